Source: an optimization exercise on an open RTL-to-GDS flow (aim: small area). Production flows keep margins and buffers that such runs may drop.
Where RTL was checked, it was by simulation tests only, not by an equivalence proof against the original.
The runs stand in the order in which they began. Some may have run side by side, so a run need not build on the results above it, and the first need not be the original design.
Some runs may be left out. An edit can pass the tests and still lose a function that they never use.
For run 4, only the layout was checked, not whether the RTL still works.
Power and IR drop assume default switching activity.

[design/flow/config.mk]
export PLATFORM = sky130hd
export DESIGN_NAME = calculator
export DESIGN_NICKNAME = calculator
export VERILOG_FILES = /design/flow/design.v
export SDC_FILE = /design/flow/constraint.sdc
export NUM_CORES = 4
export LEC_CHECK = 0
export ABC_AREA = 1
export CAP_MARGIN = 20
export CORE_MARGIN = 2
export CORE_UTILIZATION = 40
export SLEW_MARGIN = 20
[design/flow/constraint.sdc]
create_clock -name core_clock -period 50.0 [get_ports {CLOCK_50}]
set_input_delay 10.0000 -clock core_clock [delete_from_list [all_inputs] [get_ports {CLOCK_50}]]
set_output_delay 10.0000 -clock core_clock [all_outputs]
set_load 0.01 [all_outputs]
[design/flow/design.v]
module alu (input signed [10:0] regA, regB,  
				input [1:0] opcode,
				input clock, computestrobe,
				output reg signed[20:0] result,  
				output reg remain,  
				output reg [20:0] remainder  
				);
	reg [10:0] N, D;
	reg signed [20:0] res_t;
	reg [20:0] rem_t;
	reg signed [22:0] P;
	integer i;
	always @(posedge clock) begin
		if (computestrobe) begin
			res_t = result;
			rem_t = remainder; 
			remain <= 1'b0;
			case(opcode)
			2'b00 : begin 
				res_t = regA + regB;
			end
			2'b01 : begin
				res_t = regA - regB;
			end
			2'b10 : begin
				P = {{11{1'b0}}, regB, 1'b0};
				for (i = 11; i > 0; i = i-1) begin
					case (P [1:0]) 
						2'b01 : P[22:12] = P[22:12] + regA;
						2'b10 : P[22:12] = P[22:12] - regA;
						default: begin end
					endcase
					P = {P[22], P[22:1]};
				end
				res_t = P [21:1];
			end
			2'b11 : begin
				res_t = 21'd0;
				rem_t = 21'd0;
				N = (regA[10] == 1)? -regA: regA;
				D = (regB[10] == 1)? -regB: regB;
				if(D != 11'd0) begin  
					for (i = 10; i >= 0; i = i-1) begin
						rem_t = rem_t << 1;
						rem_t[0] = N[i];
						if (rem_t >= D) begin
							rem_t = rem_t - D;
							res_t[i] = 1'b1;
						end
					end
					if(regA[10] == 1'b1 && rem_t != 21'd0) begin  
						rem_t = D - rem_t;
						res_t = res_t + 1'b1;
					end
					res_t = ((regA[10] == 1)^(regB[10] == 1))? -res_t:res_t;
					remain <= 1'b1;
				end
			end
			default : begin	end
			endcase
			result <= res_t;
			remainder <= rem_t;
		end
	end
endmodule 
module bcdtobin (
	input [31:0] BCD,
	output reg signed [10:0] binout);
	reg signed [10:0] temp;
	always @ (*) begin
		temp = 11'd0;  
		if(BCD[3:0] < 4'b1010) begin  
			temp = temp + BCD[3:0];		
		end else if (BCD[3:0] == 4'b1110) begin  
			temp = -temp;  
		end
		if(BCD[7:4] < 4'b1010) begin  
			temp = temp + (11'd10*BCD[7:4]);		
		end else if (BCD[7:4] == 4'b1110) begin  
			temp = -temp;
		end
		if(BCD[11:8] < 4'b1010) begin  
			temp = temp + (11'd100 * BCD[11:8]);
		end else if (BCD[11:8] == 4'b1110) begin  
			temp = -temp;
		end
		if(BCD[15:12] == 4'b1110) begin  
			temp = -temp;
		end
		binout = temp;
	end
endmodule 
module bintobcd(input signed [20:0] bin,
						output reg [31:0] bcdnum);
		reg [51:0] masterreg;
		reg negative;
		integer i;
		always @(bin) begin
			masterreg = {52{1'b0}};
			negative = (bin[20] == 1)? 1'b1: 1'b0;
			masterreg[19:0] = (negative)? -bin[19:0]: bin[19:0];
			for (i = 0; i < 20; i = i + 1) begin
				if(masterreg[23:20] >= 4'd5 ) begin
				  masterreg[23:20] = masterreg[23:20] + 4'd3;
				end
				if(masterreg[27:24] >= 4'd5 ) begin
				  masterreg[27:24] = masterreg[27:24] + 4'd3;
				end
				if(masterreg[31:28] >= 4'd5 ) begin
				  masterreg[31:28] = masterreg[31:28] + 4'd3;
				end
				if(masterreg[35:32] >= 4'd5 ) begin
				  masterreg[35:32] = masterreg[35:32] + 4'd3;
				end
				if(masterreg[39:36] >= 4'd5 ) begin
				  masterreg[39:36] = masterreg[39:36] + 4'd3;
				end
				if(masterreg[43:40] >= 4'd5 ) begin
				  masterreg[43:40] = masterreg[43:40] + 4'd3;
				end
				if(masterreg[47:44] >= 4'd5 ) begin
				  masterreg[47:44] = masterreg[47:44] + 4'd3;
				end
				masterreg = masterreg << 1;
			end
			masterreg[51:48] = (negative)? 4'b1110 : 4'b1111;
			bcdnum = masterreg[51:20];
		end
	endmodule 
module numlength (input signed [20:0] binary_num,
	output reg [3:0]length);
reg signed [20:0] abs_num;
always @ (*) begin
	abs_num = (binary_num[20] == 1)? -binary_num: binary_num;
	length <= 3'd1;
	if (abs_num > 22'd9) length <= 3'd2;
	if (abs_num > 22'd99) length <= 3'd3;
	if (abs_num > 22'd999) length <= 3'd4;
	if (abs_num > 22'd9999) length <= 3'd5;
	if (abs_num > 22'd99999) length <= 3'd6;
end
endmodule
module resultformatter (input clock, remain,
					input [20:0] ALUresult, ALUremainder,
					output reg [31:0] formattedresult, 
					output reg [31:0] result_formem);
	wire [3:0] length_result, length_remainder;
	reg [31:0] temp_result, temp_result_1, temp_remainder;
	reg [3:0] result_used, result_used_1, remainder_used;
	wire [31:0] result_bcd, remainder_bcd;
	wire result_neg;
	numlength resultlength (.binary_num(ALUresult),
									.length(length_result));
	numlength remainderlength (.binary_num(ALUremainder),
										.length(length_remainder));
	bintobcd result_to_bcd(.bin(ALUresult),
									.bcdnum(result_bcd));
	bintobcd remainder_to_bcd(.bin(ALUremainder),
									.bcdnum(remainder_bcd));
	assign result_neg = ALUresult[20];
	integer i;
	reg [31:0] fr_t, fm_t;
	always @ (posedge clock) begin
		fr_t = formattedresult;
		result_used = 4'd0;
		remainder_used = 4'd0;
		temp_remainder = remainder_bcd;
		temp_result = result_bcd;
		for (i = 0; i < 8; i = i + 1) begin
			fr_t = fr_t >> 4;  
			if (remainder_used < length_remainder && remain) begin  
				fr_t[31:28] = temp_remainder[3:0];  
				temp_remainder = temp_remainder >> 4;  
				remainder_used = remainder_used + 1'd1;  
			end else if (remainder_used == length_remainder && remain) begin
				fr_t[31:28] = 4'b1010;  
				remainder_used = remainder_used + 1'd1;
			end else if (result_used < length_result) begin  
				fr_t[31:28] = temp_result[3:0];  
				temp_result = temp_result >> 4;  
				result_used = result_used + 1'd1;  
			end else if (result_used == length_result && result_neg == 1) begin  
				fr_t[31:28] = 4'b1110;  
				result_used = result_used + 1'd1;
			end else begin
				fr_t[31:28] = 4'b1111;  
			end
		end
		formattedresult <= fr_t;
	end
	always @ (posedge clock) begin
		fm_t = result_formem;
		result_used_1 = 3'd0;
		temp_result_1 = result_bcd;
		for (i = 0; i < 8; i = i + 1) begin
			fm_t = fm_t >> 4;
			if (result_used_1 < length_result && result_used_1 < 3'd3) begin  
				fm_t[31:28] = temp_result_1[3:0];
				temp_result_1 = temp_result_1 >> 4;
				result_used_1 = result_used_1 + 1'd1;
			end else begin
				fm_t[31:28] = 4'b1111;  
			end
		end
		result_formem <= fm_t;
	end
endmodule 
module control (input dig_in,
				input reset_in,
				input ex_in,
				input op_in,
				input bksp_in,
				input MS_in,
				input MR_in,
				input MC_in,
				input sub_in,
				input clock,
				input rst,
				output reg bksp_A,
				output reg bksp_B,
				output reg load_A,
				output reg load_B,
				output reg load_mem,
				output reg clear_mem,
				output reg load_A_mem,
				output reg load_B_mem,
				output reg load_op,
				output reg execute,
				output reg reset_out,
				output reg [1:0] display_select);
	parameter start = 0, op_A = 1, op_A_neg = 2, oprnd = 3, op_B = 4, op_B_neg = 5, result = 6;
	reg[2:0]state;
	always @(posedge clock) begin
		if (rst) state <= start;
		else case(state)
			start: begin
				if (sub_in) state <= op_A_neg;
				if (dig_in || MR_in) state <= op_A;
			end
			op_A: begin
				if(op_in) state <= oprnd;
				if(reset_in) state <= start;
			end
			op_A_neg: begin
				if (sub_in || bksp_in) state <= start;
				if (dig_in || MR_in) state <= op_A;
				if(reset_in) state <= start;
			end
			oprnd: begin
				if (sub_in) state <= op_B_neg;
				if(dig_in) state <= op_B;
				if(reset_in) state <= start;
			end
			op_B: begin
				if(ex_in) state <= result;
				if(reset_in) state <= start;
			end
			op_B_neg: begin
				if (sub_in || bksp_in) state <= oprnd;
				if (dig_in || MR_in) state <= op_B;
				if(reset_in) state <= start;
			end
			result: begin
				if (reset_in) state <= start;
			end
		endcase
	end
	always @(*) begin
		bksp_A <= 0;
		bksp_B <= 0;
		load_A <= 0;
		load_B <= 0;
		load_mem <= (MS_in)? 1'b1:1'b0;
		clear_mem <= (MC_in)? 1'b1:1'b0;
		load_A_mem <= 0;
		load_B_mem <= 0;
		load_op <= 0;
		execute <= 0;
		reset_out <= 0;
		case(state)
			start: begin
				if (MR_in) load_A_mem <=1;
				else if (sub_in || dig_in) load_A <= 1;
				else 	reset_out <= 1;
				display_select <= 2'b00;
			end
			op_A: begin
				if(dig_in) load_A <= 1;
				if(MR_in) load_A_mem <=1;
				if(bksp_in) bksp_A <= 1;
				if (op_in) load_op <= 1;
				display_select = 2'b00;
			end
			op_B: begin
				if(dig_in) load_B <= 1;
				if(MR_in) load_B_mem <=1;
				if(bksp_in) bksp_B <= 1;
				if(ex_in) execute <= 1;
				display_select = 2'b01;
			end
			op_A_neg: begin
				if(dig_in) load_A <= 1;
				if (sub_in || bksp_in) bksp_A <= 1'b1;
				if(MR_in) load_A_mem <=1;
				display_select = 2'b00;
			end
			op_B_neg: begin
				if(dig_in) load_B <= 1;
				if(MR_in) load_B_mem <=1;
				if (sub_in || bksp_in) bksp_B <= 1'b1;
				display_select = 2'b01;
			end
			oprnd: begin
				if (sub_in || dig_in) load_B <= 1'b1;
				display_select = 2'b01;
			end
			result: begin
				display_select = 2'b10;
			end
			default : begin
				display_select <= 2'b00;
			end
		endcase
	end
endmodule
module bcdreg (input clock,
			input rst,
			input [3:0] digit,
			input [31:0] mem,
			input load,
			input bksp,
			input clear,
			input load_mem,
			output reg [31:0] bcdreg
);
	reg [31:0] nxt;
	always @ (posedge clock) begin
			nxt = bcdreg;
			if (rst || clear) begin  
				nxt = {8{4'b1111}};
			end else if (load_mem) begin
				nxt = mem;
			end else if (bksp) begin
				nxt = nxt >> 4;
				nxt[31:28] = 4'b1111;
			end else if (load) begin
				if(nxt[11:8] == 4'b1110) begin 
					nxt[15:0] = nxt[15:0] << 4;
				end else begin
					nxt[11:0] = nxt[11:0] << 4;
				end
				nxt[3:0] = digit;
			end
		bcdreg <= nxt;
	end
endmodule 
module memreg (input clock,
			input rst,
			input [31:0] mem_input,
			input load,
			input clear,
			output reg [31:0] memreg
);
	always @ (posedge clock) begin
			if (rst || clear) begin
				memreg <= {{7{4'b1111}},4'b0000};
			end else if (load) begin
				memreg <= mem_input;
			end 
	end
endmodule 
module memmux (input [1:0] display_select,
					input [31:0] A, B, result,
					output reg [31:0] mem_input);
	always @(*) begin
		case (display_select)
			2'b00 : mem_input = A;
			2'b01 : mem_input = B;
			2'b10 : mem_input = result;
			default : mem_input = A;
		endcase
	end
endmodule 
module displaymux (input [1:0] display_select,
					input [31:0] reg_A, reg_B, reg_result,
					output reg [3:0] hex0_out, hex1_out, hex2_out, hex3_out, hex4_out, hex5_out, hex6_out, hex7_out);
	reg [31:0] selected_reg;
	always @(*) begin
		case (display_select)
			2'b00 : selected_reg = reg_A;
			2'b01 : selected_reg = reg_B;
			2'b10 : selected_reg = reg_result;
			default : selected_reg = reg_A;
		endcase
	 hex0_out = selected_reg[3:0];
	 hex1_out = selected_reg[7:4];
	 hex2_out = selected_reg[11:8];
	 hex3_out = selected_reg[15:12];
	 hex4_out = selected_reg[19:16];
	 hex5_out = selected_reg[23:20];
	 hex6_out = selected_reg[27:24];
	 hex7_out = selected_reg[31:28];
	end
endmodule 
module char_7seg( input [3:0] S,
						output reg [0:6] Display);
	always @(S)
	begin
		case (S)
		4'b0000  : Display <= 7'b0000001;  
		4'b0001  : Display <= 7'b1001111;  
		4'b0010  : Display <= 7'b0010010;  
		4'b0011  : Display <= 7'b0000110;  
		4'b0100  : Display <= 7'b1001100;  
		4'b0101  : Display <= 7'b0100100;  
		4'b0110  : Display <= 7'b0100000;  
		4'b0111  : Display <= 7'b0001111;  
		4'b1000  : Display <= 7'b0000000;  
		4'b1001  : Display <= 7'b0001100;  
		4'b1010  : Display <= 7'b1111010;  
		4'b1110  : Display <= 7'b1111110;  
		default  : Display <= 7'b1111111;  
		endcase
	end
endmodule
module inputhandler (
	input keystrobe,
	input [3:0] keycode,
	output dig_strobe,
	output reset_strobe,
	output ex_strobe,
	output op_strobe,
	output sub_strobe,
	output [3:0] dig_code,
	output [1:0] op_code);
assign dig_strobe = ((keycode < 4'b1010) && keystrobe)? 1'b1:1'b0;
assign reset_strobe = ((keycode == 4'b1010) && keystrobe)? 1'b1:1'b0;
assign ex_strobe = ((keycode == 4'b1011) && keystrobe)? 1'b1:1'b0;
assign op_strobe = ((keycode > 4'b1011) && keystrobe)? 1'b1:1'b0;
assign sub_strobe = ((keycode == 4'b1110) && keystrobe)? 1'b1:1'b0;
assign dig_code = keycode;
assign op_code = ~keycode[1:0];  
endmodule
module opreg (input load,
			input [1:0] op_code,
			input clock,
			output reg [1:0] operator);
	always @ (posedge clock) begin
		if(load)	operator <= op_code;
	end
endmodule 
module posedgetrigger (
		input clock,
		input rst,
		input signal,
		output strobe);
	reg signal_last;
	always @(posedge clock) begin
			if (rst) signal_last <= 1'b0;
			else signal_last <= signal;
	end
	assign strobe = (signal && ~signal_last)? 1'b1:1'b0;
endmodule 
module negedgetrigger (
		input clock,
		input rst,
		input signal,
		output strobe);
	reg signal_last;
	always @(posedge clock) begin
			if (rst) signal_last <= 1'b1;
			else signal_last <= signal;
	end
	assign strobe = (~signal && signal_last)? 1'b1:1'b0;
endmodule 
module PBhandler (
	input [3:0] KEY,
	input clock,
	input rst,
	output bksp_strobe,
	output MS_strobe,
	output MR_strobe,
	output MC_strobe);
negedgetrigger bksp (.clock(clock), .rst(rst), .signal(KEY[0]), .strobe(bksp_strobe));
negedgetrigger MS (.clock(clock), .rst(rst), .signal(KEY[1]), .strobe(MS_strobe));
negedgetrigger MR (.clock(clock), .rst(rst), .signal(KEY[2]), .strobe(MR_strobe));
negedgetrigger MC (.clock(clock), .rst(rst), .signal(KEY[3]), .strobe(MC_strobe));
endmodule
`default_nettype none
module calculator (input CLOCK_50,
							input RESET,
							input KEYPRESSED,
							input [3:0] KEYCODE,
							input [3:0] KEY,
							output [0:6] HEX0, HEX1, HEX2, HEX3, HEX4, HEX5, HEX6, HEX7
							);
		wire clockmain = CLOCK_50;
		wire rst = RESET;
		wire [3:0] keycode = KEYCODE;
		wire keystrobe;
		wire load_A, load_B;
		wire bksp_A, bksp_B;
		posedgetrigger keypressedge (.clock(clockmain), .rst(rst), .signal(KEYPRESSED), .strobe(keystrobe));
		wire dig_strobe, reset_strobe, ex_strobe, op_strobe, sub_strobe;
		wire [3:0] dig_code;
		wire [1:0] op_code;
		inputhandler keypad (
			.keystrobe(keystrobe),
			.keycode(keycode),
			.dig_strobe(dig_strobe),
			.reset_strobe(reset_strobe),
			.ex_strobe(ex_strobe),
			.op_strobe(op_strobe),
			.sub_strobe(sub_strobe),
			.dig_code(dig_code),
			.op_code(op_code)
		);
		wire bksp_strobe, MS_strobe, MR_strobe, MC_strobe;
		PBhandler PB (
			.KEY(KEY),
			.clock(clockmain),
			.rst(rst),
			.bksp_strobe(bksp_strobe),
			.MS_strobe(MS_strobe),
			.MR_strobe(MR_strobe),
			.MC_strobe(MC_strobe)
		);
		wire [1:0] display_select;
		wire load_op, reset_state, execute, load_A_mem, load_B_mem, load_mem, clear_mem;
		control FSM (
			.dig_in(dig_strobe),
			.reset_in(reset_strobe),
			.ex_in(ex_strobe),
			.op_in(op_strobe),
			.bksp_in(bksp_strobe),
			.MS_in(MS_strobe),
			.MR_in(MR_strobe),
			.MC_in(MC_strobe),
			.sub_in(sub_strobe),
			.clock(clockmain),
			.rst(rst),
			.bksp_A(bksp_A),
			.bksp_B(bksp_B),
			.load_A(load_A),
			.load_B(load_B),
			.load_mem(load_mem),
			.clear_mem(clear_mem),
			.load_A_mem(load_A_mem),
			.load_B_mem(load_B_mem),
			.load_op(load_op),
			.reset_out(reset_state),
			.execute(execute),  
			.display_select(display_select)
		);
		wire[31:0] reg_A, reg_B;
		wire [31:0] memory_selected, memory_stored;
		bcdreg operand_A (.clock(clockmain), .rst(rst),
							.digit(dig_code),
							.load(load_A),
							.bksp(bksp_A),
							.clear(reset_state),
							.bcdreg(reg_A),
							.mem(memory_stored),
							.load_mem(load_A_mem)
							);
		bcdreg operand_B (.clock(clockmain), .rst(rst),
							.digit(dig_code),
							.load(load_B),
							.bksp(bksp_B),
							.clear(reset_state),
							.bcdreg(reg_B),
							.mem(memory_stored),
							.load_mem(load_B_mem)
							);
		wire [1:0] operator;
		opreg op (.clock(clockmain),
			.load(load_op),
			.op_code(op_code),
			.operator(operator)
		);
		wire [10:0] reg_A_binary, reg_B_binary;
		wire [31:0] reg_result, reg_memresult;
		wire [20:0] result_bin, remainder_bin; 
		wire remain;
		bcdtobin reg_A_tobinary (.BCD(reg_A), .binout(reg_A_binary));
		bcdtobin reg_B_tobinary (.BCD(reg_B), .binout(reg_B_binary));
		alu alu_1 (.regA(reg_A_binary), 
					.regB(reg_B_binary),
					.opcode(operator),
					.clock(clockmain),
					.computestrobe(execute),
					.result(result_bin),
					.remain(remain),
					.remainder(remainder_bin));
		resultformatter resultformatter_1 (.clock(clockmain),
														.remain(remain),
														.ALUresult(result_bin),
														.ALUremainder(remainder_bin),
														.formattedresult(reg_result),
														.result_formem(reg_memresult));
		memmux memory_select (.display_select(display_select),
									.A(reg_A),
									.B(reg_B),
									.result(reg_memresult),
									.mem_input(memory_selected));
		memreg memory_register (.clock(clockmain), .rst(rst),
										.mem_input(memory_selected),
										.load(load_mem),
										.clear(clear_mem),
										.memreg(memory_stored));
		wire [3:0] hex0char_A, hex1char_A, hex2char_A, bcdneg_A;
		wire [3:0] hex0char_B, hex1char_B, hex2char_B, bcdneg_B;
		wire [3:0] hex0_out, hex1_out, hex2_out, hex3_out, hex4_out, hex5_out, hex6_out, hex7_out;
		displaymux displayMUX (.display_select(display_select),
								.reg_A(reg_A),
								.reg_B(reg_B),
								.reg_result(reg_result),
								.hex0_out(hex0_out), 
								.hex1_out(hex1_out), 
								.hex2_out(hex2_out), 
								.hex3_out(hex3_out), 
								.hex4_out(hex4_out), 
								.hex5_out(hex5_out), 
								.hex6_out(hex6_out), 
								.hex7_out(hex7_out)
								);
		char_7seg H0 (.S(hex0_out), .Display(HEX0));
		char_7seg H1 (.S(hex1_out), .Display(HEX1));
		char_7seg H2 (.S(hex2_out), .Display(HEX2));
		char_7seg H3 (.S(hex3_out), .Display(HEX3));
		char_7seg H4 (.S(hex4_out), .Display(HEX4));
		char_7seg H5 (.S(hex5_out), .Display(HEX5));
		char_7seg H6 (.S(hex6_out), .Display(HEX6));
		char_7seg H7 (.S(hex7_out), .Display(HEX7));
endmodule 
[design/flow/run.sh]
#!/bin/bash
# synth_recipe.tcl (not shown) runs the flow's synth.tcl, then flattens the netlist and writes it again
# the make line also repeats each setting of config.mk as NAME=value (left out here)
make -C /OpenROAD-flow-scripts/flow DESIGN_CONFIG=/design/flow/config.mk WORK_HOME=/design/flow/orfs CLKGATE_MAP_FILE= SYNTH_SCRIPT=/design/flow/synth_recipe.tcl finish
==> results of run 1 <==
## how the worst min path moves through the flow
stage                               start                         end  slack (ns)  cells after the start
2_1_floorplan        operand_B.bcdreg[15]        operand_B.bcdreg[15]        0.45                      2
3_3_place_gp   memory_register.memreg[14]  memory_register.memreg[14]        0.47                      2
3_5_place_dp   memory_register.memreg[12]  memory_register.memreg[12]        0.47                      2
4_1_cts        memory_register.memreg[12]  memory_register.memreg[12]        0.49                      2
5_1_grt        memory_register.memreg[12]  memory_register.memreg[12]        0.51                      2
6_report       memory_register.memreg[16]  memory_register.memreg[16]        0.49                      2
## layout by cell type, fill, tap and decap left out, types with 15 or more instances in the layout
cell	count
a211oi_1	26
a21oi_1	384
a31oi_1	27
buf_4	47
clkbuf_16	30
clkdlybuf4s50_1	66
clkinv_1	17
conb_1	20
dfxtp_1	168
edfxtp_1	45
fa_1	31
ha_1	670
inv_1	1511
inv_2	38
mux2i_1	15
nand2_1	2040
nand2_2	63
nand2_4	24
nand3_1	756
nand3_2	31
nand3b_1	35
nand4_1	109
nor2_1	888
nor2_2	21
nor2_4	20
nor3_1	88
nor4_1	15
o211ai_1	58
o21ai_0	812
o21ai_1	86
o21bai_1	42
o221ai_1	24
o22ai_1	28
o31ai_1	59
or2_2	53
xnor2_1	73
xor2_1	247
## metrics by stage
stage,hold WS [ns],utilization [%],worst slack (ns),area (sq um),instances
finish,0.487,42.7,14.31,54300,10500
global route,0.513,42.7,9.87,54300,10500
CTS,0.487,42.7,14.35,54300,10500
detailed placement,0.473,42.0,14.52,53400,10400
global placement,0.466,42.0,15.51,53400,10400
floorplan,0.451,-,19.05,51200,8875
## metal layers
metal | global-route usage (%) | vias to the layer above | share of wire [%]
met1 | 30.4 | 24800 | 45
met3 | 1.30 | 249 | 4.6
met5 | 0 | - | 0.0082
met4 | 6.23 | 2 | 2.7
met2 | 42.0 | 1361 | 47
li1 | - | 28600 | -
## final cells by class
cell class                 count  share of cell area, %
inverter                    1572                   10.9
sequential                   213                   8.68
tap                         1662                   3.83
clock buffer                  36                   1.52
timing repair buffer         114                   1.92
clock inverter                16                  0.216
multi-input combinational   6884                   72.9
## state kept, by name (all words and copies together), names as in the netlist, 2 cells and up
| register | cells |
|---|---|
| FSM.state | 3 |
| alu_1.remainder | 21 |
| alu_1.result | 21 |
| memory_register.memreg | 32 |
| op.operator | 2 |
| operand_A.bcdreg | 32 |
| operand_B.bcdreg | 32 |
| resultformatter_1.formattedresult | 32 |
| resultformatter_1.result_formem | 32 |
## worst register-to-register path, delay by kind of cell (launching register included)
kind	cells	cell delay, ns
mux	1	0.38
fa+ha+maj	15	4.47
flops	1	0.35
compound gates	58	11.48
simple gates	113	14.96
buf+inv	25	3.74
## cells by family (layout without fill, tap and decap cells)
family                     after synthesis  count (layout)
AOI/OAI and AO/OA                     1628            1628
DFF                                    213             213
muxes                                   18              18
other                                    1              20
adders and majority gates              702             702
and+or+nand+nor                       4195            4195
buffers and inverters                 1778            1738
xor gates and xnor gates               321             321
==> impl_metrics.toml, run 1 <==
[worst_setup_path]
crit_start = "operand_A.bcdreg[1]"
cp-endpoint = "alu_1.result[18]"
path_class = "flop to flop"
worstPathRequired_ns = 50.29
worst-path-stages = 212
path_buf_inv = 25
crit_path_start_kind = "flop"
path_common_cell = "nand2_1"
cp_slowest_cell = "nand3_1"
r2r_slack_ns = 14.31
critPathTopFamily = "simple AND/OR/NAND/NOR gates"
r2r_start = "operand_A.bcdreg[1]"
critPathMaxStageDelay_ns = 0.64
cp_max_fo = 41
r2r-end = "alu_1.result[18]"
reg2reg_depth = 212
critPathArrivalTime_ns = 35.97
end_kind = "flop"

[timing]
finalCriticalPeriod_ns = 35.69
slew_headroom_pct = 21.7
finalSetupTns_ns = 0
setup_violations = 0
worst_clock_skew_ns = 0.0334
max_slew.worst_pin.slew_ns = 1.18
finalMaxSlewViolations = 0
period_share_pct = 71.4
rsz0062_at_grt = "false"
fmax_mhz = 28.0
finalHoldViolCount = 0

[job]
drv_cap = 0

[yosys]
synth-xor-area-share_pct = 5.50
synth_edf_count = 45
netlist.area_leader.share_pct = 16.4
syn_inst = 8856
synth_fa_ha_area_share_pct = 17.6
synth_seq_cells = 213
synthArstFlopShare_pct = 0
synth_largest_area_cell = "ha_1"
post-synth-top-count-cell = "nand2_1"
ys_warn_count = 14
yosys-top-cells-area = "ha_1 16%, nand2_1 15%, inv_1 11%, o21ai_0 8.0%, nand3_1 7.4%"
synth-simple-area-share_pct = 36.0
syn_area_per_cell_sq_um = 5.78
synth_common_cells = "2040 x nand2_1, 1511 x inv_1, 889 x nor2_1"
synth_flop_cell = "dfxtp_1"
yosys-mux-area-fraction_pct = 0.360
ys_seq_area_share_pct = 9.21
synth_top_family_by_area = "simple AND/OR/NAND/NOR gates"
ys_types = 84
synthesis.area_sq_mm = 0.0512
synth_compound_area_share_pct = 17.8

[cts]
clockRootBuffer = "clkbuf_16"
cts_resized = 0
clkTransAtPathRegs_ns = 0.06
post_cts_buffers = 0
cts_hold_buf = 0
clock_sinks = 213
clock_latency_ns = 0.61
cts_buffers = 28
cts_htree_levels = 1
cts_tree = "built"
cts_max_path_buffers = 3

[placement]
place.gp.congestion = 0.914
port_buffers = 66
dpl.hpwl_mm = 127

[layout]
fillers = 13600
syn_to_final_growth_pct = 6.20
drive_above_1_share_pct = 4.57
register_area_sq_mm = 0.00471
multiInputGateArea_sq_mm = 0.0396
final_nets = 9526
diodes = 0

[drt]
drt_first_pass_iters = 7
drcViolationCount = 0
routedWlPerCell_microns = 15.0
ant_nets = 0
via_per_inst = 5.25
drt-total-wl_mm = 158
drtIter0Drc = 4193
vias = 55100

[global_route]
grt_max_degree = 65
track_usage_pct = 23.4
grt_pass1_vias = 51300
grt-ovfl-total = 0
antenna_found_initial = 1
grt_pass1_wl_mm = 258

[floorplanning]
die_h_microns = 362
initial_utilization_pct = 40.2
rows = 131
ioPinCount = 67
core-area_sq_mm = 0.127
die_w_microns = 362
die_area_sq_mm = 0.131

[worst_hold_path]
hold_path_class = "flop to flop"

[run_status]
status = "finished clean"
Power of run 1 is not shown: default switching activity piles up to over one toggle a cycle in this logic, so the estimate is an artifact.
==> inputs of run 2 (changes only) <==
==> design/flow/design.v (replaced) <==
`default_nettype none
module calculator (input CLOCK_50,
                   input RESET,
                   input KEYPRESSED,
                   input [3:0] KEYCODE,
                   input [3:0] KEY,
                   output [0:6] HEX0, HEX1, HEX2, HEX3, HEX4, HEX5, HEX6, HEX7
                   );
	wire clk = CLOCK_50;
	wire rst = RESET;
	localparam S_START = 3'd0, S_OPA = 3'd1, S_OPAN = 3'd2, S_OPRND = 3'd3,
	           S_OPB = 3'd4, S_OPBN = 3'd5, S_RES = 3'd6;
	localparam P_IDLE = 2'd0, P_COMP = 2'd1, P_FIX = 2'd2, P_EMIT = 2'd3;
	reg        kp_l;
	reg [3:0]  key_l;
	reg [2:0]  state;
	reg [31:0] X;
	reg [12:0] Y;
	reg [15:0] R;
	reg [12:0] mem;
	reg [1:0]  op;
	reg [1:0]  ph;
	reg [2:0]  cnt;
	reg        seen, neg, adj;
	wire ks   = KEYPRESSED & ~kp_l;
	wire [3:0] pb = key_l & ~KEY;
	wire dig  = ks & (KEYCODE < 4'd10);
	wire rin  = ks & (KEYCODE == 4'd10);
	wire exin = ks & (KEYCODE == 4'd11);
	wire opin = ks & (KEYCODE > 4'd11);
	wire sub  = ks & (KEYCODE == 4'd14);
	wire bk = pb[0], ms = pb[1], mr = pb[2], mc = pb[3];
	always @(posedge clk) begin
		kp_l  <= rst ? 1'b0 : KEYPRESSED;
		key_l <= rst ? 4'hF : KEY;
	end
	reg [2:0] nstate;
	always @(*) begin
		nstate = state;
		case (state)
			S_START: begin
				if (sub) nstate = S_OPAN;
				if (dig | mr) nstate = S_OPA;
			end
			S_OPA: begin
				if (opin) nstate = S_OPRND;
				if (rin) nstate = S_START;
			end
			S_OPAN: begin
				if (sub | bk) nstate = S_START;
				if (dig | mr) nstate = S_OPA;
				if (rin) nstate = S_START;
			end
			S_OPRND: begin
				if (sub) nstate = S_OPBN;
				if (dig) nstate = S_OPB;
				if (rin) nstate = S_START;
			end
			S_OPB: begin
				if (exin) nstate = S_RES;
				if (rin) nstate = S_START;
			end
			S_OPBN: begin
				if (sub | bk) nstate = S_OPRND;
				if (dig | mr) nstate = S_OPB;
				if (rin) nstate = S_START;
			end
			S_RES: begin
				if (rin) nstate = S_START;
			end
			default: ;
		endcase
	end
	always @(posedge clk)
		state <= rst ? S_START : nstate;
	wire st_start = state == S_START;
	wire st_opa   = state == S_OPA;
	wire st_opan  = state == S_OPAN;
	wire st_oprnd = state == S_OPRND;
	wire st_opb   = state == S_OPB;
	wire st_opbn  = state == S_OPBN;
	wire st_res   = state == S_RES;
	wire x_mem   = mr & (st_start | st_opa | st_opan | st_opb | st_opbn);
	wire x_bksp  = ((st_opa | st_opb) & bk) | ((st_opan | st_opbn) & (sub | bk));
	wire x_load  = (st_start & (sub | dig) & ~mr) | ((st_opa | st_opb | st_opan | st_opbn) & dig)
	             | (st_oprnd & (sub | dig));
	wire x_clear = st_start & ~mr & ~sub & ~dig;
	wire load_op = st_opa & opin;
	wire execute = st_opb & exin;
	reg [15:0] xop;
	always @(*) begin
		xop = X[15:0];
		if (x_mem)
			xop = {3'b111, ~mem[12], mem[11:0]};
		else if (x_bksp)
			xop = {4'hF, X[15:4]};
		else if (x_load) begin
			if (X[11:8] == 4'hE) xop = {X[11:0], KEYCODE};
			else                 xop = {X[15:12], X[7:0], KEYCODE};
		end
	end
	function [3:0] cln;         
		input [3:0] d;
		cln = (d[3] & d[2]) ? 4'd0 : d;
	endfunction
	function [3:0] n9;          
		input [3:0] d;
		n9 = 4'd9 - d;
	endfunction
	function [4:0] bcdadd;      
		input [3:0] a, b;
		input c;
		reg [4:0] s;
		begin
			s = a + b + c;
			if (s > 5'd9) bcdadd = {1'b1, s[3:0] + 4'd6};
			else          bcdadd = {1'b0, s[3:0]};
		end
	endfunction
	function [3:0] inc10;
		input [3:0] d;
		inc10 = (d == 4'd9) ? 4'd0 : d + 4'd1;
	endfunction
	wire [3:0] L0 = Y[3:0], L1 = Y[7:4], L2 = Y[11:8];
	wire [11:0] M = {cln(X[11:8]), cln(X[7:4]), cln(X[3:0])};
	wire sa = Y[12] | (L2 == 4'hE) | (L1 == 4'hE) | (L0 == 4'hE);
	wire sb = (X[15:12] == 4'hE) | (X[11:8] == 4'hE) | (X[7:4] == 4'hE) | (X[3:0] == 4'hE);
	wire bzero = (M == 12'd0);
	wire [1:0] eop = execute ? (op[1] ? {1'b1, op[0] & ~bzero} : {1'b0, sa ^ sb ^ op[0]}) : op;
	wire comp  = execute | (ph == P_COMP);
	wire fix   = (ph == P_FIX);
	wire mulm  = (eop == 2'b10);
	wire divm  = (eop == 2'b11);
	wire effsub = ~eop[1] & eop[0];
	wire subm = fix | divm | effsub;
	wire cin  = ~fix & (divm | effsub);
	wire [15:0] Mop = subm ? {4'd9, n9(M[11:8]), n9(M[7:4]), n9(M[3:0])} : {4'd0, M};
	wire [4:0] a0 = bcdadd(R[3:0],   Mop[3:0],   cin);
	wire [4:0] a1 = bcdadd(R[7:4],   Mop[7:4],   a0[4]);
	wire [4:0] a2 = bcdadd(R[11:8],  Mop[11:8],  a1[4]);
	wire [4:0] a3 = bcdadd(R[15:12], Mop[15:12], a2[4]);
	wire [15:0] sum = {a3[3:0], a2[3:0], a1[3:0], a0[3:0]};
	wire cout = a3[4];
	wire [11:0] Yinc = {(L0 == 4'd9 && L1 == 4'd9) ? L2 + 4'd1 : L2,
	                    (L0 == 4'd9) ? inc10(L1) : L1,
	                    inc10(L0)};
	reg [15:0] nR;
	reg [12:0] nY;
	reg [1:0]  nph, nop;
	reg [2:0]  ncnt;
	reg        nseen, nneg, nadj;
	reg        blank, emit;
	reg [3:0]  ch;
	reg [3:0]  d, t, wb;
	reg        divop, partq, rr, last, emitd;
	always @(*) begin
		nR = R; nY = Y; nph = ph; nop = op; ncnt = cnt;
		nseen = seen; nneg = neg; nadj = adj;
		blank = 1'b0; emit = 1'b0; ch = 4'hF;
		d = 4'd0; t = 4'd0; wb = 4'hF;
		divop = 1'b0; partq = 1'b0; rr = 1'b0; last = 1'b0; emitd = 1'b0;
		if (load_op) begin
			nY  = {~xop[12], xop[11:0]};
			nop = ~KEYCODE[1:0];
		end
		if (execute) begin
			nop  = eop;
			nph  = P_COMP;
			nneg = op[1] ? (sa ^ sb) : sa;
			nadj = divm & sa;
		end
		if (comp) begin
			if (mulm) begin
				if (cln(L0) != 4'd0) begin
					nR = sum;
					nY[3:0] = L0 - 4'd1;
				end else begin
					nR = {adj ? 4'd9 : 4'd0, R[15:4]};
					nY[11:0] = {R[3:0], Y[11:4]};
					ncnt = cnt + 3'd1;
					if (cnt == 3'd2) begin
						nph = P_EMIT; ncnt = 3'd0; blank = 1'b1; nseen = 1'b0;
					end
				end
			end else if (divm & cout) begin
				nR = sum;
				nY[11:0] = Yinc;
			end else if (cnt != 3'd3) begin
				nR = {R[11:0], cln(L2)};
				nY[11:0] = {Y[7:0], R[15:12]};
				ncnt = cnt + 3'd1;
			end else if (divm) begin
				blank = 1'b1; ncnt = 3'd0; nseen = 1'b0;
				if (adj & (R[11:0] != 12'd0)) begin
					nR = sum;
					nY[11:0] = Yinc;
					nph = P_FIX;
				end else begin
					nadj = 1'b0;
					nph = P_EMIT;
				end
			end else begin
				nR = sum; blank = 1'b1; ncnt = 3'd0; nop = 2'b10;
				if (effsub & ~cout) begin
					nadj = 1'b1; nneg = ~neg; nph = P_FIX;
				end
			end
		end
		if (fix) begin
			nR = sum;
			nph = (op == 2'b11) ? P_EMIT : P_COMP;
		end
		if (ph == P_EMIT) begin
			divop = (op == 2'b11);
			d     = divop ? L2 : R[15:12];
			partq = divop & (cnt < 3'd3);
			rr    = divop & (cnt == 3'd3);
			t     = (adj & ~partq) ? n9(d) : d;
			last  = (divop & (cnt == 3'd2)) | (cnt == 3'd6);
			if (neg & ~seen & (t != 4'd0) & ~rr) begin
				emit = 1'b1; ch = 4'hE; nneg = 1'b0;
			end else begin
				emitd = seen | (t != 4'd0) | last;
				if (rr) begin
					emit = 1'b1; ch = 4'hA; nseen = 1'b0; nneg = 1'b0;
				end else begin
					emit = emitd; ch = t; nseen = seen | emitd;
				end
				wb = emitd ? t : 4'hF;
				nR = {R[11:0], (cnt < 3'd3) ? (divop ? wb : L2) : 4'd0};
				nY[11:0] = {Y[7:0], divop ? R[15:12] : wb};
				ncnt = cnt + 3'd1;
				if (cnt == 3'd6) begin
					nph = P_IDLE; ncnt = 3'd0; nadj = 1'b0;
				end
			end
		end
		if (rst) begin
			nph = P_EMIT; ncnt = 3'd0;    
		end
	end
	always @(posedge clk) begin
		R <= nR; Y <= nY; ph <= nph; op <= nop; cnt <= ncnt;
		seen <= nseen; neg <= nneg; adj <= nadj;
		if (rst | x_clear | load_op | blank) X <= 32'hFFFFFFFF;
		else if (emit)     X <= {X[27:0], ch};
		else if (~execute) X[15:0] <= xop;
		if (rst | mc) mem <= 13'h0FF0;
		else if (ms)  mem <= st_res ? {1'b0, Y[11:0]} : {~X[12], X[11:0]};
	end
	function [0:6] seg;
		input [3:0] s;
		begin
			seg[0] = (s[2] & ~s[1] & ~s[0]) | (s[3] & s[1]) | (~s[3] & ~s[2] & ~s[1] & s[0]);
			seg[1] = (s[2] & ~s[1] & s[0]) | (s[2] & s[1] & ~s[0]) | (s[3] & s[1]);
			seg[2] = (~s[2] & s[1] & ~s[0]) | (s[3] & s[1]);
			seg[3] = (~s[2] & ~s[1] & s[0]) | (s[2] & ~s[1] & ~s[0]) | (s[2] & s[1] & s[0]) | (s[3] & s[1]);
			seg[4] = s[0] | (s[2] & ~s[1]) | (s[3] & s[2]);
			seg[5] = (s[1] & s[0]) | (~s[2] & s[1]) | (s[3] & s[1]) | (~s[3] & ~s[2] & s[0]);
			seg[6] = (s[2] & s[1] & s[0]) | (~s[3] & ~s[2] & ~s[1]);
		end
	endfunction
	assign HEX0 = seg(X[3:0]);
	assign HEX1 = seg(X[7:4]);
	assign HEX2 = seg(X[11:8]);
	assign HEX3 = seg(X[15:12]);
	assign HEX4 = seg(X[19:16]);
	assign HEX5 = seg(X[23:20]);
	assign HEX6 = seg(X[27:24]);
	assign HEX7 = seg(X[31:28]);
endmodule
==> run 2 against run 1 <==
Compared with the run above:
- still clean on timing, DRC and antenna
- first-iteration DRC count is 74% lower
- clock skew fell by 0.019 ns
- worst setup slack better by 15 ns
- critical path depth shrank 163
- hold slack lost 0.024 ns
- final cell count decreased by 82%
==> impl_metrics.toml, run 2 <==
[layout]
layout_commonest_cell = "nand2_1"
regMostFlops = "X"
final_util_pct = 45.6
register_area_sq_mm = 0.00185
syn_to_final_growth_pct = 11.4
diodes = 0
final_nets = 1639
drive_above_1_share_pct = 4.11
reg_top3 = "X x32, R x16"
largest_reg_flops = 32
layout_common_cells = "377 x nand2_1, 207 x inv_1, 177 x o21ai_0"
multiInputGateArea_sq_mm = 0.00630
instances_no_fill = 1867
fillers = 2425

[timing]
finalSetupTns_ns = 0
fmax_mhz = 49.3
worst_clock_skew_ns = 0.0139
finalWorstSetupSlack_ns = 29.73
finalHoldViolCount = 0
setup_violations = 0
max_slew.worst_pin.slew_ns = 1.05
period_share_pct = 40.5
slew_headroom_pct = 29.8
rsz0062_at_grt = "false"
finalMaxSlewViolations = 0
finalCriticalPeriod_ns = 20.27

[global_route]
grt_pass1_wl_mm = 51.8
track_usage_pct = 27.0
grt-ovfl-total = 0
grt_max_degree = 52
antenna_found_initial = 0
grt_pass1_vias = 9576

[floorplanning]
initial_utilization_pct = 40.9
die_h_microns = 156
ioPinCount = 67
core-area_sq_mm = 0.0227
die_area_sq_mm = 0.0245
die_w_microns = 156
rows = 55

[placement]
place.gp.congestion = 0.920
dp_worst_setup_slack_ns = 29.48
dpl.hpwl_mm = 24.1
port_buffers = 66
placed_cells = 1850

[worst_setup_path]
critPathMaxStageDelay_ns = 0.62
cp_max_fo = 32
worstPathRequired_ns = 50.20
cp_slowest_cell = "nor2_4"
r2r_start = "Y[0]"
path_class = "input port to flop"
crit_start = "KEYPRESSED"
crit_path_start_kind = "input port"
path_common_cell = "nand2_1"
path_buf_inv = 7
critPathArrivalTime_ns = 20.47
critPathTopFamily = "adder cells"
end_kind = "flop"

[worst_hold_path]
min_from = "neg"
hold_path_class = "flop to flop"

[drt]
routedWlPerCell_microns = 17.6
via_per_inst = 5.64
drcViolationCount = 0
vias = 10500
ant_nets = 0
drtIter0Drc = 1097
drt_first_pass_iters = 5
drt-total-wl_mm = 32.8

[yosys]
synth_largest_area_cell = "dfxtp_1"
synthArstFlopShare_pct = 0
yosys-top-cells-area = "dfxtp_1 20%, nand2_1 15%, o21ai_0 9.5%, inv_1 8.4%, a21oi_1 6.4%"
ys_types = 52
synth_edf_count = 1
post-synth-top-count-cell = "nand2_1"
synth_seq_cells = 92
ys_warn_count = 1
netlist.area_leader.share_pct = 19.6
synth_flop_cell = "dfxtp_1"
synth_common_cells = "377 x nand2_1, 207 x inv_1, 177 x o21ai_0"
syn_inst = 1562
synthesis.area_sq_mm = 0.00930
ys_seq_area_share_pct = 19.9
syn_area_per_cell_sq_um = 5.95

[run_status]
status = "finished clean"

[cts]
clock_sinks = 92
cts_resized = 0
cts_htree_levels = 3
clkTransAtPathRegs_ns = 0.07
post_cts_buffers = 0
cts_tree = "built"
cts_buffers = 9
cts_max_path_buffers = 2
clockRootBuffer = "clkbuf_16"
cts_hold_buf = 0
clock_latency_ns = 0.38

[job]
drv_cap = 0
-- run 2: metal layers --
layer	global-route usage (%)	vias to the layer above	routed length [microns]
li1	-	5214	-
met1	35.6	4795	14300
met2	44.2	449	15000
met3	4.29	75	2370
met4	10.9	0	1210
met5	0	-	0
-- run 2: cells by family (layout without fill, tap and decap cells) --
family,count (synthesis),count (layout),share of synthesized area (%)
and+or+nand+nor,678,678,31.9
xor gates and xnor gates,29,29,2.73
AOI/OAI and AO/OA,420,420,25.6
DFF,92,92,19.9
buffers and inverters,292,312,12.5
adders and majority gates,51,51,7.43
-- run 2: stage by stage --
step / instance area (sq um) / hold WS [ns]
2_1_floorplan: 9300 / 0.424
3_3_place_gp: 10000 / 0.440
3_5_place_dp: 10000 / 0.439
4_1_cts: 10300 / 0.450
5_1_grt: 10400 / 0.466
6_report: 10400 / 0.462
-- run 2: layout make-up --
class,instances,share of cell area [%]
Inverter,225,8.18
Sequential cell,92,17.9
Clock inverter,7,0.833
Tap cell,285,3.44
Multi-Input combinational cell,1178,60.8
Clock buffer,9,2.17
Timing Repair Buffer,71,6.71
-- run 2: final timing paths --
| kind | slack [ns] | depth (start not counted) | to |
|---|---|---|---|
| max | 29.73 | 49 | X[22] |
| min | 0.46 | 1 | neg |
| max reg2reg | 38.65 | 50 | X[22] |
| min reg2reg | 0.46 | 1 | neg |
Power of run 2 is left out for the same reason.
==> inputs of run 3 (changes only) <==
--- a/design/flow/design.v
+++ b/design/flow/design.v
@@ -17,6 +17,7 @@
 	reg [31:0] X;
 	reg [12:0] Y;
 	reg [15:0] R;
+	reg [3:0]  K;
 	reg [12:0] mem;
 	reg [1:0]  op;
 	reg [1:0]  ph;
@@ -87,18 +88,6 @@
 	wire x_clear = st_start & ~mr & ~sub & ~dig;
 	wire load_op = st_opa & opin;
 	wire execute = st_opb & exin;
-	reg [15:0] xop;
-	always @(*) begin
-		xop = X[15:0];
-		if (x_mem)
-			xop = {3'b111, ~mem[12], mem[11:0]};
-		else if (x_bksp)
-			xop = {4'hF, X[15:4]};
-		else if (x_load) begin
-			if (X[11:8] == 4'hE) xop = {X[11:0], KEYCODE};
-			else                 xop = {X[15:12], X[7:0], KEYCODE};
-		end
-	end
 	function [3:0] cln;         
 		input [3:0] d;
 		cln = (d[3] & d[2]) ? 4'd0 : d;
@@ -144,110 +133,86 @@
 	wire [11:0] Yinc = {(L0 == 4'd9 && L1 == 4'd9) ? L2 + 4'd1 : L2,
 	                    (L0 == 4'd9) ? inc10(L1) : L1,
 	                    inc10(L0)};
-	reg [15:0] nR;
-	reg [12:0] nY;
-	reg [1:0]  nph, nop;
-	reg [2:0]  ncnt;
-	reg        nseen, nneg, nadj;
-	reg        blank, emit;
-	reg [3:0]  ch;
-	reg [3:0]  d, t, wb;
-	reg        divop, partq, rr, last, emitd;
-	always @(*) begin
-		nR = R; nY = Y; nph = ph; nop = op; ncnt = cnt;
-		nseen = seen; nneg = neg; nadj = adj;
-		blank = 1'b0; emit = 1'b0; ch = 4'hF;
-		d = 4'd0; t = 4'd0; wb = 4'hF;
-		divop = 1'b0; partq = 1'b0; rr = 1'b0; last = 1'b0; emitd = 1'b0;
-		if (load_op) begin
-			nY  = {~xop[12], xop[11:0]};
-			nop = ~KEYCODE[1:0];
+	wire emph = (ph == P_EMIT);
+	wire c0 = (cnt == 3'd0), c3 = (cnt == 3'd3), c6 = (cnt == 3'd6);
+	wire Knz = (K != 4'd0);
+	wire rnz = (R[11:0] != 12'd0);
+	wire mul_add = comp & mulm & Knz & ~c0;
+	wire div_add = comp & divm & cout;
+	wire rot_c   = comp & ~mul_add & ~div_add & ~c3;
+	wire fin     = comp & ~mul_add & ~div_add & c3;
+	wire fin_adj = fin & divm & adj & rnz;
+	wire fin_as  = fin & ~eop[1];
+	wire as_neg  = fin_as & effsub & ~cout;
+	wire divop = (op == 2'b11);
+	wire rr    = emph & divop & c3;                       
+	wire [3:0] t = (adj & (cnt[2] | c3)) ? n9(L2) : L2;
+	wire tz    = (t == 4'd0);
+	wire last  = (divop & (cnt == 3'd2)) | c6;
+	wire ehold = emph & neg & ~seen & ~tz & ~rr;    
+	wire erot  = emph & ~ehold;
+	wire emitd = seen | ~tz | last;
+	wire emit  = ehold | (erot & (rr | emitd));
+	wire [3:0] ch = ehold ? 4'hE : rr ? 4'hA : t;
+	wire [3:0] wb = emitd ? t : 4'hF;
+	wire rot   = rot_c | erot;
+	wire sumR  = mul_add | div_add | fin_adj | fin_as | fix;
+	wire incY  = (mul_add & cout) | div_add | fin_adj;
+	wire [3:0] r0src = comp ? (mulm ? 4'd0 : cln(L2)) : (cnt[2] | c3) ? 4'd0 : wb;
+	always @(posedge clk) begin
+		R <= ({16{sumR}} & sum) | ({16{rot}} & {R[11:0], r0src}) | ({16{~sumR & ~rot}} & R);
+		if (rot_c)        K <= cln(L2);
+		else if (mul_add) K <= K - 4'd1;
+		if (rst)                      ph <= P_EMIT;    
+		else if (execute)             ph <= P_COMP;
+		else if (fin_adj | as_neg)    ph <= P_FIX;
+		else if (fin | fix)           ph <= P_EMIT;
+		else if (erot & c6)           ph <= P_IDLE;
+		if (rst | fin | (erot & c6))  cnt <= 3'd0;
+		else if (rot)                 cnt <= cnt + 3'd1;
+		if (fin | rr)                 seen <= 1'b0;
+		else if (erot)                seen <= seen | emitd;
+		if (rst)                      neg <= 1'b0;
+		else if (execute)             neg <= op[1] ? (sa ^ sb) : sa;
+		else if (as_neg)              neg <= ~neg;
+		else if (ehold | rr)          neg <= 1'b0;
+		if (execute)                  adj <= divm & sa;
+		else if (fin & divm)          adj <= adj & rnz;
+		else if (as_neg)              adj <= 1'b1;
+		else if (erot & c6)           adj <= 1'b0;
+		if (load_op)                  op <= ~KEYCODE[1:0];
+		else if (execute)             op <= eop;
+	end
+	wire ldm  = x_mem & ~execute;
+	wire shr  = x_bksp & ~x_mem & ~execute;
+	wire shl  = x_load & ~x_mem & ~x_bksp;
+	wire clrX = rst | x_clear | load_op | fin;
+	wire x2e  = (X[11:8] == 4'hE);
+	wire shlo = shl | emit;                         
+	wire sh3  = (shl & x2e) | emit;                 
+	wire hold_lo = ~ldm & ~shr & ~shlo;
+	wire hold_3  = ~ldm & ~shr & ~sh3;
+	wire [3:0] ins = emit ? ch : KEYCODE;
+	wire [15:0] xpre =
+		  ({16{ldm}} & {3'b111, ~mem[12], mem[11:0]})
+		| ({16{shr}} & {4'hF, X[15:4]})
+		| ({{4{sh3}}, {12{shlo}}} & {X[11:0], ins})
+		| ({{4{hold_3}}, {12{hold_lo}}} & X[15:0]);
+	always @(posedge clk) begin
+		if (clrX) X <= 32'hFFFFFFFF;
+		else begin
+			if (emit) X[31:16] <= X[27:12];
+			X[15:0] <= xpre;
 		end
-		if (execute) begin
-			nop  = eop;
-			nph  = P_COMP;
-			nneg = op[1] ? (sa ^ sb) : sa;
-			nadj = divm & sa;
-		end
-		if (comp) begin
-			if (mulm) begin
-				if (cln(L0) != 4'd0) begin
-					nR = sum;
-					nY[3:0] = L0 - 4'd1;
-				end else begin
-					nR = {adj ? 4'd9 : 4'd0, R[15:4]};
-					nY[11:0] = {R[3:0], Y[11:4]};
-					ncnt = cnt + 3'd1;
-					if (cnt == 3'd2) begin
-						nph = P_EMIT; ncnt = 3'd0; blank = 1'b1; nseen = 1'b0;
-					end
-				end
-			end else if (divm & cout) begin
-				nR = sum;
-				nY[11:0] = Yinc;
-			end else if (cnt != 3'd3) begin
-				nR = {R[11:0], cln(L2)};
-				nY[11:0] = {Y[7:0], R[15:12]};
-				ncnt = cnt + 3'd1;
-			end else if (divm) begin
-				blank = 1'b1; ncnt = 3'd0; nseen = 1'b0;
-				if (adj & (R[11:0] != 12'd0)) begin
-					nR = sum;
-					nY[11:0] = Yinc;
-					nph = P_FIX;
-				end else begin
-					nadj = 1'b0;
-					nph = P_EMIT;
-				end
-			end else begin
-				nR = sum; blank = 1'b1; ncnt = 3'd0; nop = 2'b10;
-				if (effsub & ~cout) begin
-					nadj = 1'b1; nneg = ~neg; nph = P_FIX;
-				end
-			end
-		end
-		if (fix) begin
-			nR = sum;
-			nph = (op == 2'b11) ? P_EMIT : P_COMP;
-		end
-		if (ph == P_EMIT) begin
-			divop = (op == 2'b11);
-			d     = divop ? L2 : R[15:12];
-			partq = divop & (cnt < 3'd3);
-			rr    = divop & (cnt == 3'd3);
-			t     = (adj & ~partq) ? n9(d) : d;
-			last  = (divop & (cnt == 3'd2)) | (cnt == 3'd6);
-			if (neg & ~seen & (t != 4'd0) & ~rr) begin
-				emit = 1'b1; ch = 4'hE; nneg = 1'b0;
-			end else begin
-				emitd = seen | (t != 4'd0) | last;
-				if (rr) begin
-					emit = 1'b1; ch = 4'hA; nseen = 1'b0; nneg = 1'b0;
-				end else begin
-					emit = emitd; ch = t; nseen = seen | emitd;
-				end
-				wb = emitd ? t : 4'hF;
-				nR = {R[11:0], (cnt < 3'd3) ? (divop ? wb : L2) : 4'd0};
-				nY[11:0] = {Y[7:0], divop ? R[15:12] : wb};
-				ncnt = cnt + 3'd1;
-				if (cnt == 3'd6) begin
-					nph = P_IDLE; ncnt = 3'd0; nadj = 1'b0;
-				end
-			end
-		end
-		if (rst) begin
-			nph = P_EMIT; ncnt = 3'd0;    
-		end
-	end
-	always @(posedge clk) begin
-		R <= nR; Y <= nY; ph <= nph; op <= nop; cnt <= ncnt;
-		seen <= nseen; neg <= nneg; adj <= nadj;
-		if (rst | x_clear | load_op | blank) X <= 32'hFFFFFFFF;
-		else if (emit)     X <= {X[27:0], ch};
-		else if (~execute) X[15:0] <= xop;
+		if (load_op)    Y <= {~xpre[12], xpre[11:0]};
+		else if (incY)  Y[11:0] <= Yinc;
+		else if (rot)   Y[11:0] <= {Y[7:0], R[15:12]};
 		if (rst | mc) mem <= 13'h0FF0;
-		else if (ms)  mem <= st_res ? {1'b0, Y[11:0]} : {~X[12], X[11:0]};
-	end
+		else if (ms)  mem <= st_res ? {1'b0, divop ? Y[11:0] : fixE} : {~X[12], X[11:0]};
+	end
+	wire [11:0] fixE = {X[11:9], X[8] | (X[11] & X[10] & X[9]),
+	                    X[7:5],  X[4] | (X[7] & X[6] & X[5]),
+	                    X[3:1],  X[0] | (X[3] & X[2] & X[1])};
 	function [0:6] seg;
 		input [3:0] s;
 		begin
==> run 3 against run 2 <==
Compared with the run above:
- hold slack improved by 0.025 ns
- design area decreased by 18%
- still clean
- largest cell class unchanged
- area after synthesis shrank 19%
- core utilization rose by 0.47 points
- global-route usage decreased by 4.5 points
- first-iteration DRC count down 41%
- routed wire length decreased by 33%
==> impl_metrics.toml, run 3 <==
[timing]
finalMaxSlewViolations = 0
worst_clock_skew_ns = 0.00704
period_share_pct = 37.4
fmax_mhz = 53.5
max_slew.worst_pin.slew_ns = 0.876
finalHoldViolCount = 0
setup_violations = 0
finalCriticalPeriod_ns = 18.70
rsz0062_at_grt = "false"
hold-worst-slack_ns = 0.488
finalSetupTns_ns = 0
slew_headroom_pct = 41.3

[placement]
port_buffers = 66
place.gp.congestion = 0.910
placed_cell_area_sq_mm = 0.00826
placed_cells = 1367
dpl.hpwl_mm = 16.9

[drt]
vias = 7509
drtIter0Drc = 650
ant_nets = 0
drcViolationCount = 0
via_per_inst = 5.42
drt_first_pass_iters = 5
routedWlPerCell_microns = 15.8
drt-total-wl_mm = 21.9

[global_route]
grt_pass1_vias = 6956
grt_use_met1_pct = 31.3
grt_use_met2_pct = 34.4
grt_busiest_layer = "met2"
gr-usage-met3_pct = 4.14
track_usage_pct = 22.5
grt_pass1_wl_mm = 35.6
antenna_found_initial = 2
grt_max_degree = 36
grt-ovfl-total = 0

[layout]
final_nets = 1201
reg_top3 = "X x32, R x16"
instances_no_fill = 1385
final_util_pct = 46.1
layout_common_cells = "243 x nand2_1, 159 x inv_1, 116 x nand3_1"
syn_to_final_growth_pct = 13.9
largest_reg_flops = 32
layout_commonest_cell = "nand2_1"
drive_above_1_share_pct = 4.96
regMostFlops = "X"
fin_area_sq_mm = 0.00854

[worst_setup_path]
cp_max_fo = 22
critPathTopFamily = "simple AND/OR/NAND/NOR gates"
cp_slowest_cell = "clkdlybuf4s50_1"
critPathArrivalTime_ns = 18.82
path_class = "input port to flop"
crit_path_start_kind = "input port"
end_kind = "flop"
worstPathRequired_ns = 50.12
path_buf_inv = 6
r2r_slack_ns = 40.42
critPathMaxStageDelay_ns = 0.52
path_common_cell = "nand2_1"

[cts]
cts_htree_levels = 3
cts_resized = 0
cts_hold_buf = 0
cts_buffers = 9
clockRootBuffer = "clkbuf_16"
cts_max_path_buffers = 2
clock_latency_ns = 0.36
clkTransAtPathRegs_ns = 0.06
post_cts_buffers = 0
clock_sinks = 96
cts_tree = "built"

[power_and_ir_drop]
leakagePower_nw = 4.26
power.density_mw_per_mm2 = 62.7
peakVddDrop_mv = 0.0234

[floorplanning]
die_h_microns = 141
core-area_sq_mm = 0.0185
die_area_sq_mm = 0.0198
ioPinCount = 67
initial_utilization_pct = 40.5
rows = 50
die_w_microns = 141

[yosys]
yosys-top-cells-area = "dfxtp_1 20%, nand2_1 12%, edfxtp_1 8.0%, inv_1 8.0%, nand3_1 7.7%"
synthesis.area_sq_mm = 0.00749
ys_seq_area_share_pct = 28.3
post-synth-top-count-cell = "nand2_1"
netlist.area_leader.share_pct = 20.3
syn_inst = 1097
synth_flop_cell = "dfxtp_1"
ys_types = 50
syn_area_per_cell_sq_um = 6.83
synthArstFlopShare_pct = 0
synth_largest_area_cell = "dfxtp_1"
synth_seq_cells = 96
ys_warn_count = 1
synth_common_cells = "243 x nand2_1, 159 x inv_1, 116 x nand3_1"
synth_edf_count = 20

[job]
drv_cap = 0

[worst_hold_path]
hold_path_class = "flop to flop"

[run_status]
status = "finished clean"
-- run 3: cell count changes in the layout (fill, tap and decap cells not counted), moves of 11 or more --
cell and change:
a21oi_1 -66, dfxtp_1 -15, edfxtp_1 +19, inv_1 -48
nand2_1 -134, nand3_1 +11, nand4_1 +22, nor2_1 -54
o211ai_1 -19, o21ai_0 -102, o21ai_1 -11, o31ai_1 -11
-- run 3: metal layers --
layer  up-vias  wire [microns]
met2       234            9680
met5         -               0
met1      3454           10200
li1       3782               -
met4         0             561
met3        39            1500
-- run 3: report_power, final --
group	switching, mW	internal (mW)
combinational	0.201	0.132
sequential	0.0332	0.103
clock	0.0319	0.0341
total	0.266	0.269
-- run 3: through the flow --
stage | power [mW] | setup WS [ns]
global placement | 0.465 | 31.24
CTS | 0.535 | 31.36
global route | 0.589 | 30.53
detailed placement | 0.467 | 31.00
floorplan | 0.373 | 32.62
finish | 0.535 | 31.30
-- run 3: worst register-to-register path: cells and delay by family (launching register included) --
| kind | cells | cell delay (ns) |
|---|---|---|
| buffers and inverters | 6 | 0.97 |
| adders and majority gates | 9 | 3.61 |
| DFF | 1 | 0.58 |
| and+or+nand+nor | 25 | 3.39 |
| xor gates and xnor gates | 4 | 0.78 |
-- run 3: worst paths after layout --
kind / to / startpoint / cells after the start
worst max register to register: Y[10] / X[6] / 44
worst min register to register: mem[8] / mem[8] / 2
worst min-delay path: mem[8] / mem[8] / 2
worst max-delay path: Y[10] / KEYCODE[1] / 43
-- run 3: cells by family after synthesis --
kind of cell	after synthesis	synth area share (%)
AND/OR/NAND/NOR	523	32.8
buffers and inverters	202	11.3
AO/OA/AOI/OAI	203	16.1
flip-flops	96	28.3
XOR/XNOR	27	3.16
adder cells (fa/ha/maj)	46	8.38
-- run 3: area by class of cell --
type	count	area, sq um
flip-flops and latches	96	2120
diodes	2	5.00
repair buffers	68	676
clock buffers	12	236
inverters	170	643
fillers	1970	9980
clock inverters	4	27.5
well taps	234	293
multi-input cells	799	4530
==> inputs of run 4 (changes only) <==
--- a/design/flow/design.v
+++ b/design/flow/design.v
@@ -208,11 +208,14 @@
 		else if (incY)  Y[11:0] <= Yinc;
 		else if (rot)   Y[11:0] <= {Y[7:0], R[15:12]};
 		if (rst | mc) mem <= 13'h0FF0;
-		else if (ms)  mem <= st_res ? {1'b0, divop ? Y[11:0] : fixE} : {~X[12], X[11:0]};
-	end
-	wire [11:0] fixE = {X[11:9], X[8] | (X[11] & X[10] & X[9]),
-	                    X[7:5],  X[4] | (X[7] & X[6] & X[5]),
-	                    X[3:1],  X[0] | (X[3] & X[2] & X[1])};
+		else if (ms)  mem <= memd;
+	end
+	wire mres = st_res & ~divop;
+	wire mdiv = st_res & divop;
+	wire [11:0] mx = {X[11:9], X[8] | (mres & X[11] & X[10] & X[9]),
+	                  X[7:5],  X[4] | (mres & X[7] & X[6] & X[5]),
+	                  X[3:1],  X[0] | (mres & X[3] & X[2] & X[1])};
+	wire [12:0] memd = {~X[12] & ~st_res, ({12{mdiv}} & Y[11:0]) | ({12{~mdiv}} & mx)};
 	function [0:6] seg;
 		input [3:0] s;
 		begin
==> design/flow/flow/run.sh (new file) <==
#!/bin/bash
# The standard layout (standard.sh), with two changes:
#  - synthesis maps the logic with an area-oriented ABC script (flow/abc_area.script)
#    instead of ORFS's; everything else in synthesis is unchanged, so the registers are
#    the standard synthesis's;
#  - the ports are buffered with the smallest buffer cell (buf_1).
set -euo pipefail
here=$(pwd)
rm -rf "$here/orfs_scripts"
cp -r "$FLOW_HOME/scripts" "$here/orfs_scripts"
cp "$here/flow/abc_area.script" "$here/orfs_scripts/abc_area.script"
export SCRIPTS_DIR="$here/orfs_scripts"
export BUFFER_PORTS_ARGS="-buffer_cell sky130_fd_sc_hd__buf_1"
bash standard.sh > "$here/standard_flow.log" 2>&1
==> design/flow/flow/abc_area.script (new file) <==
strash
&get -n
&deepsyn -T 60
&put
dch -f
amap
topo
==> design/flow/standard.sh (new file) <==
#!/bin/bash
# synth_recipe.tcl (not shown) runs the flow's synth.tcl, then flattens the netlist and writes it again
# the make line also repeats each setting of config.mk as NAME=value (left out here)
make -C /OpenROAD-flow-scripts/flow DESIGN_CONFIG=/design/flow/config.mk WORK_HOME=/design/flow/orfs CLKGATE_MAP_FILE= SYNTH_SCRIPT=/design/flow/synth_recipe.tcl "${@:-finish}"
--- a/design/flow/config.mk
+++ b/design/flow/config.mk
@@ -9,4 +9,5 @@
 export CAP_MARGIN = 20
 export CORE_MARGIN = 2
 export CORE_UTILIZATION = 40
+export CTS_BUF_LIST = sky130_fd_sc_hd__clkbuf_8
 export SLEW_MARGIN = 20
removed: design/flow/run.sh
==> run 4 against run 3 <==
Compared with the run above:
- clock power is 18% lower
- power decreased by 42%
- synthesized cell count is 25% lower
- final cell count fell by 19%
- core utilization is 0.20 points higher
- critical path type unchanged
==> impl_metrics.toml, run 4 <==
[run_status]
status = "finished clean"

[yosys]
ys_types = 44
synthesis.area_sq_mm = 0.00628
synth_common_cells = "156 x nor2_1, 127 x clkinv_1, 76 x dfxtp_1"
syn_area_per_cell_sq_um = 7.68
synthArstFlopShare_pct = 0
synth_top_family_by_area = "compound AO/OA/AOI/OAI gates"
syn_inst = 818
netlist.area_leader.share_pct = 24.2
synth_seq_cells = 96
synth_fa_ha_area_share_pct = 9.60
synth_flop_cell = "dfxtp_1"
post-synth-top-count-cell = "nor2_1"
ys_warn_count = 1
synth_edf_count = 20
yosys-mux-area-fraction_pct = 0
ys_seq_area_share_pct = 33.8
yosys-top-cells-area = "dfxtp_1 24%, edfxtp_1 9.6%, nor2_1 9.3%, clkinv_1 7.6%, ha_1 7.4%"
synth-simple-area-share_pct = 21.0
synth-xor-area-share_pct = 0
synth_largest_area_cell = "dfxtp_1"
synth_compound_area_share_pct = 28.0

[power_and_ir_drop]
power_frac_seq_pct = 37.6
leakagePower_nw = 2.50
switching_share_pct = 44.3
p_comb_share_pct = 44.8
p_switching_mw = 0.137
p_clk_share_pct = 17.6
power.density_mw_per_mm2 = 43.9
peakVddDrop_mv = 0.0210
p_int_mw = 0.172

[floorplanning]
initial_utilization_pct = 41.2
ioPinCount = 67
core-area_sq_mm = 0.0153
die_w_microns = 129
die_h_microns = 129
rows = 45
die_area_sq_mm = 0.0167

[drt]
drt_first_pass_iters = 6
drt-total-wl_mm = 18.9
ant_nets = 0
drcViolationCount = 0
vias = 6366
routedWlPerCell_microns = 16.9
via_per_inst = 5.70
drtIter0Drc = 595

[cts]
cts_buffers = 9
clock_latency_ns = 0.40
post_cts_buffers = 0
cts_max_path_buffers = 2
cts_tree = "built"
cts_resized = 0
cts_hold_buf = 0
clock_sinks = 96
clkTransAtPathRegs_ns = 0.09
clockRootBuffer = "clkbuf_8"
cts_htree_levels = 3

[placement]
port_buffers = 66
dpl.hpwl_mm = 14.8
placed_cells = 1101
place.gp.congestion = 0.945
dp_worst_setup_slack_ns = 27.88
placed_cell_area_sq_mm = 0.00686

[global_route]
grt_pass1_vias = 5784
grt_max_degree = 18
antenna_found_initial = 0
grt-ovfl-total = 0
grt_pass1_wl_mm = 30.0
track_usage_pct = 23.2

[worst_setup_path]
crit_path_start_kind = "input port"
critPathMaxStageDelay_ns = 0.79
path_common_cell = "nor2_1"
path_class = "input port to flop"
end_kind = "flop"
cp_slowest_cell = "a2111oi_0"
critPathArrivalTime_ns = 22.07
cp_max_fo = 11
worstPathRequired_ns = 50.14

[layout]
register_area_sq_mm = 0.00212
layout_common_cells = "156 x nor2_1, 127 x clkinv_1, 76 x dfxtp_1"
multiInputGateArea_sq_mm = 0.00369
final_util_pct = 46.3
reg_top3 = "X x32, R x16"
largest_reg_flops = 32
final_nets = 956
layout_commonest_cell = "nor2_1"
diodes = 0
syn_to_final_growth_pct = 12.4
fillers = 1534
drive_above_1_share_pct = 2.65
fin_area_sq_mm = 0.00706
instances_no_fill = 1117
regMostFlops = "X"

[timing]
finalWorstSetupSlack_ns = 28.07
worst_clock_skew_ns = 0.0161
fmax_mhz = 45.6
setup_violations = 0
period_share_pct = 43.9
finalCriticalPeriod_ns = 21.93
finalMaxSlewViolations = 0
rsz0062_at_grt = "false"
finalHoldViolCount = 0
slew_headroom_pct = 31.7
finalSetupTns_ns = 0
max_slew.worst_pin.slew_ns = 0.998

[job]
drv_cap = 0

[worst_hold_path]
hold_path_class = "flop to flop"
## run 4: stage by stage
step	hold slack (ns)	power [mW]
after floorplan	0.432	0.212
after global placement	0.447	0.255
after detailed placement	0.454	0.255
after CTS	0.471	0.309
after global routing	0.484	0.336
final	0.469	0.310
## run 4: critical path: cells and delay by family
family,cells,cell delay (ns)
AOI/OAI and AO/OA,14,3.48
adders and majority gates,8,3.04
buffers and inverters,7,1.34
and+or+nand+nor,18,4.18
## run 4: power by group through the flow
stage | registers (mW) | logic [mW] | clock network, mW
2_1_floorplan | 0.108 | 0.104 | 0
3_3_place_gp | 0.118 | 0.137 | 0
3_5_place_dp | 0.118 | 0.137 | 0
4_1_cts | 0.116 | 0.137 | 0.0558
5_1_grt | 0.119 | 0.158 | 0.0591
6_report | 0.117 | 0.139 | 0.0544
## run 4: final cells by class
class | count | share of cell area (%)
Clock inverter | 5 | 0.797
Tap cell | 211 | 3.74
Inverter | 127 | 6.75
Timing Repair Buffer | 73 | 4.25
Multi-Input combinational cell | 594 | 52.3
Sequential cell | 96 | 30.0
Clock buffer | 11 | 2.14
## run 4: per-layer routing
layer | vias up | share of wire, % | global-route usage (%)
met4 | 0 | 3.9 | 10.2
met1 | 2927 | 45 | 30.8
met5 | - | 0 | 0
met2 | 241 | 44 | 36.2
li1 | 3145 | - | -
met3 | 53 | 6.6 | 5.28
## run 4: path summary, 6_finish.rpt
check                                to  cells past startpoint        from  slack (ns)
worst max-delay path               Y[8]                     47  KEYPRESSED       28.07
worst min-delay path            mem[12]                      2     mem[12]        0.47
worst max register to register     Y[8]                     47        Y[8]       36.91
worst min register to register  mem[12]                      2     mem[12]        0.47
## run 4: cells by family after synthesis
| kind of cell | after synthesis |
|---|---|
| AO/OA/AOI/OAI | 256 |
| adder cells (fa/ha/maj) | 44 |
| buffers and inverters | 128 |
| flip-flops | 96 |
| AND/OR/NAND/NOR | 294 |
==> inputs of run 5 (changes only) <==
--- a/design/flow/design.v
+++ b/design/flow/design.v
@@ -22,7 +22,7 @@
 	reg [1:0]  op;
 	reg [1:0]  ph;
 	reg [2:0]  cnt;
-	reg        seen, neg, adj;
+	reg        neg, adj;
 	wire ks   = KEYPRESSED & ~kp_l;
 	wire [3:0] pb = key_l & ~KEY;
 	wire dig  = ks & (KEYCODE < 4'd10);
@@ -134,6 +134,7 @@
 	                    (L0 == 4'd9) ? inc10(L1) : L1,
 	                    inc10(L0)};
 	wire emph = (ph == P_EMIT);
+	wire seen = ~X[3] | (~X[2] & ~X[1]);
 	wire c0 = (cnt == 3'd0), c3 = (cnt == 3'd3), c6 = (cnt == 3'd6);
 	wire Knz = (K != 4'd0);
 	wire rnz = (R[11:0] != 12'd0);
@@ -170,8 +171,6 @@
 		else if (erot & c6)           ph <= P_IDLE;
 		if (rst | fin | (erot & c6))  cnt <= 3'd0;
 		else if (rot)                 cnt <= cnt + 3'd1;
-		if (fin | rr)                 seen <= 1'b0;
-		else if (erot)                seen <= seen | emitd;
 		if (rst)                      neg <= 1'b0;
 		else if (execute)             neg <= op[1] ? (sa ^ sb) : sa;
 		else if (as_neg)              neg <= ~neg;
==> design/flow/flow/abc_area.script (replaced) <==
strash
dch -f
amap
&get -n
&deepsyn -T 60
&put
dch -f
amap
topo
==> run 5 against run 4 <==
Compared with the run above:
- design area shrank 0.85%
- sequential cell count is 1 lower
- via count shrank 0.33%
- critical path type unchanged
- sequential power up 5%
==> impl_metrics.toml, run 5 <==
[placement]
dpl.hpwl_mm = 15.5
port_buffers = 66
dp_worst_setup_slack_ns = 28.07
place.gp.congestion = 0.974
placed_cells = 1117

[layout]
layout_common_cells = "152 x nor2_1, 136 x clkinv_1, 83 x o21ai_0"
largest_reg_flops = 32
final_nets = 972
reg_top3 = "X x32, R x16"
syn_to_final_growth_pct = 11.3
instances_no_fill = 1133
diodes = 0
layout_commonest_cell = "nor2_1"
drive_above_1_share_pct = 2.06
regMostFlops = "X"

[global_route]
grt_use_met1_pct = 33.7
antenna_found_initial = 1
grt_busiest_layer = "met2"
track_usage_pct = 23.7
grt_pass1_vias = 5682
grt_use_met2_pct = 36.8
gr-usage-met3_pct = 3.59
grt_max_degree = 19
grt_pass1_wl_mm = 30.6
grt-ovfl-total = 0

[worst_setup_path]
worstPathRequired_ns = 50.29
path_common_cell = "nor2_1"
critPathMaxStageDelay_ns = 0.57
path_class = "input port to flop"
crit_path_start_kind = "input port"
cp_max_fo = 14
cp_slowest_cell = "a221oi_1"
critPathArrivalTime_ns = 22.06
end_kind = "flop"
path_buf_inv = 6
critPathTopFamily = "compound AO/OA/AOI/OAI gates"
r2r_slack_ns = 37.12

[job]
drv_cap = 0

[drt]
vias = 6345
drt_first_pass_iters = 5
drtIter0Drc = 555
drcViolationCount = 0
drt-total-wl_mm = 19.5
routedWlPerCell_microns = 17.2
ant_nets = 0
via_per_inst = 5.60

[yosys]
synth_edf_count = 20
post-synth-top-count-cell = "nor2_1"
synth_flop_cell = "dfxtp_1"
synth_largest_area_cell = "dfxtp_1"
synthesis.area_sq_mm = 0.00629
yosys-top-cells-area = "dfxtp_1 24%, edfxtp_1 9.5%, nor2_1 9.1%, clkinv_1 8.1%, ha_1 7.4%"
synth_common_cells = "152 x nor2_1, 136 x clkinv_1, 83 x o21ai_0"
syn_area_per_cell_sq_um = 7.51
netlist.area_leader.share_pct = 23.9
syn_inst = 838
synthArstFlopShare_pct = 0
ys_types = 44
ys_seq_area_share_pct = 33.4
ys_warn_count = 1
synth_seq_cells = 95

[timing]
finalCriticalPeriod_ns = 21.77
finalSetupTns_ns = 0
worst_clock_skew_ns = 0.00820
setup_violations = 0
finalWorstSetupSlack_ns = 28.23
max_slew.worst_pin.slew_ns = 1.07
finalMaxSlewViolations = 0
rsz0062_at_grt = "false"
hold-worst-slack_ns = 0.486
fmax_mhz = 45.9
slew_headroom_pct = 27.4
finalHoldViolCount = 0
period_share_pct = 43.5

[cts]
post_cts_buffers = 0
clockRootBuffer = "clkbuf_8"
cts_resized = 0
cts_buffers = 9
cts_tree = "built"
cts_htree_levels = 3
cts_hold_buf = 0
cts_max_path_buffers = 2
clkTransAtPathRegs_ns = 0.10
clock_sinks = 95
clock_latency_ns = 0.39

[power_and_ir_drop]
power.density_mw_per_mm2 = 58.4
leakagePower_nw = 2.52
peakVddDrop_mv = 0.0301
finalPower_mw = 0.409

[worst_hold_path]
hold_path_class = "flop to flop"

[floorplanning]
core-area_sq_mm = 0.0153
rows = 45
initial_utilization_pct = 41.2
die_area_sq_mm = 0.0167
die_w_microns = 129
ioPinCount = 67
die_h_microns = 129

[run_status]
status = "finished clean"
-- run 5: changes by cell type after synthesis, sizes merged, moves of 7 or more --
cell and change:
nor3 -7, nand2 +18, clkinv +9, o21ai +29, a221o -8, o221ai +11
a21oi -7
-- run 5: stage by stage --
stage / instance area (sq um) / utilization [%]
finish: 7000 / 45.9
floorplan: 6290 / -
CTS: 7000 / 45.9
detailed placement: 6820 / 44.7
global route: 7000 / 45.9
global placement: 6820 / 44.7
-- run 5: path summary, 6_finish.rpt --
path	start	depth (start not counted)	endpoint
max	KEYPRESSED	45	R[0]
min	mem[3]	2	mem[3]
max reg2reg	X[2]	43	R[0]
min reg2reg	mem[3]	2	mem[3]
-- run 5: area by class of cell --
cell class	instances	area (sq um)
repair buffers	69	270
inverters	136	510
clock inverters	7	58.8
well taps	211	264
clock buffers	9	124
fillers	1602	8250
flip-flops and latches	95	2100
multi-input cells	606	3670
-- run 5: routing by layer --
metal / vias to the layer above / share of wire (%)
met4: 2 / 1.9
met3: 33 / 7.4
met2: 247 / 44
li1: 3186 / -
met1: 2877 / 46
met5: - / 0.067
-- run 5: power by group --
| group | switching (mW) | internal [mW] | leakage, nW | total, mW |
|---|---|---|---|---|
| Clock | 0.0319 | 0.0193 | 0.0993 | 0.0512 |
| Combinational | 0.151 | 0.0838 | 1.61 | 0.234 |
| Sequential | 0.0249 | 0.0983 | 0.813 | 0.123 |
| Total | 0.207 | 0.201 | 2.52 | 0.409 |
-- run 5: cell families (layout without fill, tap and decap cells) --
group | count (synthesis) | count (layout) | synth area share, %
buf+inv | 137 | 221 | 8.17
compound gates | 275 | 275 | 29.1
flops | 95 | 95 | 33.4
simple gates | 287 | 287 | 19.7
fa+ha+maj | 44 | 44 | 9.59
-- run 5: worst min-delay path, delay by kind of cell (launching register included) --
family / cells / cell delay, ns
AO/OA/AOI/OAI: 1 / 0.06
flip-flops: 1 / 0.34
AND/OR/NAND/NOR: 1 / 0.05
==> inputs of run 6 (changes only) <==
==> design/flow/flow/run.sh (replaced) <==
#!/bin/bash
# The standard layout (standard.sh), with two changes:
#  - synthesis maps the logic with an area-oriented ABC script (flow/abc_area.script)
#    instead of ORFS's; everything else in synthesis is unchanged, so the registers are
#    the standard synthesis's;
#  - synthesis leaves adders to ABC instead of mapping them to half/full adder cells
#    first (ADDER_MAP_FILE empty);
#  - the ports are buffered with the smallest buffer cell (buf_1).
set -euo pipefail
here=$(pwd)
rm -rf "$here/orfs_scripts"
cp -r "$FLOW_HOME/scripts" "$here/orfs_scripts"
cp "$here/flow/abc_area.script" "$here/orfs_scripts/abc_area.script"
export SCRIPTS_DIR="$here/orfs_scripts"
export ADDER_MAP_FILE=
export BUFFER_PORTS_ARGS="-buffer_cell sky130_fd_sc_hd__buf_1"
bash standard.sh > "$here/standard_flow.log" 2>&1
==> run 6 against run 5 <==
Compared with the run above:
- via count increased by 5.9%
- first-iteration DRC count increased by 14%
- design area decreased by 3.3%
- combinational power decreased by 26%
- largest power group unchanged
- sequential cell count unchanged
- synthesized cell count increased by 3.7%
- routed wire length decreased by 0.78%
- critical path type unchanged
- clock power increased by 0.8%
- clock skew increased by 0.0056 ns
- still clean
==> impl_metrics.toml, run 6 <==
[run_status]
status = "finished clean"

[placement]
dpl.hpwl_mm = 15.1
port_buffers = 66
placed_cell_area_sq_mm = 0.00658
dp_worst_setup_slack_ns = 29.99
place.gp.congestion = 0.906

[layout]
fillers = 1545
largest_reg_flops = 32
fin_area_sq_mm = 0.00677
diodes = 0
layout_commonest_cell = "nor2_1"
regMostFlops = "X"
layout_common_cells = "191 x nor2_1, 130 x clkinv_1, 76 x o21ai_0"
final_util_pct = 46.3
drive_above_1_share_pct = 2.30
syn_to_final_growth_pct = 11.8
reg_top3 = "X x32, R x16"
final_nets = 961

[cts]
cts_resized = 0
cts_htree_levels = 3
cts_tree = "built"
post_cts_buffers = 0
clockRootBuffer = "clkbuf_8"
clkTransAtPathRegs_ns = 0.10
clock_latency_ns = 0.40
clock_sinks = 95
cts_hold_buf = 0
cts_max_path_buffers = 2
cts_buffers = 9

[worst_setup_path]
r2r_slack_ns = 39.39
worstPathRequired_ns = 50.04
path_buf_inv = 8
critPathMaxStageDelay_ns = 0.65
critPathTopFamily = "simple AND/OR/NAND/NOR gates"
reg2reg_depth = 49
path_common_cell = "nor2_1"
path_class = "input port to flop"
cp_max_fo = 13
crit_path_start_kind = "input port"
cp_slowest_cell = "nor2_1"
r2r_start = "Y[10]"
r2r-end = "Y[10]"
end_kind = "flop"
critPathArrivalTime_ns = 19.77

[drt]
drt-total-wl_mm = 19.4
vias = 6720
drt_first_pass_iters = 7
drtIter0Drc = 633
drcViolationCount = 0
routedWlPerCell_microns = 17.0
ant_nets = 0
via_per_inst = 5.90

[yosys]
ys_warn_count = 1
synth_largest_area_cell = "dfxtp_1"
synthesis.area_sq_mm = 0.00606
syn_inst = 869
netlist.area_leader.share_pct = 24.8
post-synth-top-count-cell = "nor2_1"
synth_edf_count = 20
synthArstFlopShare_pct = 0
synth_seq_cells = 95
ys_seq_area_share_pct = 34.7
yosys-top-cells-area = "dfxtp_1 25%, nor2_1 12%, edfxtp_1 9.9%, clkinv_1 8.1%, o21ai_0 6.3%"
ys_types = 45
syn_area_per_cell_sq_um = 6.97
synth_flop_cell = "dfxtp_1"
synth_common_cells = "191 x nor2_1, 130 x clkinv_1, 76 x o21ai_0"

[floorplanning]
core-area_sq_mm = 0.0146
ioPinCount = 67
initial_utilization_pct = 41.4
rows = 44
die_w_microns = 127
die_h_microns = 127
die_area_sq_mm = 0.0161

[timing]
finalWorstSetupSlack_ns = 30.27
slew_headroom_pct = 23.6
rsz0062_at_grt = "false"
period_share_pct = 39.5
finalCriticalPeriod_ns = 19.73
fmax_mhz = 50.7
worst_clock_skew_ns = 0.0138
finalSetupTns_ns = 0
max_slew.worst_pin.slew_ns = 1.14
finalMaxSlewViolations = 0
setup_violations = 0
finalHoldViolCount = 0

[global_route]
grt-ovfl-total = 0
grt_pass1_wl_mm = 31.3
antenna_found_initial = 0
track_usage_pct = 24.4
grt_pass1_vias = 5851
grt_max_degree = 20

[worst_hold_path]
holdPathStages = 2
hold_end = "mem[12]"
hold_path_class = "flop to flop"
min_from = "mem[12]"

[power_and_ir_drop]
p_clk_share_pct = 15.1
leakagePower_nw = 2.28
switching_share_pct = 49.6
power_frac_seq_pct = 34.6
p_switching_mw = 0.169
p_int_mw = 0.172
p_comb_share_pct = 50.3
peakVddDrop_mv = 0.0260
power.density_mw_per_mm2 = 50.3

[job]
drv_cap = 0
[run 6: cell families (layout without fill, tap and decap cells)]
family,after synthesis,in the layout,synth area share (%)
flops,95,95,34.7
buf+inv,131,217,8.11
compound gates,281,281,31.4
simple gates,362,362,25.8
[run 6: per-stage QoR]
step | instances | hold WS [ns] | total power, mW
floorplan | 869 | 0.431 | 0.235
detailed placement | 1123 | 0.453 | 0.286
global placement | 1123 | 0.451 | 0.289
CTS | 1139 | 0.476 | 0.338
finish | 1139 | 0.476 | 0.341
global route | 1139 | 0.488 | 0.368
[run 6: worst max-delay path by stage]
| stage | from | cells after the start | slack (ns) | to |
|---|---|---|---|---|
| after floorplan | KEYPRESSED | 49 | 31.36 | R[14] |
| after global placement | KEYPRESSED | 52 | 30.56 | Y[8] |
| after detailed placement | KEYPRESSED | 52 | 29.99 | Y[8] |
| after CTS | KEYPRESSED | 52 | 30.39 | Y[10] |
| after global routing | KEYPRESSED | 52 | 28.86 | Y[11] |
| final | KEYPRESSED | 52 | 30.27 | Y[10] |
[run 6: power groups by stage]
stage	logic, mW	registers [mW]	clock network, mW
final	0.172	0.118	0.0516
after global routing	0.193	0.120	0.0553
after CTS	0.168	0.117	0.0528
after detailed placement	0.167	0.119	0
after global placement	0.169	0.120	0
after floorplan	0.124	0.111	0
[run 6: cell type report]
type	count	area, sq um	share of cell area, %
Clock inverter	7	72.6	1.07
Multi-Input combinational cell	643	3470	51.3
Timing Repair Buffer	71	285	4.21
Inverter	130	488	7.20
Tap cell	184	230	3.40
Clock buffer	9	124	1.83
Sequential cell	95	2100	31.0
[run 6: metal layers]
layer	global-route usage [%]	wire length (microns)	vias up	share of wire [%]
met5	0	0	-	0
met3	4.65	1530	33	7.9
met2	36.9	8300	276	43
met1	35.5	9180	3101	47
li1	-	-	3310	-
met4	6.98	394	0	2.0
[run 6: worst register-to-register path, delay by kind of cell, from the launching register on]
family	cells	cell delay (ns)
and+or+nand+nor	25	4.37
AOI/OAI and AO/OA	17	4.19
buffers and inverters	7	1.19
DFF	1	0.49
==> inputs of run 7 (changes only) <==
--- a/design/flow/design.v
+++ b/design/flow/design.v
@@ -17,7 +17,6 @@
 	reg [31:0] X;
 	reg [12:0] Y;
 	reg [15:0] R;
-	reg [3:0]  K;
 	reg [12:0] mem;
 	reg [1:0]  op;
 	reg [1:0]  ph;
@@ -136,6 +135,7 @@
 	wire emph = (ph == P_EMIT);
 	wire seen = ~X[3] | (~X[2] & ~X[1]);
 	wire c0 = (cnt == 3'd0), c3 = (cnt == 3'd3), c6 = (cnt == 3'd6);
+	wire [3:0] K = X[31:28];                        
 	wire Knz = (K != 4'd0);
 	wire rnz = (R[11:0] != 12'd0);
 	wire mul_add = comp & mulm & Knz & ~c0;
@@ -162,8 +162,6 @@
 	wire [3:0] r0src = comp ? (mulm ? 4'd0 : cln(L2)) : (cnt[2] | c3) ? 4'd0 : wb;
 	always @(posedge clk) begin
 		R <= ({16{sumR}} & sum) | ({16{rot}} & {R[11:0], r0src}) | ({16{~sumR & ~rot}} & R);
-		if (rot_c)        K <= cln(L2);
-		else if (mul_add) K <= K - 4'd1;
 		if (rst)                      ph <= P_EMIT;    
 		else if (execute)             ph <= P_COMP;
 		else if (fin_adj | as_neg)    ph <= P_FIX;
@@ -200,7 +198,9 @@
 	always @(posedge clk) begin
 		if (clrX) X <= 32'hFFFFFFFF;
 		else begin
-			if (emit) X[31:16] <= X[27:12];
+			if (emit)         X[31:16] <= X[27:12];
+			else if (rot_c)   X[31:28] <= cln(L2);
+			else if (mul_add) X[31:28] <= K - 4'd1;
 			X[15:0] <= xpre;
 		end
 		if (load_op)    Y <= {~xpre[12], xpre[11:0]};
--- a/design/flow/flow/run.sh
+++ b/design/flow/flow/run.sh
@@ -1,5 +1,5 @@
 #!/bin/bash
-# The standard layout (standard.sh), with two changes:
+# The standard layout (standard.sh), with these changes:
 #  - synthesis maps the logic with an area-oriented ABC script (flow/abc_area.script)
 #    instead of ORFS's; everything else in synthesis is unchanged, so the registers are
 #    the standard synthesis's;
==> design/flow/flow/abc_area.script (replaced) <==
strash
dch -f
amap
&get -n
&deepsyn -T 150
&put
dch -f
amap
topo
==> run 7 against run 6 <==
Compared with the run above:
- hold slack better by 0.011 ns
- synthesized cell count fell by 0.81%
- combinational power grew 37%
- first-iteration DRC count down 1.3%
- worst setup slack got worse by 0.52 ns
- power rose by 18%
- clock power is 3% lower
- critical path depth fell by 4
- critical path type unchanged
- critical endpoint is now R[14]
- largest cell class unchanged
- largest power group unchanged
==> impl_metrics.toml, run 7 <==
[cts]
cts_max_path_buffers = 2
clkTransAtPathRegs_ns = 0.10
clock_sinks = 91
post_cts_buffers = 0
cts_tree = "built"
cts_hold_buf = 0
clock_latency_ns = 0.39
clockRootBuffer = "clkbuf_8"
cts_buffers = 9
cts_resized = 0
cts_htree_levels = 3

[drt]
vias = 6647
ant_nets = 0
drcViolationCount = 0
drtIter0Drc = 625
drt_first_pass_iters = 5
drt-total-wl_mm = 19.2
via_per_inst = 5.87
routedWlPerCell_microns = 17.0

[yosys]
syn_inst = 862
ys_warn_count = 1
ys_seq_area_share_pct = 33.8
synth_flop_cell = "dfxtp_1"
yosys-top-cells-area = "dfxtp_1 26%, nor2_1 12%, clkinv_1 8.4%, edfxtp_1 8.2%, o21ai_0 7.5%"
synth_common_cells = "187 x nor2_1, 131 x clkinv_1, 88 x o21ai_0"
synthArstFlopShare_pct = 0
syn_area_per_cell_sq_um = 6.80
post-synth-top-count-cell = "nor2_1"
synth_seq_cells = 91
synth_edf_count = 16
synth_largest_area_cell = "dfxtp_1"
netlist.area_leader.share_pct = 25.6
synthesis.area_sq_mm = 0.00586
ys_types = 46

[floorplanning]
die_area_sq_mm = 0.0156
die_h_microns = 125
core-area_sq_mm = 0.0144
rows = 44
die_w_microns = 125
ioPinCount = 67
initial_utilization_pct = 40.6

[worst_setup_path]
crit_path_start_kind = "input port"
critPathMaxStageDelay_ns = 0.80
cp_max_fo = 17
end_kind = "flop"
cp_slowest_cell = "o41ai_1"
path_common_cell = "clkinv_1"
worstPathRequired_ns = 50.25
path_class = "input port to flop"
critPathArrivalTime_ns = 20.50

[global_route]
grt_pass1_vias = 5804
antenna_found_initial = 0
grt_max_degree = 18
track_usage_pct = 24.0
grt_pass1_wl_mm = 30.2
grt-ovfl-total = 0

[layout]
drive_above_1_share_pct = 2.32
largest_reg_flops = 32
fillers = 1547
reg_top3 = "X x32, R x16"
multiInputGateArea_sq_mm = 0.00339
final_nets = 954
layout_commonest_cell = "nor2_1"
register_area_sq_mm = 0.00198
layout_common_cells = "187 x nor2_1, 131 x clkinv_1, 87 x o21ai_0"
diodes = 0
regMostFlops = "X"
syn_to_final_growth_pct = 11.9

[job]
drv_cap = 0

[timing]
finalMaxSlewViolations = 0
rsz0062_at_grt = "false"
max_slew.worst_pin.slew_ns = 1.03
hold-worst-slack_ns = 0.487
worst_clock_skew_ns = 0.0195
setup_violations = 0
fmax_mhz = 49.4
finalCriticalPeriod_ns = 20.25
slew_headroom_pct = 31.1
finalHoldViolCount = 0
period_share_pct = 40.5
finalSetupTns_ns = 0

[power_and_ir_drop]
finalPower_mw = 0.402
leakagePower_nw = 2.24
power.density_mw_per_mm2 = 61.2
peakVddDrop_mv = 0.0206

[placement]
place.gp.congestion = 0.926
dpl.hpwl_mm = 14.9
port_buffers = 66

[worst_hold_path]
hold_path_class = "flop to flop"

[run_status]
status = "finished clean"
-- run 7: power by group --
group          switching, mW  leakage (nW)  total, mW  internal (mW)
Combinational          0.162          1.36      0.235         0.0727
Sequential            0.0206         0.787      0.117         0.0962
Clock                 0.0309        0.0900     0.0498         0.0189
-- run 7: metal layers --
metal  vias to the layer above  global-route usage [%]  wire [microns]
met1                      3016                    32.8            8480
met5                         -                       0               0
met3                        53                    5.43            1780
li1                       3273                       -               -
met2                       305                    36.3            8250
met4                         0                    10.3             678
-- run 7: logic make-up (layout without fill, tap and decap cells) --
| kind of cell | count (synthesis) | after routing | share of synthesized area, % |
|---|---|---|---|
| AO/OA/AOI/OAI | 292 | 292 | 32.7 |
| flip-flops | 91 | 91 | 33.8 |
| AND/OR/NAND/NOR | 346 | 346 | 24.9 |
| buffers and inverters | 132 | 218 | 8.46 |
| XOR/XNOR | 1 | 1 | 0.150 |
-- run 7: worst max-delay path: cells and delay by family --
kind	cells	cell delay, ns
AO/OA/AOI/OAI	18	4.71
AND/OR/NAND/NOR	21	4.25
buffers and inverters	9	1.50
-- run 7: path summary, 6_finish.rpt --
path,startpoint,to,slack [ns],cells past startpoint
worst max-delay path,KEYPRESSED,R[14],29.75,48
worst min-delay path,mem[12],mem[12],0.49,2
worst max register to register,kp_l,R[14],39.21,46
worst min register to register,mem[12],mem[12],0.49,2
-- run 7: per-stage QoR --
stage | area (sq um) | setup WS [ns] | instances | util (%)
floorplan | 5860 | 31.00 | 862 | -
global placement | 6380 | 29.97 | 1116 | 44.2
detailed placement | 6380 | 29.51 | 1116 | 44.2
CTS | 6560 | 29.84 | 1132 | 45.5
global route | 6560 | 28.43 | 1132 | 45.5
finish | 6560 | 29.75 | 1132 | 45.5
-- run 7: area by class of cell --
class,instances,area share [%]
clock buffers,9,1.89
clock inverters,7,0.878
inverters,131,7.50
multi-input cells,639,51.7
flip-flops and latches,91,30.2
well taps,184,3.51
repair buffers,71,4.35
==> inputs of run 8 (changes only) <==
--- a/design/flow/flow/run.sh
+++ b/design/flow/flow/run.sh
@@ -5,7 +5,8 @@
 #    the standard synthesis's;
 #  - synthesis leaves adders to ABC instead of mapping them to half/full adder cells
 #    first (ADDER_MAP_FILE empty);
-#  - the ports are buffered with the smallest buffer cell (buf_1).
+#  - the ports are buffered with the smallest buffer cell (buf_1);
+#  - clock tree synthesis adds no dummy loads.
 set -euo pipefail
 here=$(pwd)
 rm -rf "$here/orfs_scripts"
@@ -14,4 +15,5 @@
 export SCRIPTS_DIR="$here/orfs_scripts"
 export ADDER_MAP_FILE=
 export BUFFER_PORTS_ARGS="-buffer_cell sky130_fd_sc_hd__buf_1"
+export CTS_ARGS="-sink_clustering_enable -repair_clock_nets -buf_list sky130_fd_sc_hd__clkbuf_8 -dont_use_dummy_load"
 bash standard.sh > "$here/standard_flow.log" 2>&1
==> run 8 against run 7 <==
Compared with the run above:
- still clean
- synthesized cell count stayed put
- first-iteration DRC count down 1.6%
- register-to-register slack about the same
- sequential cell count did not move
- routed wire length decreased by 0.32%
- clock skew up 0.020 ns
- via count down 0.21%
==> impl_metrics.toml, run 8 <==
[worst_hold_path]
holdPathStages = 2
hold_path_class = "flop to flop"

[floorplanning]
die_h_microns = 125
ioPinCount = 67
initial_utilization_pct = 40.6
rows = 44
die_w_microns = 125
die_area_sq_mm = 0.0156
core-area_sq_mm = 0.0144

[cts]
cts_tree = "built"
cts_buffers = 9
cts_hold_buf = 0
clkTransAtPathRegs_ns = 0.09
cts_htree_levels = 3
clock_sinks = 91
clockRootBuffer = "clkbuf_8"
clock_latency_ns = 0.39
cts_resized = 0
post_cts_buffers = 0
cts_max_path_buffers = 2

[global_route]
grt_pass1_vias = 5800
antenna_found_initial = 0
grt-ovfl-total = 0
grt_max_degree = 18
track_usage_pct = 23.9
grt_pass1_wl_mm = 30.3

[worst_setup_path]
cp_slowest_cell = "o41ai_1"
crit_path_start_kind = "input port"
end_kind = "flop"
path_common_cell = "clkinv_1"
cp_max_fo = 17
critPathArrivalTime_ns = 20.49
path_class = "input port to flop"
critPathMaxStageDelay_ns = 0.80
worst-path-stages = 48
reg2reg_depth = 46
path_buf_inv = 9
critPathTopFamily = "compound AO/OA/AOI/OAI gates"
worstPathRequired_ns = 50.22

[yosys]
synth_largest_area_cell = "dfxtp_1"
syn_area_per_cell_sq_um = 6.80
synth_compound_area_share_pct = 32.7
yosys-mux-area-fraction_pct = 0
synth_fa_ha_area_share_pct = 0
synth_seq_cells = 91
synth-xor-area-share_pct = 0.149
synthArstFlopShare_pct = 0
synth_flop_cell = "dfxtp_1"
synth-simple-area-share_pct = 24.9
netlist.area_leader.share_pct = 25.6
post-synth-top-count-cell = "nor2_1"
synthesis.area_sq_mm = 0.00586
syn_inst = 862
ys_types = 46
ys_seq_area_share_pct = 33.8
synth_common_cells = "187 x nor2_1, 131 x clkinv_1, 88 x o21ai_0"
yosys-top-cells-area = "dfxtp_1 26%, nor2_1 12%, clkinv_1 8.4%, edfxtp_1 8.2%, o21ai_0 7.5%"
synth_edf_count = 16
synth_top_family_by_area = "compound AO/OA/AOI/OAI gates"
ys_warn_count = 1

[drt]
drcViolationCount = 0
drt_first_pass_iters = 6
drtIter0Drc = 615
ant_nets = 0
vias = 6633
via_per_inst = 5.90
routedWlPerCell_microns = 17.0
drt-total-wl_mm = 19.1

[timing]
slew_headroom_pct = 29.9
max_slew.worst_pin.slew_ns = 1.05
finalHoldViolCount = 0
finalCriticalPeriod_ns = 20.27
worst_clock_skew_ns = 0.0394
rsz0062_at_grt = "false"
fmax_mhz = 49.3
period_share_pct = 40.5
finalSetupTns_ns = 0
hold-worst-slack_ns = 0.481
finalMaxSlewViolations = 0
setup_violations = 0

[placement]
port_buffers = 66
dpl.hpwl_mm = 14.9
placed_cells = 1116
place.gp.congestion = 0.926
placed_cell_area_sq_mm = 0.00638

[layout]
largest_reg_flops = 32
syn_to_final_growth_pct = 11.0
instances_no_fill = 1125
drive_above_1_share_pct = 1.59
reg_top3 = "X x32, R x16"
final_nets = 954
regMostFlops = "X"
layout_common_cells = "187 x nor2_1, 131 x clkinv_1, 87 x o21ai_0"
diodes = 0
layout_commonest_cell = "nor2_1"
fin_area_sq_mm = 0.00650

[power_and_ir_drop]
leakagePower_nw = 2.21
power.density_mw_per_mm2 = 60.5
peakVddDrop_mv = 0.0205
finalPower_mw = 0.393

[job]
drv_cap = 0

[run_status]
status = "finished clean"
## run 8: tightest hold or removal path: stages, from the launching register on
cell	delay, ns
dfxtp_1	0.31
clkinv_1	0.05
o32ai_1	0.07
## run 8: path summary, 6_finish.rpt
kind	start	end	slack (ns)
worst min register to register	mem[12]	mem[12]	0.48
worst min-delay path	mem[12]	mem[12]	0.48
worst max register to register	kp_l	R[14]	39.20
worst max-delay path	KEYPRESSED	R[14]	29.73
## run 8: logic make-up after synthesis
logic type,count (synthesis)
xor gates and xnor gates,1
and+or+nand+nor,346
DFF,91
AOI/OAI and AO/OA,292
buffers and inverters,132
## run 8: power by group
| part | switching, mW | internal, mW |
|---|---|---|
| Sequential | 0.0206 | 0.0963 |
| Combinational | 0.162 | 0.0727 |
| Clock | 0.0253 | 0.0162 |
| Total | 0.208 | 0.185 |
## run 8: area by class of cell
cell class	instances	area, sq um
fill	1548	7920
multi-input combinational	639	3390
sequential	91	1980
inverter	131	492
timing repair buffer	71	285
tap	184	230
clock buffer	9	124
## run 8: stage by stage
step	setup WS (ns)	utilization [%]
detailed placement	29.51	44.2
global placement	29.97	44.2
global route	28.41	45.1
finish	29.73	45.1
CTS	29.83	45.1
floorplan	31.00	-
## run 8: routing by layer
metal,GRT usage (%),share of wire (%),vias up
li1,-,-,3275
met1,32.8,44,3031
met2,36.2,43,284
met3,5.31,9.5,43
met4,10.7,3.4,0
met5,0,0,-
==> inputs of run 9 (changes only) <==
--- a/design/flow/design.v
+++ b/design/flow/design.v
@@ -31,8 +31,8 @@
 	wire sub  = ks & (KEYCODE == 4'd14);
 	wire bk = pb[0], ms = pb[1], mr = pb[2], mc = pb[3];
 	always @(posedge clk) begin
-		kp_l  <= rst ? 1'b0 : KEYPRESSED;
-		key_l <= rst ? 4'hF : KEY;
+		kp_l  <= KEYPRESSED;
+		key_l <= KEY;
 	end
 	reg [2:0] nstate;
 	always @(*) begin
==> design/flow/flow/abc_area.script (replaced) <==
strash
dch -f
amap
&get -n
&deepsyn -I 4 -T 40
&put
dch -f
amap
topo
==> run 9 against run 8 <==
Compared with the run above:
- largest power group unchanged
- global-route usage up 0.099 points
- area after synthesis down 1.0%
- power down 9.7%
- critical endpoint is now R[0]
- final cell count down 3.5%
- largest cell class unchanged
- worst setup slack better by 0.20 ns
- still clean on timing, DRC and antenna
- sequential share of layout area up 0.24 points
- synthesized cell count down 4.6%
==> impl_metrics.toml, run 9 <==
[run_status]
status = "finished clean"

[timing]
setup_violations = 0
finalWorstSetupSlack_ns = 29.94
worst_clock_skew_ns = 0.0361
period_share_pct = 40.1
rsz0062_at_grt = "false"
finalHoldViolCount = 0
finalCriticalPeriod_ns = 20.06
max_slew.worst_pin.slew_ns = 1.22
finalSetupTns_ns = 0
slew_headroom_pct = 18.5
fmax_mhz = 49.8
finalMaxSlewViolations = 0

[drt]
ant_nets = 0
routedWlPerCell_microns = 17.4
via_per_inst = 5.90
vias = 6405
drtIter0Drc = 751
drt_first_pass_iters = 9
drt-total-wl_mm = 18.9
drcViolationCount = 0

[yosys]
synth_largest_area_cell = "dfxtp_1"
ys_types = 45
synth_flop_cell = "dfxtp_1"
ys_seq_area_share_pct = 34.2
yosys-top-cells-area = "dfxtp_1 26%, nor2_1 9.9%, edfxtp_1 8.3%, clkinv_1 7.9%, o21ai_0 6.0%"
post-synth-top-count-cell = "nor2_1"
ys_warn_count = 1
synth_seq_cells = 91
syn_inst = 822
synth_common_cells = "153 x nor2_1, 122 x clkinv_1, 75 x dfxtp_1, 75 x nand2_1, 70 x o21ai_0"
synth_edf_count = 16
syn_area_per_cell_sq_um = 7.06
synthesis.area_sq_mm = 0.00580
netlist.area_leader.share_pct = 25.9
synthArstFlopShare_pct = 0

[layout]
diodes = 0
syn_to_final_growth_pct = 11.2
layout_commonest_cell = "nor2_1"
register_area_sq_mm = 0.00198
layout_common_cells = "153 x nor2_1, 122 x clkinv_1, 75 x dfxtp_1, 75 x nand2_1, 70 x o21ai_0"
fin_area_sq_mm = 0.00645
multiInputGateArea_sq_mm = 0.00336
reg_top3 = "X x32, R x16"
final_util_pct = 44.9
largest_reg_flops = 32
regMostFlops = "X"
drive_above_1_share_pct = 1.77
fillers = 1489
final_nets = 915

[placement]
dpl.hpwl_mm = 14.7
port_buffers = 66
placed_cell_area_sq_mm = 0.00633
place.gp.congestion = 0.989
dp_worst_setup_slack_ns = 29.82

[worst_hold_path]
min_from = "mem[3]"
hold_end = "mem[3]"
holdPathStages = 2
hold_path_class = "flop to flop"

[worst_setup_path]
crit_path_start_kind = "input port"
r2r_slack_ns = 38.47
path_common_cell = "nor2_1"
r2r-end = "R[0]"
crit_start = "KEYCODE[3]"
path_class = "input port to flop"
r2r_start = "X[2]"
critPathMaxStageDelay_ns = 0.50
cp_max_fo = 16
worstPathRequired_ns = 50.27
end_kind = "flop"
cp_slowest_cell = "clkinv_1"
critPathArrivalTime_ns = 20.34
reg2reg_depth = 56

[global_route]
grt_pass1_vias = 5667
grt_max_degree = 17
antenna_found_initial = 0
grt_pass1_wl_mm = 30.0
track_usage_pct = 24.0
grt-ovfl-total = 0

[floorplanning]
die_h_microns = 124
core-area_sq_mm = 0.0144
rows = 44
ioPinCount = 67
die_area_sq_mm = 0.0155
die_w_microns = 124
initial_utilization_pct = 40.4

[power_and_ir_drop]
peakVddDrop_mv = 0.0289
leakagePower_nw = 2.18
power.density_mw_per_mm2 = 55.0

[cts]
cts_max_path_buffers = 2
clock_latency_ns = 0.39
cts_resized = 0
clock_sinks = 91
cts_hold_buf = 0
cts_tree = "built"
clockRootBuffer = "clkbuf_8"
clkTransAtPathRegs_ns = 0.08
post_cts_buffers = 0
cts_buffers = 9
cts_htree_levels = 3

[job]
drv_cap = 0
==> run 9: kinds of logic after synthesis <==
kind of cell	Yosys count	synth area share, %
AOI/OAI and AO/OA	286	33.9
and+or+nand+nor	322	24.0
DFF	91	34.2
buffers and inverters	123	7.96
==> run 9: per-stage QoR <==
step / std cells / power [mW] / hold slack [ns]
after global placement: 1077 / 0.312 / 0.453
after CTS: 1086 / 0.351 / 0.471
after floorplan: 822 / 0.252 / 0.432
final: 1086 / 0.355 / 0.477
after detailed placement: 1077 / 0.310 / 0.448
after global routing: 1086 / 0.384 / 0.496
==> run 9: worst max-delay path by stage <==
stage / cells after the start / endpoint / slack, ns
after detailed placement: 56 / R[13] / 29.82
after global routing: 55 / R[3] / 28.39
final: 57 / R[0] / 29.94
after CTS: 56 / R[0] / 30.20
after global placement: 56 / R[3] / 30.15
after floorplan: 52 / Y[10] / 30.43
==> run 9: routing by layer <==
layer | up-vias | wire length [microns] | GRT usage [%] | part of all wire, %
li1 | 3198 | - | - | -
met1 | 2886 | 8470 | 32.6 | 45
met2 | 269 | 8260 | 37.2 | 44
met3 | 52 | 1450 | 5.03 | 7.7
met4 | 0 | 696 | 10.1 | 3.7
met5 | - | 0 | 0 | 0
==> run 9: area by class of cell <==
class	count	area share, %
clock buffers	9	1.92
inverters	122	7.10
multi-input cells	608	52.1
flip-flops and latches	91	30.7
well taps	184	3.57
repair buffers	72	4.54
==> run 9: worst max-delay path: cells and delay by family <==
family,cells,cell delay [ns]
AO/OA/AOI/OAI,22,4.33
AND/OR/NAND/NOR,27,4.15
buffers and inverters,8,1.80
==> run 9: power by group <==
part           leakage, nW  total, mW  internal [mW]  switching [mW]
Combinational         1.33      0.197         0.0648           0.132
Clock               0.0647     0.0402         0.0162          0.0240
Sequential           0.787      0.118         0.0941          0.0234
Total                 2.18      0.355          0.175           0.180
==> inputs of run 10 (changes only) <==
--- a/design/flow/design.v
+++ b/design/flow/design.v
@@ -31,8 +31,8 @@
 	wire sub  = ks & (KEYCODE == 4'd14);
 	wire bk = pb[0], ms = pb[1], mr = pb[2], mc = pb[3];
 	always @(posedge clk) begin
-		kp_l  <= KEYPRESSED;
-		key_l <= KEY;
+		kp_l  <= rst ? 1'b0 : KEYPRESSED;
+		key_l <= rst ? 4'hF : KEY;
 	end
 	reg [2:0] nstate;
 	always @(*) begin
==> design/flow/flow/abc_area.script (replaced) <==
strash
dch -f
amap
&get -n
&deepsyn -T 150
&put
dch -f
amap
topo
--- a/design/flow/config.mk
+++ b/design/flow/config.mk
@@ -10,4 +10,5 @@
 export CORE_MARGIN = 2
 export CORE_UTILIZATION = 40
 export CTS_BUF_LIST = sky130_fd_sc_hd__clkbuf_8
+export GPL_TIMING_DRIVEN = 0
 export SLEW_MARGIN = 20
==> run 10 against run 9 <==
Compared with the run above:
- still clean
- design area rose by 0.50%
- area after synthesis rose by 1.0%
- register-to-register slack worse by 0.52 ns
- critical path depth fell by 11
- hold slack lost 0.0045 ns
- clock skew decreased by 0.0056 ns
- critical path type unchanged
- critical endpoint is now R[14]
- highest routed layer unchanged
==> impl_metrics.toml, run 10 <==
[timing]
period_share_pct = 43.1
slew_headroom_pct = 28.4
finalMaxSlewViolations = 0
finalCriticalPeriod_ns = 21.53
finalSetupTns_ns = 0
worst_clock_skew_ns = 0.0305
setup_violations = 0
fmax_mhz = 46.4
finalHoldViolCount = 0
rsz0062_at_grt = "false"
max_slew.worst_pin.slew_ns = 1.07

[layout]
reg_top3 = "X x32, R x16"
diodes = 0
syn_to_final_growth_pct = 10.6
layout_commonest_cell = "nor2_1"
fillers = 1546
layout_common_cells = "185 x nor2_1, 131 x clkinv_1, 87 x o21ai_0"
largest_reg_flops = 32
drive_above_1_share_pct = 1.49
final_nets = 951
regMostFlops = "X"

[cts]
cts_hold_buf = 0
cts_resized = 0
clockRootBuffer = "clkbuf_8"
clock_sinks = 91
cts_tree = "built"
cts_max_path_buffers = 2
post_cts_buffers = 0
cts_htree_levels = 3
clock_latency_ns = 0.39
clkTransAtPathRegs_ns = 0.09
cts_buffers = 9

[power_and_ir_drop]
p_int_mw = 0.184
p_clk_share_pct = 10.5
finalPower_mw = 0.387
power_frac_seq_pct = 30.1
switching_share_pct = 52.4
peakVddDrop_mv = 0.0217
p_switching_mw = 0.203
leakagePower_nw = 2.19
power.density_mw_per_mm2 = 59.6
p_comb_share_pct = 59.4

[yosys]
synth_compound_area_share_pct = 32.7
syn_area_per_cell_sq_um = 6.80
ys_types = 46
post-synth-top-count-cell = "nor2_1"
synthArstFlopShare_pct = 0
synth_common_cells = "187 x nor2_1, 131 x clkinv_1, 88 x o21ai_0"
synth_largest_area_cell = "dfxtp_1"
synth_edf_count = 16
synth_flop_cell = "dfxtp_1"
ys_seq_area_share_pct = 33.8
synth-simple-area-share_pct = 24.9
synth_fa_ha_area_share_pct = 0
synth_seq_cells = 91
synthesis.area_sq_mm = 0.00586
ys_warn_count = 1
synth_top_family_by_area = "compound AO/OA/AOI/OAI gates"
yosys-mux-area-fraction_pct = 0
netlist.area_leader.share_pct = 25.6
synth-xor-area-share_pct = 0.149
syn_inst = 862
yosys-top-cells-area = "dfxtp_1 26%, nor2_1 12%, clkinv_1 8.4%, edfxtp_1 8.2%, o21ai_0 7.5%"

[global_route]
grt_pass1_wl_mm = 30.2
antenna_found_initial = 0
grt-ovfl-total = 0
grt_pass1_vias = 5805
grt_max_degree = 18
track_usage_pct = 23.6

[worst_setup_path]
cp_max_fo = 17
cp-endpoint = "R[14]"
end_kind = "flop"
r2r-end = "R[14]"
crit_start = "KEYCODE[3]"
crit_path_start_kind = "input port"
cp_slowest_cell = "o41ai_1"
r2r_slack_ns = 37.95
critPathMaxStageDelay_ns = 0.99
path_common_cell = "clkinv_1"
critPathArrivalTime_ns = 21.74
r2r_start = "kp_l"
path_class = "input port to flop"
reg2reg_depth = 45
worstPathRequired_ns = 50.21

[placement]
port_buffers = 66
dpl.hpwl_mm = 14.3
place.gp.congestion = 0.939

[drt]
via_per_inst = 5.78
drcViolationCount = 0
drtIter0Drc = 605
drt_first_pass_iters = 5
drt-total-wl_mm = 18.5
ant_nets = 0
vias = 6486
routedWlPerCell_microns = 16.4

[floorplanning]
die_h_microns = 125
die_w_microns = 125
initial_utilization_pct = 40.6
die_area_sq_mm = 0.0156
core-area_sq_mm = 0.0144
ioPinCount = 67
rows = 44

[worst_hold_path]
hold_path_class = "flop to flop"

[run_status]
status = "finished clean"

[job]
drv_cap = 0
[run 10: changes by cell type after synthesis, moves of 5 or more]
cell and change:
o221ai_1 +14, o22a_1 -6, a222oi_1 -10, nor3_1 -5, or2_0 -5, a21oi_1 +9, clkinv_1 +9, o21ai_0 +18
a22oi_1 -11, nor2_1 +34, o22ai_1 +6, a31oi_1 -6
[run 10: layer usage]
metal / vias to the layer above / share of wire, % / track usage, %
met5: - / 0 / 0
met4: 0 / 1.7 / 7.91
met3: 25 / 8.2 / 4.36
met2: 257 / 43 / 36.2
met1: 2953 / 47 / 33.5
li1: 3251 / - / -
[run 10: worst min path at each step]
stage	endpoint	slack (ns)	startpoint	cells past startpoint
3_5_place_dp	mem[12]	0.46	mem[12]	2
6_report	mem[12]	0.47	mem[12]	2
2_1_floorplan	mem[1]	0.43	mem[1]	2
5_1_grt	mem[12]	0.51	mem[12]	2
4_1_cts	mem[12]	0.47	mem[12]	2
3_3_place_gp	mem[12]	0.45	mem[12]	2
[run 10: critical path, delay by kind of cell]
kind	cells	cell delay, ns
AOI/OAI and AO/OA	18	5.23
buffers and inverters	8	1.65
and+or+nand+nor	20	4.82
[run 10: final cells by class]
cell class / instances / area, sq um / share of cell area [%]
multi-input combinational: 639 / 3400 / 52.4
sequential: 91 / 1980 / 30.6
inverter: 131 / 492 / 7.59
timing repair buffer: 67 / 253 / 3.90
tap: 184 / 230 / 3.55
clock buffer: 9 / 124 / 1.91
buffer: 1 / 3.75 / 0.0579
[run 10: cell families after synthesis]
group / Yosys count
xor+xnor: 1
flops: 91
buf+inv: 132
simple gates: 346
compound gates: 292
[run 10: power groups by stage]
stage | sequential, mW | combinational, mW | clock (mW)
2_1_floorplan | 0.112 | 0.166 | 0
3_3_place_gp | 0.118 | 0.224 | 0
3_5_place_dp | 0.118 | 0.224 | 0
4_1_cts | 0.116 | 0.225 | 0.0419
5_1_grt | 0.120 | 0.258 | 0.0439
6_report | 0.116 | 0.230 | 0.0405
[run 10: stage by stage]
stage | instances | instance area [sq um] | setup slack [ns] | hold WS (ns) | utilization, %
floorplan | 862 | 5860 | 31.00 | 0.433 | -
global placement | 1112 | 6340 | 27.94 | 0.453 | 43.9
detailed placement | 1113 | 6350 | 28.22 | 0.457 | 44.0
CTS | 1122 | 6480 | 28.55 | 0.471 | 44.9
global route | 1122 | 6480 | 27.08 | 0.514 | 44.9
finish | 1122 | 6480 | 28.47 | 0.472 | 44.9
==> inputs of run 11 (changes only) <==
--- a/design/flow/design.v
+++ b/design/flow/design.v
@@ -31,8 +31,8 @@
 	wire sub  = ks & (KEYCODE == 4'd14);
 	wire bk = pb[0], ms = pb[1], mr = pb[2], mc = pb[3];
 	always @(posedge clk) begin
-		kp_l  <= rst ? 1'b0 : KEYPRESSED;
-		key_l <= rst ? 4'hF : KEY;
+		kp_l  <= KEYPRESSED;
+		key_l <= KEY;
 	end
 	reg [2:0] nstate;
 	always @(*) begin
@@ -231,8 +231,20 @@
 	assign HEX1 = seg(X[7:4]);
 	assign HEX2 = seg(X[11:8]);
 	assign HEX3 = seg(X[15:12]);
-	assign HEX4 = seg(X[19:16]);
-	assign HEX5 = seg(X[23:20]);
-	assign HEX6 = seg(X[27:24]);
-	assign HEX7 = seg(X[31:28]);
+	function [0:6] segnr;
+		input [3:0] s;
+		begin
+			segnr[0] = (s[2] & ~s[1] & ~s[0]) | (s[3] & s[1]) | (~s[3] & ~s[2] & ~s[1] & s[0]);
+			segnr[1] = ~((~s[1] & ~s[0]) | ~s[2] | (~s[3] & s[1] & s[0]));
+			segnr[2] = (~s[2] & s[1] & ~s[0]) | (s[3] & s[1]);
+			segnr[3] = ~((~s[2] & ~s[0]) | (~s[2] & s[1]) | (s[2] & ~s[1] & s[0]) | (~s[3] & s[1] & ~s[0]));
+			segnr[4] = ~((~s[2] & ~s[0]) | (~s[3] & s[1] & ~s[0]));
+			segnr[5] = (s[1] & s[0]) | (~s[2] & s[1]) | (s[3] & s[1]) | (~s[3] & ~s[2] & s[0]);
+			segnr[6] = (s[2] & s[1] & s[0]) | (~s[3] & ~s[2] & ~s[1]);
+		end
+	endfunction
+	assign HEX4 = segnr(X[19:16]);
+	assign HEX5 = segnr(X[23:20]);
+	assign HEX6 = segnr(X[27:24]);
+	assign HEX7 = {6'b111111, X[28]};
 endmodule
==> design/flow/flow/abc_area.script (replaced) <==
strash
dch -f
amap
&get -n
&deepsyn -I 4 -T 40
&put
dch -f
amap
topo
==> run 11 against run 10 <==
Compared with the run above:
- still clean
- global-route usage increased by 0.81 points
- sequential cell count unchanged
- die area decreased by 0.22%
- area after synthesis decreased by 0.23%
- power decreased by 21%
- clock skew decreased by 0.013 ns
- sequential share of layout area about the same
- sequential power about the same
- routed wire length increased by 3.2%
- non-clock buffer count increased by 1
- register-to-register slack got worse by 0.62 ns
==> impl_metrics.toml, run 11 <==
[yosys]
synth_edf_count = 16
synth_seq_cells = 91
syn_inst = 849
synthesis.area_sq_mm = 0.00585
netlist.area_leader.share_pct = 25.7
ys_types = 45
synthArstFlopShare_pct = 0
synth_flop_cell = "dfxtp_1"
synth_common_cells = "188 x nor2_1, 126 x clkinv_1, 75 x dfxtp_1"
synth_largest_area_cell = "dfxtp_1"
syn_area_per_cell_sq_um = 6.89
ys_seq_area_share_pct = 33.9
ys_warn_count = 1
yosys-top-cells-area = "dfxtp_1 26%, nor2_1 12%, edfxtp_1 8.2%, clkinv_1 8.1%, o21ai_0 5.7%"
post-synth-top-count-cell = "nor2_1"

[drt]
routedWlPerCell_microns = 17.2
drt-total-wl_mm = 19.0
via_per_inst = 5.76
drcViolationCount = 0
drtIter0Drc = 689
vias = 6384
ant_nets = 0
drt_first_pass_iters = 5

[worst_setup_path]
critPathArrivalTime_ns = 22.32
path_buf_inv = 12
cp_slowest_cell = "nor3_1"
reg2reg_depth = 52
worstPathRequired_ns = 50.27
r2r-end = "R[13]"
critPathTopFamily = "simple AND/OR/NAND/NOR gates"
cp_max_fo = 14
end_kind = "flop"
path_common_cell = "clkinv_1"
path_class = "input port to flop"
r2r_start = "state[0]"
crit_path_start_kind = "input port"
critPathMaxStageDelay_ns = 0.74
worst-path-stages = 53
cp-endpoint = "R[13]"
r2r_slack_ns = 37.33
crit_start = "KEYCODE[3]"

[worst_hold_path]
hold_path_class = "flop to flop"

[cts]
cts_resized = 0
cts_tree = "built"
clock_sinks = 91
cts_buffers = 9
clkTransAtPathRegs_ns = 0.09
clockRootBuffer = "clkbuf_8"
cts_max_path_buffers = 2
clock_latency_ns = 0.39
post_cts_buffers = 0
cts_hold_buf = 0
cts_htree_levels = 3

[layout]
layout_commonest_cell = "nor2_1"
reg_top3 = "X x32, R x16"
regMostFlops = "X"
largest_reg_flops = 32
diodes = 0
drive_above_1_share_pct = 2.27
layout_common_cells = "188 x nor2_1, 126 x clkinv_1, 75 x dfxtp_1"
syn_to_final_growth_pct = 10.8
final_nets = 938

[global_route]
gr-usage-met3_pct = 4.68
antenna_found_initial = 0
grt_pass1_vias = 5760
grt-ovfl-total = 0
grt_pass1_wl_mm = 30.4
grt_use_met1_pct = 34.3
grt_use_met2_pct = 38.0
grt_busiest_layer = "met2"
grt_max_degree = 19
track_usage_pct = 24.4

[run_status]
status = "finished clean"

[placement]
dp_worst_setup_slack_ns = 27.83
dpl.hpwl_mm = 14.6
place.gp.congestion = 0.941
port_buffers = 60

[floorplanning]
ioPinCount = 67
rows = 44
die_w_microns = 125
die_h_microns = 125
die_area_sq_mm = 0.0156
core-area_sq_mm = 0.0144
initial_utilization_pct = 40.5

[job]
drv_cap = 0

[timing]
fmax_mhz = 45.4
setup_violations = 0
hold-worst-slack_ns = 0.471
finalHoldViolCount = 0
period_share_pct = 44.1
rsz0062_at_grt = "false"
finalWorstSetupSlack_ns = 27.95
finalCriticalPeriod_ns = 22.05
finalSetupTns_ns = 0
max_slew.worst_pin.slew_ns = 1.13
finalMaxSlewViolations = 0
worst_clock_skew_ns = 0.0174
slew_headroom_pct = 24.6

[power_and_ir_drop]
leakagePower_nw = 2.23
peakVddDrop_mv = 0.0135
finalPower_mw = 0.305
power.density_mw_per_mm2 = 47.1
## run 11: changes by cell type in the layout (fill, tap and decap cells not counted), moves of 6 or more
| cell | delta |
|---|---|
| a222oi_1 | +6 |
| a22oi_1 | +7 |
| buf_1 | -7 |
| buf_4 | +9 |
| conb_1 | +6 |
| nand2_1 | -21 |
| nand3_1 | +10 |
| o211ai_1 | -8 |
| o21ai_0 | -20 |
| o221ai_1 | -17 |
| or2_0 | +6 |
## run 11: cell families after synthesis
group           synth area share, %
compound gates                 30.8
buf+inv                        8.99
other cells                  0.0642
flops                          33.9
simple gates                   26.3
## run 11: worst min path at each step
stage,startpoint,to,cells past startpoint
after floorplan,mem[2],mem[2],2
after global placement,mem[1],mem[1],2
after detailed placement,mem[1],mem[1],2
after CTS,mem[12],mem[12],2
after global routing,mem[12],mem[12],2
final,mem[1],mem[1],2
## run 11: area by class of cell
cell class | count | area (sq um)
Buffer | 7 | 52.6
Clock buffer | 9 | 124
Fill cell | 1570 | 7950
Inverter | 126 | 473
Multi-Input combinational cell | 630 | 3370
Sequential cell | 91 | 1980
Tap cell | 184 | 230
Timing Repair Buffer | 62 | 240
## run 11: stage by stage
step / cells / util [%] / area (sq um)
after floorplan: 854 / - / 5860
after global placement: 1098 / 43.8 / 6320
after detailed placement: 1100 / 44.0 / 6350
after CTS: 1109 / 44.9 / 6480
after global routing: 1109 / 44.9 / 6480
final: 1109 / 44.9 / 6480
## run 11: worst min-delay path: stages, from the launching register on
cell and delay, ns:
dfxtp_1 0.34, a222oi_1 0.07, clkinv_1 0.05
## run 11: layer usage
layer | wire length (microns) | share of wire [%]
met5 | 0 | 0
met2 | 8370 | 44
met1 | 8610 | 45
met4 | 351 | 1.8
met3 | 1720 | 9.0
## run 11: power breakdown
part | total (mW) | switching, mW | internal [mW]
Sequential | 0.113 | 0.0207 | 0.0919
Combinational | 0.151 | 0.0999 | 0.0508
Clock | 0.0418 | 0.0256 | 0.0162
Total | 0.305 | 0.146 | 0.159
==> inputs of run 12 (changes only) <==
==> design/flow/flow/abc_area.script (replaced) <==
strash
dch -f
amap
&get -n
&deepsyn -T 150
&put
dch -f
amap
topo
==> run 12 against run 11 <==
Compared with the run above:
- still clean
- power shrank 5.0%
- routed wire length shrank 3.7%
- clock skew grew 0.023 ns
- clock-buffer cell count is the same
- maximum frequency grew 3.8%
- worst setup slack gained 0.81 ns
- critical endpoint is now X[30]
- largest cell class unchanged
- largest power group unchanged
==> impl_metrics.toml, run 12 <==
[run_status]
status = "finished clean"

[worst_setup_path]
r2r_slack_ns = 37.98
cp_max_fo = 17
path_common_cell = "nor2_1"
crit_path_start_kind = "input port"
worstPathRequired_ns = 50.27
critPathMaxStageDelay_ns = 0.79
cp_slowest_cell = "or2_0"
r2r-end = "X[30]"
end_kind = "flop"
reg2reg_depth = 44
r2r_start = "X[10]"
critPathArrivalTime_ns = 21.51
critPathTopFamily = "simple AND/OR/NAND/NOR gates"
path_class = "input port to flop"
path_buf_inv = 6

[layout]
largest_reg_flops = 32
syn_to_final_growth_pct = 10.7
regMostFlops = "X"
reg_top3 = "X x32, R x16"
drive_above_1_share_pct = 2.24
layout_common_cells = "204 x nor2_1, 126 x clkinv_1, 82 x a21oi_1"
diodes = 0
layout_commonest_cell = "nor2_1"
final_nets = 949

[cts]
post_cts_buffers = 0
cts_resized = 0
clock_sinks = 91
cts_buffers = 9
clkTransAtPathRegs_ns = 0.08
cts_htree_levels = 3
clockRootBuffer = "clkbuf_8"
cts_tree = "built"
cts_hold_buf = 0
cts_max_path_buffers = 2
clock_latency_ns = 0.40

[yosys]
synth_flop_cell = "dfxtp_1"
ys_types = 45
synth_common_cells = "204 x nor2_1, 126 x clkinv_1, 82 x a21oi_1"
yosys-top-cells-area = "dfxtp_1 26%, nor2_1 13%, edfxtp_1 8.2%, clkinv_1 8.1%, a21oi_1 7.0%"
synth_seq_cells = 91
syn_inst = 859
synth_edf_count = 16
synth_largest_area_cell = "dfxtp_1"
ys_seq_area_share_pct = 33.9
netlist.area_leader.share_pct = 25.7
synthArstFlopShare_pct = 0
ys_warn_count = 1
post-synth-top-count-cell = "nor2_1"
syn_area_per_cell_sq_um = 6.80
synthesis.area_sq_mm = 0.00584

[timing]
setup_violations = 0
fmax_mhz = 47.1
hold-worst-slack_ns = 0.470
rsz0062_at_grt = "false"
worst_clock_skew_ns = 0.0408
period_share_pct = 42.5
finalSetupTns_ns = 0
slew_headroom_pct = 28.0
finalHoldViolCount = 0
max_slew.worst_pin.slew_ns = 1.08
finalMaxSlewViolations = 0
finalCriticalPeriod_ns = 21.24

[power_and_ir_drop]
leakagePower_nw = 2.24
peakVddDrop_mv = 0.0177
finalPower_mw = 0.290
power.density_mw_per_mm2 = 44.8

[drt]
vias = 6378
routedWlPerCell_microns = 16.4
ant_nets = 0
via_per_inst = 5.69
drtIter0Drc = 482
drt_first_pass_iters = 5
drt-total-wl_mm = 18.3
drcViolationCount = 0

[floorplanning]
die_h_microns = 125
core-area_sq_mm = 0.0144
die_w_microns = 125
initial_utilization_pct = 40.5
rows = 44
ioPinCount = 67
die_area_sq_mm = 0.0156

[placement]
dpl.hpwl_mm = 14.3
place.gp.congestion = 0.944
port_buffers = 60

[global_route]
antenna_found_initial = 0
grt_max_degree = 18
grt-ovfl-total = 0
grt_pass1_vias = 5622
grt_pass1_wl_mm = 29.1
track_usage_pct = 23.1

[job]
drv_cap = 0

[worst_hold_path]
min_from = "mem[12]"
hold_end = "mem[12]"
holdPathStages = 2
hold_path_class = "flop to flop"
[run 12: where the power goes]
| group | total (mW) | internal, mW | switching (mW) |
|---|---|---|---|
| Clock | 0.0415 | 0.0162 | 0.0254 |
| Combinational | 0.139 | 0.0458 | 0.0936 |
| Sequential | 0.109 | 0.0917 | 0.0171 |
[run 12: worst min-delay path, stage by stage (launching register included)]
cell and delay (ns):
dfxtp_1 0.31, clkinv_1 0.05, o32ai_1 0.07
[run 12: cell type report]
cell class              count  area, sq um
flip-flops and latches     91         1980
repair buffers             63          243
well taps                 184          230
inverters                 126          473
plain buffers               7         52.6
clock buffers               9          124
fillers                  1545         7960
multi-input cells         640         3360
[run 12: how the worst max path moves through the flow]
stage / startpoint / endpoint / slack (ns) / cells past startpoint
finish: KEYPRESSED / X[30] / 28.76 / 44
global route: KEYPRESSED / X[31] / 27.37 / 44
CTS: KEYPRESSED / X[30] / 28.91 / 44
detailed placement: KEYPRESSED / X[30] / 28.56 / 44
global placement: KEYPRESSED / R[9] / 24.83 / 40
floorplan: KEYPRESSED / R[15] / 30.17 / 40
[run 12: logic make-up (layout without fill, tap and decap cells)]
| logic type | after synthesis | in the layout | synth area share (%) |
|---|---|---|---|
| simple gates | 352 | 352 | 26.1 |
| compound gates | 281 | 281 | 30.7 |
| buf+inv | 133 | 205 | 9.00 |
| flops | 91 | 91 | 33.9 |
| other cells | 1 | 6 | 0.0642 |
| xor+xnor | 1 | 1 | 0.150 |
[run 12: layer usage]
metal  global-route usage [%]  routed length [microns]  up-vias
met5                        0                        0        -
met4                     9.35                      435        0
met3                     2.79                     1030       34
met2                     35.9                     8220      220
met1                     32.5                     8660     2905
li1                         -                        -     3219
[run 12: stage by stage]
| step | std cells | util [%] | worst slack (ns) | cell area, sq um |
|---|---|---|---|---|
| 2_1_floorplan | 864 | - | 30.17 | 5860 |
| 3_3_place_gp | 1108 | 43.8 | 24.83 | 6310 |
| 3_5_place_dp | 1111 | 44.0 | 28.56 | 6340 |
| 4_1_cts | 1120 | 44.8 | 28.91 | 6470 |
| 5_1_grt | 1120 | 44.8 | 27.37 | 6470 |
| 6_report | 1120 | 44.8 | 28.76 | 6470 |

[afterwards: timing with drivers on the ports]
The flow's constraints put no driver on any port. The routed layouts listed below were extracted and timed again, unchanged, in two steps.
Step 1 assumes that a clkbuf_16 drives the clock port and a buf_2 every other input.
Step 2 adds t to the input delays and takes it off the output delays; t is the mean of the earliest and latest rising clock arrival at the registers after step 1. Input paths then give back, and output paths get back, about the clock's delay inside the block.
Slacks: ideal ports / drivers / drivers and shift; pairs: ideal ports / drivers.
run	t, ns	slack for setup (ns)	worst slew at a driven data input, ns	cell pins on the clock port's net
run 1	0.659	14.312 / 14.312 / 14.312	0.07	1
run 2	0.421	29.729 / 29.758 / 29.336	0.04	1
run 3	0.403	31.296 / 31.317 / 30.914	0.03	1
run 4	0.428	28.075 / 28.092 / 27.664	0.03	1
run 5	0.423	28.230 / 28.240 / 27.817	0.04	1
run 6	0.423	30.270 / 30.283 / 29.860	0.03	1
run 7	0.420	29.752 / 29.765 / 29.345	0.03	1
run 8	0.407	29.732 / 29.744 / 29.337	0.03	1
run 9	0.410	29.936 / 29.956 / 29.546	0.03	1
run 10	0.408	28.470 / 28.479 / 28.070	0.03	1
run 11	0.417	27.950 / 27.963 / 27.546	0.03	1
run 12	0.413	28.756 / 28.770 / 28.357	0.05	1
After both steps every run listed still meets setup and hold. For run 5, which loses most, drivers alone change the setup slack by +0.010 ns; drivers and shift together by -0.413 ns.
